Context: an optimization exercise on an open-source flow, tuned for a short achievable clock period and few clock cycles. The choices shown serve that exercise and are no tape-out recipe.
Only simulation tests tie the RTL to the original design; equivalence was not proved.
Runs are listed by start time; runs that overlapped did not see each other's results, and the first one shown may already differ from the original design.
The series may have gaps, and a smaller design here may also do less where the tests do not look.
Power figures rest on the tool's default switching activity, not on a simulated workload.

===== flow/run.sh =====
#!/bin/bash
# synth_recipe.tcl (not shown) runs the flow's synth.tcl, then flattens the netlist and writes it again
# the make line also repeats each setting of config.mk as NAME=value (left out here)
make -C /OpenROAD-flow-scripts/flow DESIGN_CONFIG=/design/flow/config.mk WORK_HOME=/design/flow/orfs CLKGATE_MAP_FILE= SYNTH_SCRIPT=/design/flow/synth_recipe.tcl finish

===== flow/config.mk =====
export PLATFORM = sky130hd
export DESIGN_NAME = cmu
export DESIGN_NICKNAME = cmu
export VERILOG_FILES = /design/flow/design.v
export SDC_FILE = /design/flow/constraint.sdc
export NUM_CORES = 8
export LEC_CHECK = 0
export CAP_MARGIN = 20
export CORE_MARGIN = 2
export CORE_UTILIZATION = 30
export SLEW_MARGIN = 20
export SYNTH_MEMORY_MAX_BITS = 16384

===== flow/constraint.sdc =====
create_clock -name core_clock -period 27.0 [get_ports {clk}]
set_input_delay 5.4000 -clock core_clock [delete_from_list [all_inputs] [get_ports {clk}]]
set_output_delay 5.4000 -clock core_clock [all_outputs]
set_load 0.01 [all_outputs]

===== flow/design.v =====
localparam 
    ADDR_BITS = 32,
    WORD_BYTES = 4,
    WORD_BYTES_WIDTH = 2,    
    WORD_BITS = (WORD_BYTES * 8),
    ELEMENT_WORDS = 4,
    ELEMENT_WORDS_WIDTH = 2,    
    BLOCK_WIDTH = (ELEMENT_WORDS_WIDTH + WORD_BYTES_WIDTH),    
    ELEMENT_NUM = 64,
    WAYS = 2,
    ELEMENT_INDEX_WIDTH = 6,    
    SET_INDEX_WIDTH = 5,    
    TAG_BITS = (ADDR_BITS - SET_INDEX_WIDTH - BLOCK_WIDTH);   
module cache (
	input wire clk,   
	input wire rst,   
	input wire [ADDR_BITS-1:0] addr,   
    input wire load,    
	input wire store,   
	input wire edit,    
	input wire invalid,   
    input wire [2:0] u_b_h_w,  
	input wire [31:0] din,   
	output reg hit,   
	output reg [31:0] dout,   
	output reg valid,   
	output reg dirty,   
	output reg [TAG_BITS-1:0] tag   
	);
     localparam 
    ADDR_BITS = 32,
    WORD_BYTES = 4,
    WORD_BYTES_WIDTH = 2,    
    WORD_BITS = (WORD_BYTES * 8),
    ELEMENT_WORDS = 4,
    ELEMENT_WORDS_WIDTH = 2,    
    BLOCK_WIDTH = (ELEMENT_WORDS_WIDTH + WORD_BYTES_WIDTH),    
    ELEMENT_NUM = 64,
    WAYS = 2,
    ELEMENT_INDEX_WIDTH = 6,    
    SET_INDEX_WIDTH = 5,    
    TAG_BITS = (ADDR_BITS - SET_INDEX_WIDTH - BLOCK_WIDTH);   
    wire [31:0] word1, word2;
    wire [15:0] half_word1, half_word2;
    wire [7:0]  byte1, byte2;
    wire recent1, recent2, valid1, valid2, dirty1, dirty2;
    wire [TAG_BITS-1:0] tag1, tag2;
    wire hit1, hit2;
    reg [ELEMENT_NUM-1:0] inner_recent;
    reg [ELEMENT_NUM-1:0] inner_valid;
    reg [ELEMENT_NUM-1:0] inner_dirty;
    reg [TAG_BITS-1:0] inner_tag [0:ELEMENT_NUM-1];
    reg [31:0] inner_data [0:ELEMENT_NUM*ELEMENT_WORDS-1];
    wire [TAG_BITS-1:0] addr_tag;
    wire [SET_INDEX_WIDTH-1:0] addr_index;      
    wire [ELEMENT_INDEX_WIDTH-1:0] addr_element1; 
    wire [ELEMENT_INDEX_WIDTH-1:0] addr_element2;      
    wire [ELEMENT_INDEX_WIDTH+ELEMENT_WORDS_WIDTH-1:0] addr_word1;
    wire [ELEMENT_INDEX_WIDTH+ELEMENT_WORDS_WIDTH-1:0] addr_word2;  
    assign addr_tag = addr[31:32-TAG_BITS];              
    assign addr_index = addr[31-TAG_BITS:27-TAG_BITS];   
    assign addr_element1 = {addr_index, 1'b0};
    assign addr_element2 = {addr_index, 1'b1};           
    assign addr_word1 = {addr_element1, addr[ELEMENT_WORDS_WIDTH+WORD_BYTES_WIDTH-1:WORD_BYTES_WIDTH]};
    assign addr_word2 = {addr_element2, addr[ELEMENT_WORDS_WIDTH+WORD_BYTES_WIDTH-1:WORD_BYTES_WIDTH]};  
    assign word1 = inner_data[addr_word1];
    assign word2 = inner_data[addr_word2];   
    assign half_word1 = addr[1] ? word1[31:16] : word1[15:0];
    assign half_word2 = addr[1] ? word2[31:16] : word2[15:0];    
    assign byte1 = addr[1] ?
                   addr[0] ? word1[31:24] : word1[23:16] :
                   addr[0] ? word1[15:8] :  word1[7:0]   ;
    assign byte2 = addr[1] ?
                   addr[0] ? word2[31:24] : word2[23:16] :
                   addr[0] ? word2[15:8] :  word2[7:0]   ;       
    assign recent1 = inner_recent[addr_element1];
    assign recent2 = inner_recent[addr_element2];                
    assign valid1 = inner_valid[addr_element1];
    assign valid2 = inner_valid[addr_element2];                  
    assign dirty1 = inner_dirty[addr_element1];
    assign dirty2 = inner_dirty[addr_element2];                  
    assign tag1 = inner_tag[addr_element1];
    assign tag2 = inner_tag[addr_element2];                      
    assign hit1 = valid1 & (tag1 == addr_tag);
    assign hit2 = valid2 & (tag2 == addr_tag);                   
    always @ (negedge clk) begin
        valid <= valid1 & valid2;                
        dirty <= recent1 & dirty2 |
                 ~recent1 & dirty1;              
        tag <= recent1 ? tag2 : tag1;            
        hit <= hit1 | hit2;                      
        if (load) begin
            if (hit1) begin
                dout <=
                    u_b_h_w[1] ? word1 :
                    u_b_h_w[0] ? {u_b_h_w[2] ? 16'b0 : {16{half_word1[15]}}, half_word1} :
                    {u_b_h_w[2] ? 24'b0 : {24{byte1[7]}}, byte1};
                inner_recent[addr_element1] <= 1'b1;
                inner_recent[addr_element2] <= 1'b0;
            end
            else if (hit2) begin  
                 dout <=
                    u_b_h_w[1] ? word2 :
                    u_b_h_w[0] ? {u_b_h_w[2] ? 16'b0 : {16{half_word2[15]}}, half_word2} :
                    {u_b_h_w[2] ? 24'b0 : {24{byte2[7]}}, byte2};
                inner_recent[addr_element1] <= 1'b0;
                inner_recent[addr_element2] <= 1'b1;
            end
        end
        else dout <= inner_data[ recent1 ? addr_word2 : addr_word1 ];
        if (edit) begin
            if (hit1) begin
                inner_data[addr_word1] <= 
                    u_b_h_w[1] ?         
                        din
                    :
                        u_b_h_w[0] ?     
                            addr[1] ?        
                                {din[15:0], word1[15:0]} 
                            :
                                {word1[31:16], din[15:0]} 
                        :    
                            addr[1] ?
                                addr[0] ?
                                    {din[7:0], word1[23:0]}    
                                :
                                    {word1[31:24], din[7:0], word1[15:0]}  
                            :
                                addr[0] ?
                                    {word1[31:16], din[7:0], word1[7:0]}    
                                :
                                    {word1[31:8], din[7:0]}  
                ;
                inner_dirty[addr_element1] <= 1'b1;
                inner_recent[addr_element1] <= 1'b1;
                inner_recent[addr_element2] <= 1'b0;
            end
            else if (hit2) begin  
                inner_data[addr_word2] <= 
                    u_b_h_w[1] ?         
                        din
                    :
                        u_b_h_w[0] ?     
                            addr[1] ?        
                                {din[15:0], word2[15:0]} 
                            :
                                {word2[31:16], din[15:0]} 
                        :    
                            addr[1] ?
                                addr[0] ?
                                    {din[7:0], word2[23:0]}    
                                :
                                    {word2[31:24], din[7:0], word2[15:0]}  
                            :
                                addr[0] ?
                                    {word2[31:16], din[7:0], word2[7:0]}    
                                :
                                    {word2[31:8], din[7:0]}  
                ;
                inner_dirty[addr_element2] <= 1'b1;
                inner_recent[addr_element1] <= 1'b0;
                inner_recent[addr_element2] <= 1'b1;
            end
        end
        if (store) begin
            if (recent1) begin   
                inner_data[addr_word2] <= din;
                inner_valid[addr_element2] <= 1'b1;
                inner_dirty[addr_element2] <= 1'b0;
                inner_tag[addr_element2] <= addr_tag;
            end else begin
                inner_data[addr_word1] <= din;
                inner_valid[addr_element1] <= 1'b1;
                inner_dirty[addr_element1] <= 1'b0;
                inner_tag[addr_element1] <= addr_tag;
            end
        end
        if (invalid) begin
            inner_recent[addr_element1] <= 1'b0;
            inner_recent[addr_element2] <= 1'b0;
            inner_valid[addr_element1] <= 1'b0;
            inner_valid[addr_element2] <= 1'b0;
            inner_dirty[addr_element1] <= 1'b0;
            inner_dirty[addr_element2] <= 1'b0;
        end
        if (rst) begin
            inner_recent <= {ELEMENT_NUM{1'b0}};
            inner_valid <= {ELEMENT_NUM{1'b0}};
            inner_dirty <= {ELEMENT_NUM{1'b0}};
        end
    end
endmodule
module cmu (
		input clk,
		input rst,
		input [31:0] addr_rw,
		input en_r,
		input en_w,
        input [2:0] u_b_h_w,
		input [31:0] data_w,
		output [31:0] data_r,
		output stall,
		output reg mem_cs_o,
		output reg mem_we_o,
		output reg [31:0] mem_addr_o,
		input [31:0] mem_data_i,
		output [31:0] mem_data_o,
		input mem_ack_i
	);
     localparam 
    ADDR_BITS = 32,
    WORD_BYTES = 4,
    WORD_BYTES_WIDTH = 2,    
    WORD_BITS = (WORD_BYTES * 8),
    ELEMENT_WORDS = 4,
    ELEMENT_WORDS_WIDTH = 2,    
    BLOCK_WIDTH = (ELEMENT_WORDS_WIDTH + WORD_BYTES_WIDTH),    
    ELEMENT_NUM = 64,
    WAYS = 2,
    ELEMENT_INDEX_WIDTH = 6,    
    SET_INDEX_WIDTH = 5,    
    TAG_BITS = (ADDR_BITS - SET_INDEX_WIDTH - BLOCK_WIDTH);   
    reg [ADDR_BITS-1:0] cache_addr;
    reg cache_load;
    reg cache_store;
    reg cache_edit;
    reg [2:0] cache_u_b_h_w;
    reg [WORD_BITS-1:0] cache_din;
    wire cache_hit;
    wire [WORD_BITS-1:0] cache_dout;
    wire cache_valid;
    wire cache_dirty;
    wire [TAG_BITS-1:0] cache_tag;
    cache CACHE (
        .clk(clk),
        .rst(rst),
        .addr(cache_addr),
        .load(cache_load),
        .store(cache_store),
        .edit(cache_edit),
        .invalid(1'b0),
        .u_b_h_w(cache_u_b_h_w),
        .din(cache_din),
        .hit(cache_hit),
        .dout(cache_dout),
        .valid(cache_valid),
        .dirty(cache_dirty),
        .tag(cache_tag)
    );
    localparam
        S_IDLE = 0,
        S_PRE_BACK = 1,
        S_BACK = 2,
        S_FILL = 3,
        S_WAIT = 4;
    reg [2:0]state;
    reg [2:0]next_state;
    reg [ELEMENT_WORDS_WIDTH-1:0]word_count;
    reg [ELEMENT_WORDS_WIDTH-1:0]next_word_count;
    always @ (posedge clk) begin
        if (rst) begin
            state <= S_IDLE;
            word_count <= 2'b00;
        end
        else begin
            state <= next_state;
            word_count <= next_word_count;
        end
    end
    always @ (*) begin
        if (rst) begin
            next_state = S_IDLE;
            next_word_count = 2'b00;
        end
        else begin
            case (state)
                S_IDLE: begin
                    next_state = S_IDLE;
                    if (en_r || en_w) begin
                        if (cache_hit)
                            next_state = S_IDLE;         
                        else if (cache_valid && cache_dirty)
                            next_state = S_PRE_BACK;     
                        else
                            next_state = S_FILL;         
                    end
                    next_word_count = 2'b00;
                end
                S_PRE_BACK: begin
                    next_state = S_BACK;         
                    next_word_count = 2'b00;
                end
                S_BACK: begin
                    if (mem_ack_i && word_count == {ELEMENT_WORDS_WIDTH{1'b1}})     
                        next_state = S_FILL;     
                    else
                        next_state = S_BACK;     
                    if (mem_ack_i)
                        next_word_count = word_count+1;  
                    else
                        next_word_count = word_count;
                end
                S_FILL: begin
                    if (mem_ack_i && word_count == {ELEMENT_WORDS_WIDTH{1'b1}})
                        next_state = S_WAIT;     
                    else
                        next_state = S_FILL;     
                    if (mem_ack_i)
                        next_word_count = word_count+1;  
                    else
                        next_word_count = word_count;
                end
                S_WAIT: begin
                    next_state = S_IDLE;     
                    next_word_count = 2'b00;
                end
                default: begin
                    next_state = S_IDLE;
                    next_word_count = 2'b00;
                end
            endcase
        end
    end
    always @ (*) begin
        case(state)
            S_IDLE, S_WAIT: begin
                cache_addr = addr_rw;
                cache_load = en_r;
                cache_edit = en_w;
                cache_store = 1'b0;
                cache_u_b_h_w = u_b_h_w;
                cache_din = data_w;
            end
            S_BACK, S_PRE_BACK: begin
                cache_addr = {addr_rw[ADDR_BITS-1:BLOCK_WIDTH], next_word_count, {ELEMENT_WORDS_WIDTH{1'b0}}};
                cache_load = 1'b0;
                cache_edit = 1'b0;
                cache_store = 1'b0;
                cache_u_b_h_w = 3'b010;
                cache_din = 32'b0;
            end
            S_FILL: begin
                cache_addr = {addr_rw[ADDR_BITS-1:BLOCK_WIDTH], word_count, {ELEMENT_WORDS_WIDTH{1'b0}}};
                cache_load = 1'b0;
                cache_edit = 1'b0;
                cache_store = mem_ack_i;
                cache_u_b_h_w = 3'b010;
                cache_din = mem_data_i;
            end
            default: begin
                cache_addr = addr_rw;
                cache_load = 1'b0;
                cache_edit = 1'b0;
                cache_store = 1'b0;
                cache_u_b_h_w = u_b_h_w;
                cache_din = data_w;
            end
        endcase
    end
    assign data_r = cache_dout;
    always @ (*) begin
        case (next_state)
            S_IDLE, S_PRE_BACK, S_WAIT: begin
                mem_cs_o = 1'b0;
                mem_we_o = 1'b0;
                mem_addr_o = 32'b0;
            end
            S_BACK: begin
                mem_cs_o = 1'b1;
                mem_we_o = 1'b1;
                mem_addr_o = {cache_tag, addr_rw[ADDR_BITS-TAG_BITS-1:BLOCK_WIDTH], next_word_count, {ELEMENT_WORDS_WIDTH{1'b0}}};
            end
            S_FILL: begin
                mem_cs_o = 1'b1;
                mem_we_o = 1'b0;
                mem_addr_o = {addr_rw[ADDR_BITS-1:BLOCK_WIDTH], next_word_count, {ELEMENT_WORDS_WIDTH{1'b0}}};
            end
            default: begin
                mem_cs_o = 1'b0;
                mem_we_o = 1'b0;
                mem_addr_o = 32'b0;
            end
        endcase
    end
    assign mem_data_o = cache_dout;
    assign stall = ~(next_state == S_IDLE);   
endmodule

==> notes.md, run 1 <==
Hold EP: CACHE.inner_valid[8]
Top Ports: 203
Worst slew margin: 7.91%
drt via density: 5.55
vias in the first global route: 291000
RSZ-0062 raised after global routing: no
clock sinks: 9887
combinational family with the most area after synthesis: multiplexers
Die Area: 1330000 um2
status: complete, no violations
FP Rows: 422
WP data arrival: 13.68 ns
YS warnings: 2
Layout area overhead: 28.2%
flop2flop setup slack: 4.88 ns
Yosys top cell area share: 73.2%
CP max FO: 125
endpoint type of the worst setup path: register
Async S/R FF share, synth: 0%
first-pass GRT wire length: 2250 mm
final max-slew violation count: 0
fin nets: 33400
worst reg2reg endpoint: CACHE.inner_data[73][17]
Hold Path Depth: 2
clock buffer depth: 5
hold_ws: 0.460 ns
initial antenna violation count: 249
required time worst endpoint: 14.08 ns
Post-Synthesis Cell Area: 398000 um2
GRT overflow: 0
Initial Utilization: 30.1%
# hold bufs at CTS: 0
CTS tree: done
largest net degree at the start of global routing: 161
cells after synthesis: 22000
EDFF count, synth: 9696
Initial DRC Count: 50700
detailed placement HPWL: 1030 mm
CTS resizes: 0
CP Cell Sequence: clkdlybuf4s50_1, inv_1, a21oi_2, o21ai_4, buf_12, buf_12, buf_12, mux4_2, mux2i_1, buf_4, o22ai_1, buf_4, nor3_1, buf_4, a211oi_2, buf_6, a31oi_1, mux2i_1, a21oi_1, a21oi_4, buf_12
simple-gate share of the synthesized area: 4.45%
Avg Inst Size Synth: 18.1 um2
part of the Yosys area used for sequential elements: 74.2%
H-Tree Depth: 7
synthesized flop and latch total: 9887
xor-xnor portion of the synthesized cell area: 0.119%
worst slew pin tran: 1.38 ns
Most Frequent Cell on Critical Path: buf_12
crit start category: input pin
leakage power: 0.203 uW
most used flip-flop cell after synthesis: edfxtp_1
Critical Path Source: addr_rw[2]
R2R depth: 20
synth unique cells: 116
Final Hold Vio Count: 0
Root Driver: clkbuf_16
commonest non-fill, non-tap cell in the layout: inv_1
layout cells sized above 1: 17.3%
1st-pass router iterations: 9
Hold WC Path Type: register to register
mux cell area share after synthesis: 13.4%
total CTS buffers: 1082
largest area contributor in the netlist: edfxtp_1
Critical Path Max Stage Delay: 1.05 ns
vias: 288000
slowest CP cell: clkdlybuf4s50_1
placed cell area: 436000 um2
RR Startpoint: state[1]
Remaining DRCs: 0
die height: 1.16 mm
Post-CTS Setup Repair Bufs: 0
antenna violation net count after detailed routing: 0
final core occ: 38.6%
input/output buffers: 200
Post-Layout Inst Area: 510000 um2
skew final: 0.113 ns
gpl congestion: 1.04
global-route usage over all layers: 24.5%
Clock Latency Late Sink: 1.18 ns
Setup CP Type: input pin to register
Hold Crit Start: CACHE.inner_valid[8]
most frequent cells in the layout: inv_1, edfxtp_1, nand2_1, mux4_2, mux2i_1
Max Cap Violations: 0
drt total wl: 1700 mm
main area contributors after synthesis: edfxtp_1, mux4_2, mux2i_1
Synth Area in Compound Gates: 5.60%
detailed-route wire length per cell: 32.8 um
peak supply drop: 0.000108 V
CORE AREA: 1320000 um2
PwrDens: 98.7 nW/um2
adder-cell share of the synthesized area: 0.0252%
Setup Viol. Count Final: 0
Die X: 1.16 mm
Clock Pin Slew Worst Setup and Hold Paths: 0.03 ns
-- worst max path at each step --
stage	end
finish	CACHE.inner_data[73][17]
global route	CACHE.inner_data[73][17]
CTS	CACHE.inner_data[73][17]
detailed placement	CACHE.inner_data[72][17]
global placement	CACHE.inner_data[75][17]
floorplan	CACHE.inner_data[0][30]
-- Yosys cell counts (all sizes together) (193+ instances only) --
| cell type | count |
|---|---|
| edfxtp | 9696 |
| nand2 | 1784 |
| mux4 | 1712 |
| mux2i | 1199 |
| buf | 1103 |
| nor2 | 1005 |
| a21oi | 799 |
| o21ai | 476 |
| nand3 | 466 |
| clkbuf | 439 |
| a22oi | 296 |
| a211oi | 294 |
| mux2 | 241 |
| and3 | 218 |
| o22ai | 195 |
| nor3 | 193 |
-- worst max-delay path, delay by kind of cell --
| kind | cells | cell delay (ns) |
|---|---|---|
| AOI/OAI and AO/OA | 7 | 3.16 |
| buffers and inverters | 10 | 3.11 |
| muxes | 3 | 1.05 |
| and+or+nand+nor | 1 | 0.28 |
-- through the flow --
step	total power, uW	setup TNS [ns]	setup WS (ns)	instances
CTS	50000	0	1.13	51700
floorplan	26500	-	-3.87	22000
finish	50300	0	0.399	51900
global placement	30900	-384.52	-1.25	39900
global route	52200	0	1.09	51800
detailed placement	31000	0	0.0882	39900
-- routing by layer --
| metal | up-vias | part of all wire, % | GRT usage (%) | wire [um] |
|---|---|---|---|---|
| li1 | 112000 | - | - | - |
| met1 | 145000 | 34 | 28.3 | 572000 |
| met2 | 24900 | 43 | 34.7 | 727000 |
| met3 | 5421 | 15 | 11.9 | 261000 |
| met4 | 112 | 8.3 | 19.7 | 142000 |
| met5 | - | 0.064 | 0.322 | 1080 |
-- layout make-up --
| class | instances | area (um2) |
|---|---|---|
| inverter | 24 | 125 |
| timing repair buffer | 1866 | 21400 |
| sequential | 9887 | 295000 |
| antenna | 279 | 698 |
| tap | 17600 | 22000 |
| clock inverter | 10700 | 45100 |
| fill | 123000 | 811000 |
| multi-input combinational | 10500 | 97600 |
| clock buffer | 1104 | 27600 |
-- flip-flops by register name, summed over array words and instances (netlist names) --
signal and cells:
CACHE.inner_data 8192, CACHE.inner_tag 1472, CACHE.inner_dirty 64, CACHE.inner_valid 64
CACHE.dout 32, CACHE.inner_recent 32, CACHE.tag 23, state 3
word_count 2, CACHE.dirty 1, CACHE.hit 1, CACHE.valid 1
-- kinds of logic (layout without fill, tap and decap cells) --
family | after synthesis | after routing
muxes | 3152 | 3152
buffers and inverters | 1567 | 13700
DFF | 9887 | 9887
and+or+nand+nor | 4033 | 4033
other | 1 | 281
AOI/OAI and AO/OA | 3264 | 3264
adders and majority gates | 8 | 8
xor gates and xnor gates | 53 | 53
-- power breakdown --
| part | leakage (uW) | internal, uW | switching, uW |
|---|---|---|---|
| sequential | 0.0895 | 18100 | 145 |
| clock | 0.0704 | 10700 | 10300 |
| combinational | 0.0432 | 3480 | 7540 |
| total | 0.203 | 32300 | 18000 |
Testbench counts, summed over its fixed seeds: cycles 340,426.
==> run 2: changes to the inputs <==
==> flow/design.v (replaced) <==
localparam 
    ADDR_BITS = 32,
    WORD_BYTES = 4,
    WORD_BYTES_WIDTH = 2,    
    WORD_BITS = (WORD_BYTES * 8),
    ELEMENT_WORDS = 4,
    ELEMENT_WORDS_WIDTH = 2,    
    BLOCK_WIDTH = (ELEMENT_WORDS_WIDTH + WORD_BYTES_WIDTH),    
    ELEMENT_NUM = 64,
    WAYS = 2,
    ELEMENT_INDEX_WIDTH = 6,    
    SET_INDEX_WIDTH = 5,    
    TAG_BITS = (ADDR_BITS - SET_INDEX_WIDTH - BLOCK_WIDTH);   
module cmu (
        input clk,
        input rst,
        input [31:0] addr_rw,
        input en_r,
        input en_w,
        input [2:0] u_b_h_w,
        input [31:0] data_w,
        output [31:0] data_r,
        output stall,
        output mem_cs_o,
        output mem_we_o,
        output [31:0] mem_addr_o,
        input [31:0] mem_data_i,
        output [31:0] mem_data_o,
        input mem_ack_i
    );
     localparam 
    ADDR_BITS = 32,
    WORD_BYTES = 4,
    WORD_BYTES_WIDTH = 2,    
    WORD_BITS = (WORD_BYTES * 8),
    ELEMENT_WORDS = 4,
    ELEMENT_WORDS_WIDTH = 2,    
    BLOCK_WIDTH = (ELEMENT_WORDS_WIDTH + WORD_BYTES_WIDTH),    
    ELEMENT_NUM = 64,
    WAYS = 2,
    ELEMENT_INDEX_WIDTH = 6,    
    SET_INDEX_WIDTH = 5,    
    TAG_BITS = (ADDR_BITS - SET_INDEX_WIDTH - BLOCK_WIDTH);   
    integer i, b;
    reg [8191:0] dmem;               
    reg [TAG_BITS-1:0] tagm [0:63];  
    reg [63:0] valid;
    reg [63:0] dirty;
    reg [31:0] recent1;              
    reg        s2v;                  
    reg        q_re, q_we;
    reg [31:0] q_addr;
    reg [2:0]  q_bhw;
    reg [3:0]  q_be;
    reg [31:0] q_sdata;
    reg [TAG_BITS-1:0] s_tag0, s_tag1;
    reg        s_v0, s_v1, s_d0, s_d1, s_rec;
    reg [127:0] s_l0, s_l1;          
    reg        cs;
    reg [1:0]  m_v, m_d;             
    reg [TAG_BITS-1:0] m_vtag0, m_vtag1, m_tag0, m_tag1;
    reg [5:0]  m_line0, m_line1;     
    reg [15:0] m_mask0, m_mask1;     
    reg [2:0]  idx;                  
    reg [127:0] vbuf;                
    reg        fq_v;
    reg [5:0]  fq_line;
    reg [1:0]  fq_word;
    reg [31:0] fq_raw;
    reg [3:0]  fq_mask;
    reg        rc_cs, rc_we, rn_cs, rn_we;
    reg [29:0] rc_addr, rn_addr;
    reg [31:0] rc_data, rn_data;
    wire a_v = m_v[cs];
    wire b_v = m_v[~cs];
    wire a_d = m_d[cs];
    wire b_d = m_d[~cs];
    wire [TAG_BITS-1:0] a_vtag = cs ? m_vtag1 : m_vtag0;
    wire [TAG_BITS-1:0] a_tag = cs ? m_tag1 : m_tag0;
    wire [5:0] a_line = cs ? m_line1 : m_line0;
    wire [5:0] b_line = cs ? m_line0 : m_line1;
    wire [15:0] a_mask = cs ? m_mask1 : m_mask0;
    wire [TAG_BITS-1:0] r_tag = q_addr[31:9];
    wire [4:0] r_set = q_addr[8:4];
    wire [1:0] r_word = q_addr[3:2];
    wire hit0 = s_v0 & (s_tag0 == r_tag);
    wire hit1 = s_v1 & (s_tag1 == r_tag);
    wire hit = hit0 | hit1;
    wire vway = s_rec;
    wire [TAG_BITS-1:0] v_tag = vway ? s_tag1 : s_tag0;
    wire [5:0] vl = {r_set, vway};
    wire vdirty = s_v0 & s_v1 & (vway ? s_d1 : s_d0);
    wire [5:0] hl = {r_set, hit1};
    wire in_a = a_v & (a_line == hl);
    wire in_b = b_v & (b_line == hl);
    wire arrived = idx[2] & (idx[1:0] > r_word);      
    wire avail = ~in_b & (~in_a | arrived);
    wire fresh = fq_v & (fq_line == hl) & (fq_word == r_word);
    wire [127:0] hline = hit1 ? s_l1 : s_l0;
    wire [31:0] sword = hline[r_word*32 +: 32];
    wire [31:0] lword;
    genvar gb;
    generate
        for (gb = 0; gb < 4; gb = gb + 1) begin : g_lw
            assign lword[gb*8 +: 8] = (fresh & ~fq_mask[gb]) ? fq_raw[gb*8 +: 8] : sword[gb*8 +: 8];
        end
    endgenerate
    wire [15:0] lhalf = q_addr[1] ? lword[31:16] : lword[15:0];
    wire [7:0]  lbyte = q_addr[0] ? lhalf[15:8] : lhalf[7:0];
    assign data_r = q_bhw[1] ? lword :
                    q_bhw[0] ? {q_bhw[2] ? 16'b0 : {16{lhalf[15]}}, lhalf} :
                               {q_bhw[2] ? 24'b0 : {24{lbyte[7]}}, lbyte};
    wire quiet = ~a_v | (~b_v & (idx == 3'd7));
    wire done = s2v & hit & (q_we | avail) & quiet;
    assign stall = ~done;
    wire st_done = done & q_we;
    wire can_accept = ~b_v & (~a_v | (idx[2] & (a_line != vl))) & ~(fq_v & (fq_line == vl));
    wire alloc = s2v & ~hit & can_accept;
    wire a_last = (idx == 3'd7);
    wire adv = mem_ack_i & a_v;
    wire fill_now = adv & idx[2];
    wire a_free_n = ~a_v | (adv & a_last & ~b_v);    
    wire [2:0] idx_inc = idx + 3'd1;
    wire st_a = st_done & a_v & (a_line == hl);
    wire st_b = st_done & b_v & (b_line == hl);
    wire new_slot = a_v ? ~cs : cs;
    reg        cs_n;
    reg [1:0]  m_v_n, m_d_n;
    reg [TAG_BITS-1:0] m_vtag0_n, m_vtag1_n, m_tag0_n, m_tag1_n;
    reg [5:0]  m_line0_n, m_line1_n;
    reg [2:0]  idx_n;
    reg [127:0] vbuf_n;
    always @(*) begin
        cs_n = cs; m_v_n = m_v; m_d_n = m_d;
        m_vtag0_n = m_vtag0; m_vtag1_n = m_vtag1; m_tag0_n = m_tag0; m_tag1_n = m_tag1;
        m_line0_n = m_line0; m_line1_n = m_line1;
        idx_n = idx; vbuf_n = vbuf;
        if (adv) begin
            if (a_last) begin
                m_v_n[cs] = 1'b0;
                cs_n = ~cs;
                idx_n = b_d ? 3'd0 : 3'd4;
            end
            else idx_n = idx_inc;
        end
        if (alloc) begin
            m_v_n[new_slot] = 1'b1;
            m_d_n[new_slot] = vdirty;
            if (new_slot) begin
                m_vtag1_n = v_tag; m_tag1_n = r_tag; m_line1_n = vl;
            end
            else begin
                m_vtag0_n = v_tag; m_tag0_n = r_tag; m_line0_n = vl;
            end
            if (a_free_n) idx_n = vdirty ? 3'd0 : 3'd4;
            vbuf_n = vway ? s_l1 : s_l0;
        end
        if (rst) begin
            cs_n = 1'b0;
            m_v_n = 2'b00;
            idx_n = 3'd0;
        end
    end
    always @(posedge clk) begin
        cs <= cs_n; m_v <= m_v_n; m_d <= m_d_n;
        m_vtag0 <= m_vtag0_n; m_vtag1 <= m_vtag1_n; m_tag0 <= m_tag0_n; m_tag1 <= m_tag1_n;
        m_line0 <= m_line0_n; m_line1 <= m_line1_n;
        idx <= idx_n; vbuf <= vbuf_n;
        if (rst) begin
            fq_v <= 1'b0;
            m_mask0 <= 16'b0;
            m_mask1 <= 16'b0;
        end
        else begin
            fq_v <= fill_now;
            if (alloc) begin
                if (new_slot) m_mask1 <= 16'b0;
                else m_mask0 <= 16'b0;
            end
            if (st_a && !(idx[2] && idx[1:0] > r_word)) begin
                if (cs) m_mask1[r_word*4 +: 4] <= m_mask1[r_word*4 +: 4] | q_be;
                else m_mask0[r_word*4 +: 4] <= m_mask0[r_word*4 +: 4] | q_be;
            end
            if (st_b) begin
                if (cs) m_mask0[r_word*4 +: 4] <= m_mask0[r_word*4 +: 4] | q_be;
                else m_mask1[r_word*4 +: 4] <= m_mask1[r_word*4 +: 4] | q_be;
            end
        end
    end
    always @(posedge clk) begin
        fq_line <= a_line;
        fq_word <= idx[1:0];
        fq_raw <= mem_data_i;
        fq_mask <= a_mask[idx[1:0]*4 +: 4] |
                   ((st_a && idx[2] && idx[1:0] == r_word) ? q_be : 4'b0);
    end
    always @(posedge clk) begin
        if (rst) begin
            valid <= 64'b0;
            dirty <= 64'b0;
            recent1 <= 32'b0;
        end
        else begin
            if (alloc) begin
                tagm[vl] <= r_tag;
                valid[vl] <= 1'b1;
                dirty[vl] <= 1'b0;
                recent1[r_set] <= ~vway;
            end
            if (done) begin
                if (q_we) dirty[hl] <= 1'b1;
                recent1[r_set] <= ~hit1;
            end
        end
    end
    wire [7:0] st_idx = {hl, r_word};
    wire [7:0] f_idx = {fq_line, fq_word};
    always @(posedge clk) begin
        for (i = 0; i < 256; i = i + 1)
            for (b = 0; b < 4; b = b + 1) begin
                if (st_done && st_idx == i && q_be[b])
                    dmem[i*32 + b*8 +: 8] <= q_sdata[b*8 +: 8];
                else if (fq_v && f_idx == i && !fq_mask[b])
                    dmem[i*32 + b*8 +: 8] <= fq_raw[b*8 +: 8];
            end
    end
    wire [4:0] in_set = addr_rw[8:4];
    wire [1:0] in_word = addr_rw[3:2];
    wire [5:0] l0 = {in_set, 1'b0};
    wire [5:0] l1 = {in_set, 1'b1};
    wire [127:0] ln0 = dmem[l0*128 +: 128];
    wire [127:0] ln1 = dmem[l1*128 +: 128];
    reg [127:0] s_l0_d, s_l1_d;
    always @(*) begin
        s_l0_d = ln0;
        s_l1_d = ln1;
        for (i = 0; i < 4; i = i + 1)
            for (b = 0; b < 4; b = b + 1) begin
                if (fq_v && f_idx == {l0, i[1:0]} && !fq_mask[b])
                    s_l0_d[i*32 + b*8 +: 8] = fq_raw[b*8 +: 8];
                if (fq_v && f_idx == {l1, i[1:0]} && !fq_mask[b])
                    s_l1_d[i*32 + b*8 +: 8] = fq_raw[b*8 +: 8];
            end
    end
    wire al0 = alloc & ~vway;
    wire al1 = alloc & vway;
    wire [TAG_BITS-1:0] s_tag0_d = al0 ? addr_rw[31:9] : tagm[l0];
    wire [TAG_BITS-1:0] s_tag1_d = al1 ? addr_rw[31:9] : tagm[l1];
    wire s_v0_d = al0 | valid[l0];
    wire s_v1_d = al1 | valid[l1];
    wire s_d0_d = ~al0 & dirty[l0];
    wire s_d1_d = ~al1 & dirty[l1];
    wire s_rec_d = alloc ? ~vway : recent1[in_set];
    always @(posedge clk) begin
        if (rst) s2v <= 1'b0;
        else s2v <= (en_r | en_w) & ~done;
        q_re <= en_r;
        q_we <= en_w;
        q_addr <= addr_rw;
        q_bhw <= u_b_h_w;
        q_be <= u_b_h_w[1] ? 4'b1111 :
                u_b_h_w[0] ? (addr_rw[1] ? 4'b1100 : 4'b0011) :
                             (4'b0001 << addr_rw[1:0]);
        q_sdata <= u_b_h_w[1] ? data_w :
                   u_b_h_w[0] ? {2{data_w[15:0]}} : {4{data_w[7:0]}};
        s_tag0 <= s_tag0_d;
        s_tag1 <= s_tag1_d;
        s_v0 <= s_v0_d;
        s_v1 <= s_v1_d;
        s_d0 <= s_d0_d;
        s_d1 <= s_d1_d;
        s_rec <= s_rec_d;
        s_l0 <= s_l0_d;
        s_l1 <= s_l1_d;
    end
    wire a_v_n = m_v_n[cs_n];
    wire b_v_n = m_v_n[~cs_n];
    wire b_d_n = m_d_n[~cs_n];
    wire [TAG_BITS-1:0] a_vtag_n = cs_n ? m_vtag1_n : m_vtag0_n;
    wire [TAG_BITS-1:0] a_tag_n = cs_n ? m_tag1_n : m_tag0_n;
    wire [TAG_BITS-1:0] b_vtag_n = cs_n ? m_vtag0_n : m_vtag1_n;
    wire [TAG_BITS-1:0] b_tag_n = cs_n ? m_tag0_n : m_tag1_n;
    wire [5:0] a_line_n = cs_n ? m_line1_n : m_line0_n;
    wire [5:0] b_line_n = cs_n ? m_line0_n : m_line1_n;
    wire a_last_n = (idx_n == 3'd7);
    wire [2:0] idx_inc_n = idx_n + 3'd1;
    wire vway_d = s_rec_d;
    wire vdirty_d = s_v0_d & s_v1_d & (vway_d ? s_d1_d : s_d0_d);
    wire [TAG_BITS-1:0] vtag_d = vway_d ? s_tag1_d : s_tag0_d;
    always @(posedge clk) begin
        rc_cs <= a_v_n;
        rc_we <= a_v_n ? ~idx_n[2] : vdirty_d;
        rc_addr <= a_v_n ? {idx_n[2] ? a_tag_n : a_vtag_n, a_line_n[5:1], idx_n[1:0]}
                         : {vdirty_d ? vtag_d : addr_rw[31:9], addr_rw[8:4], 2'b00};
        rc_data <= a_v_n ? vbuf_n[idx_n[1:0]*32 +: 32] : (vway_d ? s_l1_d[31:0] : s_l0_d[31:0]);
        rn_cs <= a_v_n & (~a_last_n | b_v_n);
        rn_we <= a_last_n ? b_d_n : ~idx_inc_n[2];
        rn_addr <= a_last_n ? {b_d_n ? b_vtag_n : b_tag_n, b_line_n[5:1], 2'b00}
                            : {idx_inc_n[2] ? a_tag_n : a_vtag_n, a_line_n[5:1], idx_inc_n[1:0]};
        rn_data <= vbuf_n[idx_inc_n[1:0]*32 +: 32];
    end
    assign mem_cs_o   = mem_ack_i ? rn_cs : (rc_cs | alloc);
    assign mem_we_o   = mem_ack_i ? rn_we : rc_we;
    assign mem_addr_o = mem_ack_i ? {rn_addr, 2'b00} : {rc_addr, 2'b00};
    assign mem_data_o = mem_ack_i ? rn_data : rc_data;
endmodule
==> flow/flow/run.sh (new file) <==
#!/bin/bash
# The standard layout, with changes to how it is made (the constraints are
# unchanged): the pins are placed by flow/io.tcl, ORFS's timing repair is asked
# to keep SETUP_MARGIN ns of setup slack beyond the design's period, the
# resizer may change a cell's footprint, and antenna repair after global
# routing keeps a margin (flow/antenna.tcl).
set -euo pipefail
SETUP_MARGIN=${SETUP_MARGIN:-16}
bash standard.sh synth > synth.log 2>&1
bash standard.sh IO_CONSTRAINTS=$PWD/flow/io.tcl SETUP_SLACK_MARGIN=$SETUP_MARGIN MATCH_CELL_FOOTPRINT=0 \
    POST_GLOBAL_ROUTE_TCL=$PWD/flow/antenna.tcl finish > layout.log 2>&1
==> flow/flow/antenna.tcl (new file) <==
# After global routing: protect long nets against antenna effects with a margin,
# so that few are left for the repair after detailed routing.
repair_antennas -ratio_margin 25 -iterations 3
check_placement -verbose
write_guides $::env(RESULTS_DIR)/route.guide
==> flow/flow/io.tcl (new file) <==
# Pin placement: the main-memory interface on the right edge, with mem_ack_i in
# the middle of the outputs it selects; the processor interface on the left edge.
set lo {}
set hi {}
for {set i 0} {$i < 16} {incr i} { lappend lo "mem_data_o\[$i\]" "mem_addr_o\[$i\]" }
for {set i 16} {$i < 32} {incr i} { lappend hi "mem_data_o\[$i\]" "mem_addr_o\[$i\]" }
set memgroup [concat $lo [list mem_cs_o mem_ack_i mem_we_o] $hi]
set_io_pin_constraint -pin_names $memgroup -region right:* -group -order
set memin {}
for {set i 0} {$i < 32} {incr i} { lappend memin "mem_data_i\[$i\]" }
set_io_pin_constraint -pin_names $memin -region right:*
set cpu [list stall en_r en_w]
for {set i 0} {$i < 32} {incr i} { lappend cpu "addr_rw\[$i\]" "data_w\[$i\]" "data_r\[$i\]" }
for {set i 0} {$i < 3} {incr i} { lappend cpu "u_b_h_w\[$i\]" }
set_io_pin_constraint -pin_names $cpu -region left:*
==> flow/standard.sh (new file) <==
#!/bin/bash
# synth_recipe.tcl (not shown) runs the flow's synth.tcl, then flattens the netlist and writes it again
# the make line also repeats each setting of config.mk as NAME=value (left out here)
make -C /OpenROAD-flow-scripts/flow DESIGN_CONFIG=/design/flow/config.mk WORK_HOME=/design/flow/orfs CLKGATE_MAP_FILE= SYNTH_SCRIPT=/design/flow/synth_recipe.tcl "${@:-finish}"
--- a/flow/config.mk
+++ b/flow/config.mk
@@ -5,8 +5,8 @@
 export SDC_FILE = /design/flow/constraint.sdc
 export NUM_CORES = 8
 export LEC_CHECK = 0
-export CAP_MARGIN = 20
+export CAP_MARGIN = 40
 export CORE_MARGIN = 2
 export CORE_UTILIZATION = 30
-export SLEW_MARGIN = 20
+export SLEW_MARGIN = 40
 export SYNTH_MEMORY_MAX_BITS = 16384
removed: flow/run.sh
==> run 2 against run 1 <==
The layout now fails its checks (antenna violations). Worst hold slack worse by 0.0053 ns. Flip-flop and latch count up 762. Non-clock buffer count down 127. Combinational power down 57%. Total power down 20%. Clock skew up 0.023 ns. Synthesized area up 32%. Critical path type is now input pin to output port.
==> notes.md, run 2 <==
detailed placement HPWL: 1510 mm
Avg Inst Size Synth: 16.4 um2
largest net degree at the start of global routing: 148
total CTS buffers: 1134
Clock Pin Slew Worst Setup and Hold Paths: 0.06 ns
peak supply drop: 0.0000689 V
YS warnings: 1
leakage power: 0.189 uW
layout cells sized above 1: 51.3%
status: finished with violations
die height: 1.33 mm
Final Hold Vio Count: 0
vias: 338000
Post-Synthesis Cell Area: 526000 um2
Layout area overhead: 15.2%
most used flip-flop cell after synthesis: edfxtp_1
period utilization: 42.3%
drt via density: 6.02
CTS resizes: 601
input/output buffers: 200
max reg flops: 8192
Root Driver: clkbuf_16
Max Cap Violations: 0
H-Tree Depth: 7
FP Rows: 486
detailed-route wire length per cell: 39.5 um
Initial DRC Count: 55800
crit start category: input pin
worst slew pin tran: 1.45 ns
synth unique cells: 83
WP data arrival: 6.01 ns
Async S/R FF share, synth: 0%
drt total wl: 2220 mm
Fin Setup TNS: 0 ns
PwrDens: 66.2 nW/um2
Hold WC Path Type: register to register
Die Area: 1760000 um2
minimum clock period after layout: 11.41 ns
main area contributors after synthesis: edfxtp_1, mux2_2, mux4_2
Setup CP Type: input pin to output port
# hold bufs at CTS: 0
final max-slew violation count: 0
CTS tree: done
largest area contributor in the netlist: edfxtp_1
Worst slew margin: 3.40%
Clock Latency Late Sink: 1.40 ns
synthesized flop and latch total: 10600
top-count cell post-synth: edfxtp_1
CP max FO: 12
Biggest register: dmem
CORE AREA: 1750000 um2
most frequent cells in the layout: edfxtp_1, mux2_2, mux4_2, nand2_1, clkbuf_16
Final Worst Setup Slack: 15.59 ns
cells after synthesis: 32000
Setup Viol. Count Final: 0
vias in the first global route: 317000
EDFF count, synth: 9666
required time worst endpoint: 21.60 ns
Remaining DRCs: 0
skew final: 0.136 ns
clock sinks: 10600
Placement Setup Slack: 14.56 ns
endpoint type of the worst setup path: output port
GRT overflow: 0
gpl congestion: 1.08
Regs by FF count: dmem x8192, tagm x1472
flop2flop setup slack: 19.44 ns
clock buffer depth: 5
part of the Yosys area used for sequential elements: 58.9%
antenna violation net count after detailed routing: 1
Die X: 1.33 mm
fin nets: 31600
Initial Utilization: 30.1%
global-route usage over all layers: 24.1%
1st-pass router iterations: 9
Post-CTS Setup Repair Bufs: 40
commonest cells in the netlist: edfxtp_1, mux2_2, mux4_2, clkbuf_1, nand2_1
f_max: 0.0876 GHz
initial antenna violation count: 406
first-pass GRT wire length: 2930 mm
commonest non-fill, non-tap cell in the layout: edfxtp_1
Failing Checks: antenna violations
Yosys top cell area share: 55.2%
Top Ports: 203
[run 2: metrics by stage]
step	cells	hold slack [ns]	util (%)	instance area [um2]	power (uW)
floorplan	32000	0.367	-	526000	21200
global placement	53200	0.441	31.8	556000	23700
detailed placement	53300	0.445	32.2	563000	23800
CTS	55500	0.454	34.4	602000	39700
finish	56100	0.455	34.6	606000	40100
[run 2: worst paths after layout]
path	startpoint	end	cells after the start
min reg2reg	m_tag1[16]	m_tag1[16]	2
min	m_tag1[16]	m_tag1[16]	2
max reg2reg	q_addr[23]	rn_addr[21]	18
max	mem_ack_i	mem_data_o[26]	3
[run 2: per-layer routing]
metal | vias to the layer above | part of all wire [%] | track usage (%)
met5 | - | 0.23 | 2.26
met4 | 325 | 6.4 | 13.5
met3 | 5298 | 17 | 13.5
met2 | 26900 | 41 | 33.0
met1 | 178000 | 36 | 29.6
li1 | 127000 | - | -
[run 2: logic make-up (layout without fill, tap and decap cells)]
| group | count (synthesis) | after routing | synth area share [%] |
|---|---|---|---|
| adders and majority gates | 25 | 25 | 0.0595 |
| DFF | 10600 | 10600 | 58.9 |
| other | 1 | 578 | 0.000713 |
| buffers and inverters | 3519 | 3885 | 2.63 |
| xor gates and xnor gates | 84 | 84 | 0.140 |
| muxes | 12000 | 12000 | 32.3 |
| AOI/OAI and AO/OA | 2336 | 2336 | 2.64 |
| and+or+nand+nor | 3354 | 3354 | 3.30 |
[run 2: power breakdown]
part | switching, uW | internal (uW) | total (uW)
sequential | 1000 | 18300 | 19300
combinational | 3100 | 1650 | 4750
clock | 7050 | 9010 | 16100
[run 2: layout make-up]
| type | count | area, um2 |
|---|---|---|
| Fill cell | 164000 | 1140000 |
| Sequential cell | 10600 | 310000 |
| Multi-Input combinational cell | 17800 | 210000 |
| Clock buffer | 1514 | 31100 |
| Tap cell | 23200 | 29000 |
| Timing Repair Buffer | 1739 | 17700 |
| Clock inverter | 559 | 5910 |
| Antenna cell | 576 | 1440 |
| Inverter | 73 | 290 |
[run 2: critical path, stage by stage]
cell and delay, ns:
clkbuf_16 0.15, mux2_4 0.32, buf_6 0.13
Testbench counts for the RTL of run 2, summed over its fixed seeds: cycles 335,207.
==> run 3: changes to the inputs <==
==> flow/flow/run.sh (replaced) <==
#!/bin/bash
# The standard layout, with changes to how it is made (the constraints are
# unchanged): the pins are placed by flow/io.tcl, ORFS's timing repair is asked
# to keep SETUP_MARGIN ns of setup slack beyond the design's period, the
# resizer may change a cell's footprint, and nets longer than 150 um are
# buffered after placement (flow/wires.tcl).
set -euo pipefail
SETUP_MARGIN=${SETUP_MARGIN:-16}
bash standard.sh synth > synth.log 2>&1
bash standard.sh IO_CONSTRAINTS=$PWD/flow/io.tcl SETUP_SLACK_MARGIN=$SETUP_MARGIN MATCH_CELL_FOOTPRINT=0 \
    POST_RESIZE_TCL=$PWD/flow/wires.tcl finish > layout.log 2>&1
==> flow/flow/wires.tcl (new file) <==
# After the standard repair_design in placement: also buffer nets longer than
# 150 um, so that no long wire ends on a small gate (antenna rule) and slews
# keep a margin once the wires are routed.
repair_design -max_wire_length 150 -slew_margin 40 -cap_margin 40
removed: flow/flow/antenna.tcl
==> run 3 against run 2 <==
The run now finishes clean. Worst hold slack worse by 0.027 ns. Synthesized cell count stayed put. Combinational power is 48% higher. Clock power hardly changed. Non-clock buffer count is 7855 higher. Global-route usage is 0.39 points higher. Highest routed layer unchanged.
==> notes.md, run 3 <==
Remaining DRCs: 0
Initial DRC Count: 64600
Critical Path Max Stage Delay: 0.30 ns
vias in the first global route: 359000
clock buffer depth: 6
# hold bufs at CTS: 0
cells after synthesis: 32000
clock sinks: 10600
Max Cap Violations: 0
H-Tree Depth: 7
RSZ-0062 raised after global routing: yes
vias: 376000
Root Driver: clkbuf_16
hold_ws: 0.428 ns
global-route usage over all layers: 24.5%
Critical Path Source: mem_ack_i
placed cell area: 635000 um2
input/output buffers: 200
RR Startpoint: q_addr[19]
most frequent cells in the layout: edfxtp_1, mux2_2, buf_4, mux4_2, buf_6
YS warnings: 1
CORE AREA: 1750000 um2
met2 Usage GRT: 35.1%
minimum clock period after layout: 11.50 ns
final max-slew violation count: 0
GR peak layer: met2
synth unique cells: 83
layout cells sized above 1: 60.5%
flop2flop setup slack: 19.24 ns
Initial Utilization: 30.1%
Multi-input gate area: 209000 um2
synthesized flop and latch total: 10600
fill count: 159000
Die X: 1.33 mm
total CTS buffers: 1198
commonest cells in the netlist: edfxtp_1, mux2_2, mux4_2, clkbuf_1, nand2_1
CP Cell Sequence: buf_16, buf_12, mux2_4, buf_6
Async S/R FF share, synth: 0%
top-count cell post-synth: edfxtp_1
drt total wl: 2260 mm
crit start category: input pin
detailed placement HPWL: 1790 mm
Layout area overhead: 28.1%
WP data arrival: 6.10 ns
worst reg2reg endpoint: dmem[3379]
gpl congestion: 1.08
Avg Inst Size Synth: 16.4 um2
Post-Layout Inst Area: 674000 um2
GRT overflow: 0
R2R depth: 36
required time worst endpoint: 21.60 ns
routing usage on met3: 10.7%
detailed-route wire length per cell: 35.6 um
largest area contributor in the netlist: edfxtp_1
period utilization: 42.6%
max reg flops: 8192
die height: 1.33 mm
Hold WC Path Type: register to register
Biggest register: dmem
commonest non-fill, non-tap cell in the layout: edfxtp_1
Clock Latency Late Sink: 1.38 ns
Setup CP Type: input pin to output port
Setup Viol. Count Final: 0
worst slew pin tran: 1.09 ns
Top Ports: 203
f_max: 0.0869 GHz
Yosys top cell area share: 55.2%
Die Area: 1760000 um2
Fin Setup TNS: 0 ns
Regs by FF count: dmem x8192, tagm x1472
fin nets: 39500
PwrDens: 62.0 nW/um2
peak supply drop: 0.0000533 V
skew final: 0.162 ns
Final Hold Vio Count: 0
largest net degree at the start of global routing: 53
Post-Synthesis Cell Area: 526000 um2
final core occ: 38.5%
Worst slew margin: 26.5%
leakage power: 0.230 uW
CTS tree: done
crit path to: mem_data_o[0]
drt via density: 5.92
initial antenna violation count: 135
first-pass GRT wire length: 3050 mm
Clock Pin Slew Worst Setup and Hold Paths: 0.06 ns
CP bufs+invs: 3
GR Util met1: 31.8%
part of the Yosys area used for sequential elements: 58.9%
most used flip-flop cell after synthesis: edfxtp_1
Hold Path Depth: 1
antenna violation net count after detailed routing: 0
1st-pass router iterations: 15
endpoint type of the worst setup path: output port
EDFF count, synth: 9666
main area contributors after synthesis: edfxtp_1, mux2_2, mux4_2
Crit path max-delay family: buffers and inverters
FP Rows: 486
Register Area: 310000 um2
CP max FO: 8
slowest CP cell: mux2_4
status: complete, no violations
critical path depth: 4
## run 3: kinds of logic after synthesis
family	count (synthesis)	share of synthesized area, %
mux	12000	32.3
flops	10600	58.9
buf+inv	3519	2.63
simple gates	3354	3.30
compound gates	2336	2.64
xor+xnor	84	0.140
fa+ha+maj	25	0.0595
other cells	1	0.000713
## run 3: through the flow
stage | total power [uW] | std cells | setup slack (ns)
6_report | 41800 | 63500 | 15.50
3_5_place_dp | 25300 | 61300 | 14.48
3_3_place_gp | 23700 | 53200 | 13.98
5_1_grt | 42200 | 63400 | 15.48
4_1_cts | 41200 | 63400 | 15.49
2_1_floorplan | 21200 | 32000 | 15.51
## run 3: layout make-up
| type | count | area share (%) |
|---|---|---|
| timing repair buffer | 9594 | 13.0 |
| multi-input combinational | 17800 | 31.1 |
| tap | 23200 | 4.30 |
| sequential | 10600 | 46.1 |
| clock inverter | 513 | 0.660 |
| inverter | 73 | 0.0438 |
| clock buffer | 1556 | 4.80 |
| antenna | 100 | 0.0371 |
## run 3: what timing repair did
action	CTS	global route
endpoints found under the setup margin	102	101
setup buffers	43	16
cloned	7	1
pin swaps	25	21
resized for setup	444	55
## run 3: worst min-delay path by stage
stage / from / endpoint / slack [ns]
5_1_grt: idx[0] / fq_word[0] / 0.44
3_5_place_dp: recent1[31] / recent1[31] / 0.44
4_1_cts: idx[0] / fq_word[0] / 0.40
2_1_floorplan: idx[0] / fq_word[0] / 0.37
3_3_place_gp: valid[42] / valid[42] / 0.44
6_report: idx[0] / fq_word[0] / 0.43
## run 3: layer usage
| metal | vias up | share of wire (%) |
|---|---|---|
| met5 | - | 0.33 |
| met3 | 6665 | 15 |
| met1 | 195000 | 37 |
| met4 | 250 | 5.9 |
| li1 | 142000 | - |
| met2 | 31700 | 42 |
## run 3: report_power, final
part | leakage [uW] | switching, uW | internal [uW]
Clock | 0.0180 | 6980 | 9120
Sequential | 0.0951 | 342 | 18300
Combinational | 0.117 | 4140 | 2880
Total | 0.230 | 11500 | 30300
==> run 4: changes to the inputs <==
--- a/flow/design.v
+++ b/flow/design.v
@@ -95,21 +95,32 @@
     wire in_b = b_v & (b_line == hl);
     wire arrived = idx[2] & (idx[1:0] > r_word);      
     wire avail = ~in_b & (~in_a | arrived);
-    wire fresh = fq_v & (fq_line == hl) & (fq_word == r_word);
-    wire [127:0] hline = hit1 ? s_l1 : s_l0;
-    wire [31:0] sword = hline[r_word*32 +: 32];
-    wire [31:0] lword;
+    wire fresh0 = fq_v & (fq_line == {r_set, 1'b0}) & (fq_word == r_word);
+    wire fresh1 = fq_v & (fq_line == {r_set, 1'b1}) & (fq_word == r_word);
+    wire [31:0] sword0 = s_l0[r_word*32 +: 32];
+    wire [31:0] sword1 = s_l1[r_word*32 +: 32];
+    wire [31:0] lword0, lword1;
     genvar gb;
     generate
         for (gb = 0; gb < 4; gb = gb + 1) begin : g_lw
-            assign lword[gb*8 +: 8] = (fresh & ~fq_mask[gb]) ? fq_raw[gb*8 +: 8] : sword[gb*8 +: 8];
+            assign lword0[gb*8 +: 8] = (fresh0 & ~fq_mask[gb]) ? fq_raw[gb*8 +: 8] : sword0[gb*8 +: 8];
+            assign lword1[gb*8 +: 8] = (fresh1 & ~fq_mask[gb]) ? fq_raw[gb*8 +: 8] : sword1[gb*8 +: 8];
         end
     endgenerate
-    wire [15:0] lhalf = q_addr[1] ? lword[31:16] : lword[15:0];
-    wire [7:0]  lbyte = q_addr[0] ? lhalf[15:8] : lhalf[7:0];
-    assign data_r = q_bhw[1] ? lword :
-                    q_bhw[0] ? {q_bhw[2] ? 16'b0 : {16{lhalf[15]}}, lhalf} :
-                               {q_bhw[2] ? 24'b0 : {24{lbyte[7]}}, lbyte};
+    function [31:0] load_fmt(input [31:0] w, input [1:0] lo, input [2:0] bhw);
+        reg [15:0] h;
+        reg [7:0] c;
+        begin
+            h = lo[1] ? w[31:16] : w[15:0];
+            c = lo[0] ? h[15:8] : h[7:0];
+            load_fmt = bhw[1] ? w :
+                       bhw[0] ? {bhw[2] ? 16'b0 : {16{h[15]}}, h} :
+                                {bhw[2] ? 24'b0 : {24{c[7]}}, c};
+        end
+    endfunction
+    wire [31:0] ld0 = load_fmt(lword0, q_addr[1:0], q_bhw);
+    wire [31:0] ld1 = load_fmt(lword1, q_addr[1:0], q_bhw);
+    assign data_r = hit1 ? ld1 : ld0;
     wire quiet = ~a_v | (~b_v & (idx == 3'd7));
     wire done = s2v & hit & (q_we | avail) & quiet;
     assign stall = ~done;
==> run 4 against run 3 <==
Critical path depth increased by 1. Non-clock buffer count increased by 42. Via count decreased by 0.35%. Design area increased by 2.7%. Total power decreased by 0.15%. Clock skew increased by 0.0091 ns. Sequential share of layout area decreased by 1.2 points.
==> notes.md, run 4 <==
status: complete, no violations
RSZ-0062 raised after global routing: yes
global-route usage over all layers: 23.5%
GRT overflow: 0
drt via density: 5.75
antenna violation net count after detailed routing: 0
Post-Synthesis Cell Area: 545000 um2
first-pass GRT wire length: 3030 mm
main area contributors after synthesis: edfxtp_1, mux4_2, mux2_2
final max-slew violation count: 0
most used flip-flop cell after synthesis: edfxtp_1
WP data arrival: 6.21 ns
# hold bufs at CTS: 0
most frequent cells in the layout: edfxtp_1, mux2_2, buf_4, mux4_2, mux2_4
CP Cell Sequence: buf_16, buf_12, buf_12, mux2_4, buf_6
synth unique cells: 91
largest net degree at the start of global routing: 129
detailed-route wire length per cell: 34.5 um
crit start category: input pin
input/output buffers: 200
commonest non-fill, non-tap cell in the layout: edfxtp_1
Clock Pin Slew Worst Setup and Hold Paths: 0.06 ns
minimum clock period after layout: 11.61 ns
vias in the first global route: 358000
Root Driver: clkbuf_16
CP max FO: 8
Layout area overhead: 27.0%
Critical Path Source: mem_ack_i
period utilization: 43.0%
initial antenna violation count: 124
Final Total Pwr: 41700 uW
Regs by FF count: dmem x8192, tagm x1472
largest area contributor in the netlist: edfxtp_1
1st-pass router iterations: 14
PwrDens: 60.3 nW/um2
fin nets: 40100
f_max: 0.0862 GHz
Die Area: 1830000 um2
Die X: 1.35 mm
post-route insts no fill: 65100
max reg flops: 8192
cells after synthesis: 32700
worst slew pin tran: 1.06 ns
Critical Path Max Stage Delay: 0.31 ns
detailed placement HPWL: 1780 mm
Placed Cells: 62800
required time worst endpoint: 21.60 ns
Hold Path Depth: 2
slowest CP cell: mux2_4
Avg Inst Size Synth: 16.7 um2
total CTS buffers: 1216
Fin Setup TNS: 0 ns
gpl congestion: 0.988
peak supply drop: 0.0000529 V
part of the Yosys area used for sequential elements: 56.9%
skew final: 0.171 ns
Async S/R FF share, synth: 0%
Setup Viol. Count Final: 0
commonest cells in the netlist: edfxtp_1, mux2_2, mux4_2, mux2_4, clkbuf_1
EDFF count, synth: 9666
H-Tree Depth: 7
drt total wl: 2240 mm
RR Startpoint: q_addr[28]
clock buffer depth: 6
top-count cell post-synth: edfxtp_1
endpoint type of the worst setup path: output port
die height: 1.35 mm
layout cells sized above 1: 58.0%
clock sinks: 10600
Worst slew margin: 28.6%
vias: 374000
Hold Crit Start: m_tag0[0]
CTS tree: done
Yosys top cell area share: 53.3%
Top Ports: 203
Max Cap Violations: 0
CORE AREA: 1810000 um2
Remaining DRCs: 0
R2R depth: 31
Initial Utilization: 30.0%
FP Rows: 495
YS warnings: 1
synthesized flop and latch total: 10600
Clock Latency Late Sink: 1.40 ns
Final Hold Vio Count: 0
Biggest register: dmem
Most Frequent Cell on Critical Path: buf_12
Initial DRC Count: 64200
leakage power: 0.251 uW
Setup CP Type: input pin to output port
Hold WC Path Type: register to register
-- run 4: cell count changes in the layout (fill, tap and decap cells not counted), moves of 378 or more --
cell / before / now
mux2_2: 7978 / 4801
nand2_1: 1562 / 2216
mux2_1: 304 / 795
mux2_4: 52 / 2930
o21ai_2: 88 / 466
o22ai_2: 565 / 47
nor2_4: 475 / 92
-- run 4: final timing paths --
| kind | slack (ns) | endpoint |
|---|---|---|
| setup / recovery | 15.39 | mem_addr_o[31] |
| hold / removal | 0.46 | m_tag0[0] |
| setup reg to reg | 19.69 | dmem[5919] |
| hold reg to reg | 0.46 | m_tag0[0] |
-- run 4: where the power goes --
group	internal, uW	switching [uW]
clock network	9380	7010
registers	18300	341
logic	2880	3800
-- run 4: routing by layer --
layer  vias up  track usage [%]  part of all wire [%]  wire length, um
li1     144000                -                     -                -
met1    195000             31.8                    38           859000
met2     30100             33.8                    42           937000
met3      5057             9.68                    15           345000
met4       164             8.09                   4.4            99700
met5         -            0.505                  0.11             2500
-- run 4: what timing repair did --
action / in CTS / in global routing
resized for setup: 232 / 101
pin swaps: 11 / 10
buffers inserted: 20 / 21
endpoints found under the setup margin: 101 / 97
endpoints found under the hold margin: 0 / 0
cloned: 3 / 2
-- run 4: per-stage QoR --
step           cell area, um2  utilization [%]  hold WS (ns)  setup WS [ns]
2_1_floorplan          545000                -         0.367          15.60
3_3_place_gp           576000             31.7         0.442          14.44
3_5_place_dp           653000             36.0         0.451          14.37
4_1_cts                691000             38.1         0.461          15.40
5_1_grt                692000             38.1         0.483          15.38
6_report               692000             38.2         0.460          15.39
-- run 4: cell families after synthesis --
kind of cell / share of synthesized area, %
muxes: 33.6
and+or+nand+nor: 4.11
AOI/OAI and AO/OA: 2.46
other: 0.000689
buffers and inverters: 2.77
DFF: 56.9
xor gates and xnor gates: 0.148
adders and majority gates: 0.0551
-- run 4: area by class of cell --
| type | instances | area, um2 |
|---|---|---|
| fillers | 165000 | 1120000 |
| flip-flops and latches | 10600 | 310000 |
| multi-input cells | 18500 | 224000 |
| repair buffers | 9636 | 89500 |
| clock buffers | 1597 | 33400 |
| well taps | 24100 | 30200 |
| clock inverters | 517 | 4430 |
| diodes | 66 | 165 |
| inverters | 41 | 164 |
-- run 4: worst max-delay path, delay by kind of cell --
family,cells,cell delay (ns)
buffers and inverters,4,0.48
multiplexers,1,0.31
Testbench counts for the RTL of run 4, summed over its fixed seeds: cycles 335,207.
==> run 5: changes to the inputs <==
==> flow/flow/wires.tcl (replaced) <==
# After the standard repair_design in placement: also buffer nets longer than
# 150 um, so that no long wire ends on a small gate (antenna rule) and slews
# keep a margin once the wires are routed. The net from mem_ack_i's input
# buffer, which selects the main-memory outputs, is left to timing repair.
set ack_nets {}
foreach c [get_cells -of_objects [get_pins -of_objects [get_nets mem_ack_i]]] {
  foreach p [get_pins -of_objects $c -filter "direction==output"] {
    lappend ack_nets [get_nets -of_objects $p]
  }
}
puts "wires.tcl: keeping [llength $ack_nets] net(s) from mem_ack_i as they are"
set_dont_touch $ack_nets
repair_design -max_wire_length 150 -slew_margin 40 -cap_margin 40
unset_dont_touch $ack_nets
==> run 5 against run 4 <==
Still clean on timing, DRC and antenna. Setup slack gained 0.19 ns. Via count is essentially flat. Core utilization is essentially flat. Clock skew is essentially flat. Sequential power is essentially flat. Largest cell class unchanged.
==> notes.md, run 5 <==
slowest CP cell: mux2_4
Root Driver: clkbuf_16
commonest non-fill, non-tap cell in the layout: edfxtp_1
input/output buffers: 200
Final Worst Setup Slack: 15.58 ns
Avg Inst Size Synth: 16.7 um2
Biggest register: dmem
Post-Layout Inst Area: 691000 um2
Layout area overhead: 26.9%
Yosys top cell area share: 53.3%
layout cells sized above 1: 57.9%
Setup CP Type: input pin to output port
antenna violation net count after detailed routing: 0
GR peak layer: met2
detailed-route wire length per cell: 34.5 um
Clock Latency Late Sink: 1.40 ns
crit start category: input pin
minimum clock period after layout: 11.42 ns
worst reg2reg endpoint: dmem[5916]
gpl congestion: 0.988
Die Area: 1830000 um2
part of the Yosys area used for sequential elements: 56.9%
initial antenna violation count: 147
skew final: 0.171 ns
Initial DRC Count: 63600
detailed placement HPWL: 1780 mm
RR Startpoint: q_addr[19]
vias in the first global route: 358000
final core occ: 38.1%
post-route insts no fill: 65100
period utilization: 42.3%
Hold Path Depth: 2
main area contributors after synthesis: edfxtp_1, mux4_2, mux2_2
RSZ-0062 raised after global routing: yes
clock sinks: 10600
Clock Pin Slew Worst Setup and Hold Paths: 0.06 ns
largest area contributor in the netlist: edfxtp_1
Hold WC Path Type: register to register
Fin Setup TNS: 0 ns
Hold EP: m_tag0[8]
R2R depth: 30
Regs by FF count: dmem x8192, tagm x1472
commonest cells in the netlist: edfxtp_1, mux2_2, mux4_2, mux2_4, clkbuf_1
Final Hold Vio Count: 0
largest net degree at the start of global routing: 129
EDFF count, synth: 9666
fin nets: 40100
WP data arrival: 6.02 ns
Placed Cells: 62800
most used flip-flop cell after synthesis: edfxtp_1
Initial Utilization: 30.0%
total CTS buffers: 1212
vias: 375000
top-count cell post-synth: edfxtp_1
Critical Path Max Stage Delay: 0.32 ns
Max Cap Violations: 0
final max-slew violation count: 0
GR Util met1: 31.9%
GRT overflow: 0
1st-pass router iterations: 14
met2 Usage GRT: 33.9%
Remaining DRCs: 0
global-route usage over all layers: 23.5%
Hold Crit Start: m_tag0[8]
placed cell area: 653000 um2
H-Tree Depth: 7
Post-Synthesis Cell Area: 545000 um2
YS warnings: 1
clock buffer depth: 6
Placement Setup Slack: 14.40 ns
Setup Viol. Count Final: 0
f_max: 0.0876 GHz
Worst slew margin: 32.8%
CTS tree: done
leakage power: 0.251 uW
CP max FO: 10
Async S/R FF share, synth: 0%
die height: 1.35 mm
cells after synthesis: 32700
FP Rows: 495
Die X: 1.35 mm
flop2flop setup slack: 19.64 ns
first-pass GRT wire length: 3030 mm
routing usage on met3: 9.64%
endpoint type of the worst setup path: output port
most frequent cells in the layout: edfxtp_1, mux2_2, buf_4, mux4_2, mux2_4
PwrDens: 60.0 nW/um2
peak supply drop: 0.0000508 V
synthesized flop and latch total: 10600
drt total wl: 2240 mm
CP Cell Sequence: clkbuf_16, mux2_4, buf_6
# hold bufs at CTS: 0
synth unique cells: 91
status: complete, no violations
worst slew pin tran: 0.997 ns
required time worst endpoint: 21.60 ns
Top Ports: 203
drt via density: 5.76
CORE AREA: 1810000 um2
max reg flops: 8192
==> run 5: what timing repair did <==
action / CTS / global route
hold endpoints to repair: 0 / 0
pin swaps: 11 / 14
endpoints found under the setup margin: 101 / 96
gates cloned: 9 / 0
resized for setup: 366 / 58
buffers inserted: 17 / 5
==> run 5: power by group <==
part	internal, uW	switching, uW
clock	9190	6980
combinational	2910	3810
sequential	18300	343
==> run 5: cells by family after synthesis <==
logic type               count (synthesis)  synth area share, %
multiplexers                         12200                 33.6
AND/OR/NAND/NOR                       3820                 4.11
flip-flops                           10600                 56.9
XOR/XNOR                                86                0.148
adder cells (fa/ha/maj)                 24               0.0551
buffers and inverters                 3557                 2.77
AO/OA/AOI/OAI                         2362                 2.46
other                                    1             0.000689
==> run 5: metrics by stage <==
stage               total power (uW)  hold WS (ns)
CTS                            41100         0.461
global route                   42100         0.488
finish                         41500         0.458
detailed placement             25200         0.450
global placement               23700         0.442
floorplan                      21400         0.367
==> run 5: cell type report <==
type / instances / area (um2)
diodes: 92 / 230
clock buffers: 1608 / 33100
clock inverters: 480 / 4090
fillers: 165000 / 1120000
inverters: 41 / 164
multi-input cells: 18500 / 224000
flip-flops and latches: 10600 / 310000
well taps: 24100 / 30200
repair buffers: 9617 / 89500
==> run 5: layer usage <==
metal	vias to the layer above	wire length (um)
met1	195000	858000
met2	30500	940000
li1	144000	-
met5	-	2080
met3	4974	346000
met4	150	98500
==> run 5: worst max-delay path by stage <==
| stage | startpoint | endpoint | depth (start not counted) |
|---|---|---|---|
| final | mem_ack_i | mem_data_o[27] | 3 |
| after detailed placement | addr_rw[5] | rc_addr[11] | 30 |
| after global placement | mem_ack_i | mem_cs_o | 4 |
| after CTS | mem_ack_i | mem_addr_o[23] | 3 |
| after floorplan | mem_ack_i | mem_addr_o[24] | 3 |
| after global routing | mem_ack_i | mem_addr_o[23] | 3 |
==> run 5: worst max-delay path, delay by kind of cell <==
| kind | cells | cell delay (ns) |
|---|---|---|
| multiplexers | 1 | 0.32 |
| buffers and inverters | 2 | 0.29 |
==> run 6: changes to the inputs <==
--- a/flow/config.mk
+++ b/flow/config.mk
@@ -7,6 +7,6 @@
 export LEC_CHECK = 0
 export CAP_MARGIN = 40
 export CORE_MARGIN = 2
-export CORE_UTILIZATION = 30
+export CORE_UTILIZATION = 35
 export SLEW_MARGIN = 40
 export SYNTH_MEMORY_MAX_BITS = 16384
==> run 6 against run 5 <==
Still clean on timing, DRC and antenna. Core utilization rose by 6.0 points. Global-route usage increased by 3.4 points. Synthesized cell count unchanged. Via count shrank 0.50%. Sequential share of layout area is 0.38 points higher. Sequential power barely moved. Fmax is essentially flat. Clock skew decreased by 0.038 ns. Synthesized area unchanged. Highest routed layer unchanged.
==> notes.md, run 6 <==
Setup CP Type: input pin to output port
Power Internal: 30500 uW
Async S/R FF share, synth: 0%
WP data arrival: 6.01 ns
Flop pwr share: 44.9%
Die Area: 1570000 um2
Initial Utilization: 35.1%
drt via density: 6.07
minimum clock period after layout: 11.41 ns
antenna violation net count after detailed routing: 0
Placement Setup Slack: 14.60 ns
RSZ-0062 raised after global routing: yes
top-count cell post-synth: edfxtp_1
vias: 373000
input/output buffers: 200
Regs by FF count: dmem x8192, tagm x1472
commonest cells in the netlist: edfxtp_1, mux2_2, mux4_2, mux2_4, clkbuf_1
required time worst endpoint: 21.60 ns
Hold Crit Start: m_tag0[6]
R2R depth: 30
clock buffer depth: 6
part of the Yosys area used for sequential elements: 56.9%
Critical Path Source: mem_ack_i
leakage power: 0.250 uW
GRT overflow: 0
most used flip-flop cell after synthesis: edfxtp_1
Avg Inst Size Synth: 16.7 um2
Sw Share: 26.5%
final max-slew violation count: 0
drt total wl: 2200 mm
vias in the first global route: 358000
commonest non-fill, non-tap cell in the layout: edfxtp_1
fin nets: 39900
H-Tree Depth: 7
period utilization: 42.3%
detailed-route wire length per cell: 35.8 um
crit path to: mem_addr_o[31]
Comb pwr share: 15.7%
main area contributors after synthesis: edfxtp_1, mux4_2, mux2_2
Sw Pwr: 11000 uW
final core occ: 44.1%
initial antenna violation count: 174
cells after synthesis: 32700
Max Cap Violations: 0
first-pass GRT wire length: 2990 mm
Clock Latency Late Sink: 1.36 ns
layout cells sized above 1: 57.3%
clock sinks: 10600
Yosys top cell area share: 53.3%
fill count: 134000
max reg flops: 8192
synthesized flop and latch total: 10600
Layout area overhead: 25.9%
Remaining DRCs: 0
Die X: 1.25 mm
RR Startpoint: q_addr[25]
CTS tree: done
Root Driver: clkbuf_16
# hold bufs at CTS: 0
Hold WC Path Type: register to register
Biggest register: dmem
YS warnings: 1
Fin Setup TNS: 0 ns
detailed placement HPWL: 1730 mm
hold_ws: 0.463 ns
endpoint type of the worst setup path: output port
peak supply drop: 0.0000588 V
Post-Synthesis Cell Area: 545000 um2
CORE AREA: 1550000 um2
f_max: 0.0877 GHz
CP max FO: 10
Final Hold Vio Count: 0
crit start category: input pin
FP Rows: 458
Initial DRC Count: 64100
Setup Viol. Count Final: 0
status: complete, no violations
1st-pass router iterations: 17
Register Area: 310000 um2
most frequent cells in the layout: edfxtp_1, mux2_2, buf_4, mux4_2, mux2_4
EDFF count, synth: 9666
Multi-input gate area: 224000 um2
gpl congestion: 0.983
synth unique cells: 91
clock power share: 39.4%
Clock Pin Slew Worst Setup and Hold Paths: 0.06 ns
global-route usage over all layers: 26.9%
PwrDens: 60.5 nW/um2
Final Worst Setup Slack: 15.59 ns
flop2flop setup slack: 19.68 ns
die height: 1.25 mm
largest net degree at the start of global routing: 95
Top Ports: 203
worst slew pin tran: 0.970 ns
Worst slew margin: 33.5%
largest area contributor in the netlist: edfxtp_1
total CTS buffers: 1232
skew final: 0.134 ns
worst reg2reg endpoint: dmem[5015]
[run 6: cell counts after synthesis]
Identical to the previous run, type by type.
[run 6: cells by family after synthesis]
kind of cell / after synthesis / share of synthesized area [%]
AND/OR/NAND/NOR: 3820 / 4.11
XOR/XNOR: 86 / 0.148
multiplexers: 12200 / 33.6
adder cells (fa/ha/maj): 24 / 0.0551
buffers and inverters: 3557 / 2.77
flip-flops: 10600 / 56.9
AO/OA/AOI/OAI: 2362 / 2.46
other: 1 / 0.000689
[run 6: worst max-delay path, stage by stage]
cell	delay, ns
clkbuf_16	0.16
mux2_4	0.32
buf_6	0.13
[run 6: per-stage QoR]
stage,instance area (um2),cells,power (uW)
2_1_floorplan,545000,32700,21400
3_3_place_gp,572000,51700,23600
3_5_place_dp,646000,59200,25000
4_1_cts,685000,61300,41100
5_1_grt,685000,61300,42100
6_report,685000,61400,41500
[run 6: per-layer routing]
layer	global-route usage [%]	wire (um)	up-vias
met2	39.3	932000	29600
met3	10.1	319000	5910
met5	0.673	2910	-
met1	36.0	824000	194000
met4	11.0	118000	197
li1	-	-	143000
[run 6: worst min-delay path by stage]
| stage | cells past startpoint | slack (ns) | end |
|---|---|---|---|
| 2_1_floorplan | 0 | 0.37 | fq_word[0] |
| 3_3_place_gp | 2 | 0.44 | valid[45] |
| 3_5_place_dp | 2 | 0.45 | m_tag0[13] |
| 4_1_cts | 2 | 0.46 | m_tag0[13] |
| 5_1_grt | 2 | 0.48 | m_tag0[1] |
| 6_report | 2 | 0.46 | m_tag0[6] |
[run 6: power by group through the flow]
stage	Combinational [uW]	Clock (uW)	Sequential, uW
2_1_floorplan	2620	0	18700
3_3_place_gp	4150	0	19400
3_5_place_dp	6080	0	18900
4_1_cts	6140	16400	18600
5_1_grt	6520	17000	18600
6_report	6520	16300	18600
[run 6: final cells by class]
type,instances,area share (%)
timing repair buffer,9357,12.7
clock buffer,1613,4.89
multi-input combinational,18500,32.6
clock inverter,502,0.619
tap,20700,3.78
sequential,10600,45.3
antenna,86,0.0314
inverter,41,0.0237
[run 6: what timing repair did]
item | 4_1_cts | 5_1_grt
resized for setup | 388 | 58
pin swaps | 16 | 4
cloned | 8 | 1
setup buffers | 16 | 15
endpoints found under the setup margin | 98 | 97

port drivers added, routing unchanged:
No port has a modelled driver above. Below, the same layouts with a new extraction and two added sets of constraints.
Step 1: set_driving_cell puts a clkbuf_16 on clk and a buf_2 on each other input, an assumption about the parent block.
Step 2, shift: input delay + t, output delay - t, t = (earliest + latest rising clock arrival at the registers) / 2. This alone moves slack from input paths to output paths.
Three values: ideal, step 1, step 2; two values: the first two.
| run | t, ns | setup WS [ns] | clock arrival spread, ns |
|---|---|---|---|
| run 2 | 1.507 | 15.589 / 14.904 / 14.544 | 0.136 / 0.136 |
| run 3 | 1.489 | 15.496 / 15.244 / 14.457 | 0.163 / 0.163 |
| run 4 | 1.516 | 15.393 / 15.117 / 14.656 | 0.185 / 0.185 |
| run 5 | 1.517 | 15.583 / 15.032 / 14.669 | 0.190 / 0.190 |
| run 6 | 1.472 | 15.592 / 14.995 / 14.528 | 0.143 / 0.142 |
For run 6, which loses most, drivers alone change the setup slack by -0.597 ns; drivers and shift together by -1.064 ns.
